From an optimization exercise on the open Yosys and OpenROAD flow, aimed at a short achievable clock period and few clock cycles; shortcuts taken in it are not production practice. In this exercise RTL edits were held to simulation tests only and were not proved equivalent to the original. The runs stand in the order in which they began. Some may have run side by side, so a run need not build on the results above it, and the first need not be the original design. Not every run is shown, and edits may drop behaviour that the tests do not exercise. Power and IR drop assume default switching activity.

==> flow/design.v <==
module ALUcntrl
(
input [3:0] Opcode,
input [3:0] OpcodeExt_ImmHi,
input [15:0] Reg2Data,
input [3:0] Rsrc_ImmLo,
output reg [3:0] ALUctrl,
output reg [15:0] Rsrc_Imm
);
reg [15:0] signExt, zeroExt, shiftExt;
reg [7:0] Imm;
parameter ADDI = 4'b0101;
parameter SUBI = 4'b1001;
parameter CMPI = 4'b1011;
parameter ANDI = 4'b0001;
parameter ORI = 4'b0010;
parameter XORI = 4'b0011;
parameter MOVI = 4'b1101;
parameter LSH= 4'b1000;
parameter LUI = 4'b1111;
parameter ADD = 4'b0101;
parameter SUB = 4'b1001;
parameter CMP = 4'b1011;
parameter AND = 4'b0001;
parameter OR = 4'b0010;
parameter XOR = 4'b0011;
parameter MOV = 4'b1101;
always@(*) begin
	Rsrc_Imm <= 16'b0;
	Imm <= {OpcodeExt_ImmHi[3:0], Rsrc_ImmLo[3:0]};  
	zeroExt <= {8'b00000000, Imm[7:0]};  
	signExt <= {{8{Imm[7]}}, Imm[7:0]};  
	shiftExt <= {{12{Rsrc_ImmLo[3]}}, Imm[3:0]};  
	case(Opcode) 
		ADDI: begin ALUctrl <= 4'b0101; Rsrc_Imm <= signExt; end
		SUBI: begin ALUctrl <= 4'b1001; Rsrc_Imm <= signExt; end
		CMPI: begin ALUctrl <= 4'b1011; Rsrc_Imm <= signExt; end
		ANDI: begin ALUctrl <= 4'b0001; Rsrc_Imm <= zeroExt; end
		ORI: begin ALUctrl <= 4'b0010; Rsrc_Imm <= zeroExt; end
		XORI: begin ALUctrl <= 4'b0011; Rsrc_Imm <= zeroExt; end
		MOVI: begin ALUctrl <= 4'b1101; Rsrc_Imm <= zeroExt; end
		LSH:
			if(OpcodeExt_ImmHi[2])  
			begin
				ALUctrl <= 4'b0100;
			end
		else if (OpcodeExt_ImmHi[0])
			begin
				ALUctrl <= 4'b0111;  
				Rsrc_Imm <= shiftExt;
			end
		else 
			begin
				ALUctrl <= 4'b0000;  
				Rsrc_Imm <= shiftExt;
			end
		LUI:
		begin
			ALUctrl <= 4'b1111; 
			Rsrc_Imm <= {8'b0, Imm[7:0]};
		end
		default: case(OpcodeExt_ImmHi)  
			ADD: begin ALUctrl <= 4'b0101; Rsrc_Imm <= Reg2Data; end
			SUB: begin ALUctrl <= 4'b1001; Rsrc_Imm <= Reg2Data; end
			CMP: begin ALUctrl <= 4'b1011; Rsrc_Imm <= Reg2Data; end
			AND: begin ALUctrl <= 4'b0001; Rsrc_Imm <= Reg2Data; end
			OR: begin ALUctrl <= 4'b0010; Rsrc_Imm <= Reg2Data; end
			XOR: begin ALUctrl <= 4'b0011; Rsrc_Imm <= Reg2Data; end
			MOV: begin ALUctrl <= 4'b1101; Rsrc_Imm <= Reg2Data; end
			default: begin ALUctrl <= 4'b0000; Rsrc_Imm <= Reg2Data; end 
			endcase
		endcase
	end
endmodule
module ALU (
	input clk,
	input Reset,
	input ALUen,
	input [15:0] Rdest,
	input [15:0] Rsrc,
	input [3:0] alucont,
	output reg [15:0] result,
	output reg [15:0] PSR
);
parameter ADD = 4'b0101;
parameter SUB = 4'b1001;
parameter AND = 4'b0001;
parameter OR = 4'b0010;
parameter XOR = 4'b0011;
parameter LSH = 4'b0100;
parameter LSHI = 4'b0000;
parameter RSHI = 4'b0111;
parameter CMP = 4'b1011;
parameter MOV = 4'b1101;
parameter LUI = 4'b1111;
reg [16:0] temp;   
reg [15:0] PSR_next;  
always @(posedge clk) begin
	if (~Reset) PSR <= 16'b0;
	else PSR <= PSR_next & 16'h00E5;
end
always @(*) begin
	result = 16'b0;
	temp = 17'b0;
	PSR_next = PSR;
	if (ALUen) begin
	case (alucont)
		AND: result = Rdest & Rsrc;  
		OR: result = Rdest | Rsrc;   
		XOR: result = Rdest ^ Rsrc;  
		MOV: result = Rsrc; 		 
		ADD: begin
			temp = Rdest + Rsrc;  
			result = temp[15:0];  
			PSR_next[0] = temp[16];  
			PSR_next[5] = (Rdest[15] == Rsrc[15]) && (result[15] != Rdest[15]);  
		end
		SUB: begin
			temp = Rdest + (~Rsrc + 1);  
			result = temp[15:0];  
			PSR_next[0] = temp[16];  
			PSR_next[5] = (Rdest[15] != Rsrc[15]) && (result[15] != Rdest[15]);  
		end
		LSH: begin
			if (Rsrc == 16'b1111111111111111) begin       
				 result = Rdest >> 1;          				 
			end else if (Rsrc == 16'h0001) begin			 
				 result = Rdest << 1;          				 
			end else begin
				 result = Rdest;               				 
			end
      end
		LSHI:begin
			result = Rdest << Rsrc;  
		end
		RSHI:begin
			result = Rdest >> Rsrc;  
		end
		CMP: begin
			temp = Rdest - Rsrc;	 
		   result = 16'b0;
			PSR_next[6] = (temp[15:0] == 16'b0);    
			PSR_next[7] = temp[16];                 
			PSR_next[2] = (temp[15] == 1'b1);       
		end
		LUI:
			result = (Rsrc << 8) | Rdest[7:0];  
		default: result = 16'b0;  
	endcase
	end
end
endmodule
module mux(
input [15:0] data1, data2,
input select,
output [15:0] dataout
);
assign dataout = select ? data1 : data2;
endmodule
module Controller(
input clk,
input Reset,
input [3:0] OpCode,
input [3:0] OpCodeExt_ImmHi,
input [3:0] RSource_ImmLo,     
output reg AluEn,
output reg MemMuxEn,
output reg RegFileEn,
output reg MemWriteEn,
output reg PCEn,
output reg InstrEn,
output reg PCRead,
output reg PCWrite
);
reg [3:0] state;
reg [3:0] NS;
parameter FETCH = 4'b0000;
parameter DECODE = 4'b0001;
parameter MEMEX = 4'b0010;  
parameter ALUEX = 4'b0011;  
parameter REGWB = 4'b0111;
parameter MEMWB = 4'b0100;
parameter JEX = 4'b0101;
parameter JEXWB = 4'b1000;
parameter PCUPDATE = 4'b1111;
parameter MEMTYPE = 4'b0100;
parameter BranchTYPE = 4'b1100;
always @(posedge clk) begin
	if(~Reset)
	begin
	state <= FETCH;
	end
	else state <= NS;
end
always @(*) begin
	NS <= FETCH;
	case(state)
		FETCH:NS<= DECODE;
		DECODE:begin
			case(OpCode)
				MEMTYPE:begin
					if(OpCodeExt_ImmHi == 4'b0000 || OpCodeExt_ImmHi == 4'b0100)begin
					NS <= MEMEX;  
					end
					if(OpCodeExt_ImmHi == 4'b1100 || OpCodeExt_ImmHi == 4'b1000 || OpCodeExt_ImmHi == 4'b1111)begin
					NS <= JEX;  
					end
				end
				BranchTYPE: NS <= JEX;
				default: NS <= ALUEX;
				endcase
		end
		MEMEX:NS <= MEMWB;
		ALUEX:NS <= REGWB;
		REGWB: NS <= JEX;
		MEMWB: NS <= JEX;
		JEX: NS <= JEXWB;
		JEXWB: NS <= PCUPDATE;
		PCUPDATE: NS <= FETCH;
		default:NS <= FETCH;
	endcase
		if(~Reset)
		begin
			NS <= FETCH;
		end
end
always @(*) begin
	AluEn <= 0;
	MemMuxEn <= 0;
	RegFileEn <= 0;
	PCEn <= 0;
	MemWriteEn <= 0;
	InstrEn <= 0;
	PCRead <= 0;
	PCWrite <= 0;
	case(state)
		FETCH:begin
			AluEn <= 0;
			MemMuxEn <= 0;
			RegFileEn <= 0;
			PCEn <= 0;
			MemWriteEn <= 0;
			InstrEn <= 1;
			PCRead <= 1;
			PCWrite <= 0;
		end
		DECODE:begin
		end
		MEMEX: begin
		MemMuxEn <= 1;
		end
		ALUEX:AluEn <= 1;
		MEMWB:begin
			if(OpCode == 4'b0100 && OpCodeExt_ImmHi == 4'b0100) begin
				MemWriteEn <=1;
				RegFileEn <= 0;
			end
			else if(OpCode == 4'b0100 && OpCodeExt_ImmHi == 4'b0000)begin
				MemMuxEn <= 1;
				RegFileEn <= 1;
			end
			else
			RegFileEn <=1;
		end
		REGWB: begin
		if((OpCode == 4'b0000 && OpCodeExt_ImmHi == 4'b1011)||(OpCode == 4'b1011 || (OpCode == 4'b0100 && OpCodeExt_ImmHi == 4'b0100))) RegFileEn <=0;
		else RegFileEn <=1;
		AluEn <= 1;
		end
		JEX: begin
			PCEn <= 1;
		end
		JEXWB: begin
			PCWrite <=1;
			MemWriteEn <= 1;
		end
		PCUPDATE: begin
			PCRead <= 1;
		end
		default: RegFileEn <=0;
		endcase
end
endmodule
module InstrReg(
input clk,
input En,
input [15:0] instruction,
output reg[3:0] opcode,
output reg[3:0] opcodeExt_ImmHi,
output reg[3:0] Rdest,
output reg[3:0] Rsrc_ImmLo
);
always @(posedge clk)
	if(En)begin
		opcode <= instruction[15:12];  
		Rdest <= instruction[11:8];	 
		opcodeExt_ImmHi <= instruction[7:4];	 
		Rsrc_ImmLo <= instruction[3:0];  
	end
endmodule
module PCControl(
input clk, PCen, Reset,
input [15:0] PSR,             
input [15:0] RegData,
input [3:0] dispLo,           
input [3:0] OpcodeExt_dispHi,
input [3:0] CondRlink,        
input [3:0] Opcode,           
output reg [15:0]PC           
);
reg [3:0] RlinkIndex;
reg [15:0] Rlink [7:0];
parameter JUMP = 4'b0100;
parameter BCOND = 4'b1100;
parameter EQ = 4'b0000;  
parameter NE = 4'b0001;  
parameter GE = 4'b1101;  
parameter CS = 4'b0010;  
parameter CC = 4'b0011;  
parameter HI = 4'b0100;  
parameter LS = 4'b0101;  
parameter LO = 4'b1010;  
parameter HS = 4'b1011;  
parameter GT = 4'b0110;  
parameter LE = 4'b0111;  
parameter FS = 4'b1000;  
parameter FC = 4'b1001;  
parameter LT = 4'b1100;  
parameter UC = 4'b1110;  
parameter JAL = 4'b1000;  
parameter JCOND = 4'b1100;  
parameter RET = 4'b1111;  
always @(posedge clk) begin
if(~Reset) begin
	PC <= 16'h0;
	RlinkIndex <= 4'd0;
end
else if(PCen)begin
    case (Opcode)
        JUMP: begin
            case (OpcodeExt_dispHi)
                JAL: begin
						  if (RlinkIndex < 8) begin
								Rlink[RlinkIndex] <= PC + 1'b1;
								RlinkIndex <= RlinkIndex + 1'b1;
							end
                    PC <= RegData;
                end
                JCOND: begin
                    case (CondRlink)
                        EQ: PC <= PSR[6] ? RegData : PC + 1'b1;   
                        NE: PC <= ~PSR[6] ? RegData : PC + 1'b1;  
                        GE: PC <= (PSR[7] | PSR[6]) ? RegData : PC + 1'b1;  
                        CS: PC <= PSR[0] ? RegData : PC + 1'b1;  
                        CC: PC <= ~PSR[0] ? RegData : PC + 1'b1;  
                        HI: PC <= PSR[2] ? RegData : PC + 1'b1;  
                        LS: PC <= ~PSR[2] ? RegData : PC + 1'b1;  
                        LO: PC <= (~PSR[2] & ~PSR[6]) ? RegData : PC + 1'b1;  
                        HS: PC <= (PSR[2] | PSR[6]) ? RegData : PC + 1'b1;  
                        GT: PC <= PSR[7] ? RegData : PC + 1'b1;  
                        LE: PC <= ~PSR[7] ? RegData : PC + 1'b1;  
                        FS: PC <= PSR[5] ? RegData : PC + 1'b1;  
                        FC: PC <= ~PSR[5] ? RegData : PC + 1'b1;  
                        LT: PC <= (~PSR[7] & ~PSR[6]) ? RegData : PC + 1'b1;  
                        UC: PC <= RegData;  
                        default: PC <= PC + 1'b1;  
                    endcase
                end
                RET: begin
					 if(RlinkIndex >0) begin
							RlinkIndex <= RlinkIndex - 1;
                    PC <= Rlink[RlinkIndex - 1];
                end else begin
						 PC <= PC +1;
						 end
					 end
                default: PC <= PC + 1'b1;  
            endcase
        end
        BCOND: begin
            case (CondRlink)
                EQ: PC <= PSR[6] ? PC + {{8{OpcodeExt_dispHi[3]}},OpcodeExt_dispHi[3:0], dispLo[3:0]} : PC + 1'b1;   
                NE: PC <= ~PSR[6] ? PC + {{8{OpcodeExt_dispHi[3]}},OpcodeExt_dispHi[3:0], dispLo[3:0]} : PC + 1'b1;  
                GE: PC <= (PSR[7] | PSR[6]) ? PC + {{8{OpcodeExt_dispHi[3]}},OpcodeExt_dispHi[3:0], dispLo[3:0]} : PC + 1'b1;  
                CS: PC <= PSR[0] ? PC + {{8{OpcodeExt_dispHi[3]}},OpcodeExt_dispHi[3:0], dispLo[3:0]} : PC + 1'b1;  
                CC: PC <= ~PSR[0] ? PC + {{8{OpcodeExt_dispHi[3]}},OpcodeExt_dispHi[3:0], dispLo[3:0]} : PC + 1'b1;  
                HI: PC <= PSR[2] ? PC + {{8{OpcodeExt_dispHi[3]}},OpcodeExt_dispHi[3:0], dispLo[3:0]} : PC + 1'b1;  
                LS: PC <= ~PSR[2] ? PC + {{8{OpcodeExt_dispHi[3]}},OpcodeExt_dispHi[3:0], dispLo[3:0]} : PC + 1'b1;  
                LO: PC <= (~PSR[2] & ~PSR[6]) ? PC + {{8{OpcodeExt_dispHi[3]}},OpcodeExt_dispHi[3:0], dispLo[3:0]} : PC + 1'b1;  
                HS: PC <= (PSR[2] | PSR[6]) ? PC + {{8{OpcodeExt_dispHi[3]}},OpcodeExt_dispHi[3:0], dispLo[3:0]} : PC + 1'b1;  
                GT: PC <= PSR[7] ? PC + {{8{OpcodeExt_dispHi[3]}},OpcodeExt_dispHi[3:0], dispLo[3:0]} : PC + 1'b1;  
                LE: PC <= ~PSR[7] ? PC + {{8{OpcodeExt_dispHi[3]}},OpcodeExt_dispHi[3:0], dispLo[3:0]} : PC + 1'b1;  
                FS: PC <= PSR[5] ? PC + {{8{OpcodeExt_dispHi[3]}},OpcodeExt_dispHi[3:0], dispLo[3:0]} : PC + 1'b1;  
                FC: PC <= ~PSR[5] ? PC + {{8{OpcodeExt_dispHi[3]}},OpcodeExt_dispHi[3:0], dispLo[3:0]} : PC + 1'b1;  
                LT: PC <= (~PSR[7] & ~PSR[6]) ? PC + {{8{OpcodeExt_dispHi[3]}},OpcodeExt_dispHi[3:0], dispLo[3:0]} : PC + 1'b1;  
                UC: PC <= PC + {{8{OpcodeExt_dispHi[3]}},OpcodeExt_dispHi[3:0], dispLo[3:0]};  
                default: PC <= PC + 1'b1;  
            endcase
        end
        default: PC <= PC + 1'b1;  
    endcase
	 end
end
endmodule
module RegFile (
	 input Reset,
    input clk,                     
    input En,                      
    input [3:0] read_addr,         
    input [3:0] readwrite_addr,    
    input [15:0] write_data,       
    output [15:0] read_data1,      
    output [15:0] read_data2       
);
	reg [15:0] registers [15:0];
	integer i;  
always @(posedge clk) begin
        if (!Reset) begin
            for (i = 0; i < 16; i = i + 1) begin
		    registers[i] <= 16'h0000;  
            end
        end 
	else if (En) begin  
            registers[readwrite_addr] <= write_data;  
        end
		  end
 assign read_data2 = registers[read_addr];  
 assign read_data1 = registers[readwrite_addr];  
endmodule
module CPUCore(
input clk,
input Reset,
output wire [15:0] mem_addr,
output wire        mem_we,
output wire [15:0] mem_wdata,
input  wire [15:0] mem_rdata
);
wire[3:0] OpCodeExt_ImmHi;
wire[3:0] OpCode;
wire[3:0] Rdest;
wire[3:0] Rsrc_ImmLo;
wire AluEn;
wire MemMuxEn;
wire RegFileEn;
wire MemWriteEn;
wire PCEn;
wire InstrEn;
wire PCRead;
wire PCWrite;
wire [15:0] PC;
wire[15:0] read_data1;  
wire[15:0] read_data2;
wire [15:0] MemData;
wire [15:0] Rsrc_ImmData;
wire [15:0] ALUResult;
wire [15:0] PSR;
wire [3:0]alucont;
wire [15:0] Mem_a1;
wire [15:0] MemAddr;
wire [15:0] AluMuxOut;
wire [15:0] MemDataFromMux;
assign MemData   = mem_rdata;
assign mem_addr  = MemAddr;
assign mem_we    = MemWriteEn;
assign mem_wdata = MemDataFromMux;
InstrReg InstrReg(
.clk(clk),
.En(InstrEn),
.instruction(MemData),
.opcode(OpCode),
.opcodeExt_ImmHi(OpCodeExt_ImmHi),
.Rdest(Rdest),
.Rsrc_ImmLo(Rsrc_ImmLo)
);
Controller Controller(
	.clk(clk),
	.Reset(Reset),
	.OpCode(OpCode),
	.OpCodeExt_ImmHi(OpCodeExt_ImmHi),
	.RSource_ImmLo(Rsrc_ImmLo),
	.AluEn(AluEn),
	.MemMuxEn(MemMuxEn),
	.RegFileEn(RegFileEn),
	.PCEn(PCEn),
	.PCRead(PCRead),
	.PCWrite(PCWrite),
	.MemWriteEn(MemWriteEn),
	.InstrEn(InstrEn)
);
PCControl PCControl(
	.Reset(Reset),
	.clk(clk),
	.PSR(PSR),
	.PCen(PCEn),
	.RegData(read_data2),
	.dispLo(Rsrc_ImmLo),   
	.OpcodeExt_dispHi(OpCodeExt_ImmHi),
	.CondRlink(Rdest),
	.Opcode(OpCode),  
	.PC(PC)  
);
RegFile RegFile (
	 .Reset(Reset),
    .clk(clk),                 
    .En(RegFileEn),                  
    .read_addr(Rsrc_ImmLo),  
    .readwrite_addr(Rdest),    
    .write_data(AluMuxOut),   
    .read_data1(read_data1),  
    .read_data2(read_data2)   
);
ALUcntrl ALUcntrl
(
	.Opcode(OpCode),
	.OpcodeExt_ImmHi(OpCodeExt_ImmHi),
	.Reg2Data(read_data2),
	.Rsrc_ImmLo(Rsrc_ImmLo),
	.ALUctrl(alucont),
	.Rsrc_Imm(Rsrc_ImmData)
);
ALU ALU (
	.clk(clk),
	.Reset(Reset),
	.ALUen(AluEn),
	.Rdest(read_data1),
	.Rsrc(Rsrc_ImmData),
	.alucont(alucont),
	.result(ALUResult),
	.PSR(PSR)
);
mux muxALu(
.select(MemMuxEn),
.data1(MemData),
.data2(ALUResult),
.dataout(AluMuxOut)
);
mux muxMEM1(
.select(PCWrite),
.data1(16'h8000),
.data2(read_data2),  
.dataout(Mem_a1)
);
mux muxMEM2(
.select(PCRead),
.data1(PC),
.data2(Mem_a1),
.dataout(MemAddr)
);
mux muxMEMdata(
.select(PCWrite),
.data1(PC),
.data2(read_data1),
.dataout(MemDataFromMux)
);
endmodule
==> flow/run.sh <==
#!/bin/bash
# synth_recipe.tcl (not shown) runs the flow's synth.tcl, then flattens the netlist and writes it again
# the make line also repeats each setting of config.mk as NAME=value (left out here)
make -C /OpenROAD-flow-scripts/flow DESIGN_CONFIG=/design/flow/config.mk WORK_HOME=/design/flow/orfs CLKGATE_MAP_FILE= SYNTH_SCRIPT=/design/flow/synth_recipe.tcl finish
==> flow/config.mk <==
export PLATFORM = sky130hd
export DESIGN_NAME = CPUCore
export DESIGN_NICKNAME = CPUCore
export VERILOG_FILES = /design/flow/design.v
export SDC_FILE = /design/flow/constraint.sdc
export NUM_CORES = 4
export LEC_CHECK = 0
export CAP_MARGIN = 20
export CORE_MARGIN = 2
export CORE_UTILIZATION = 40
export PLACE_DENSITY = 0.6
export SLEW_MARGIN = 20
==> flow/constraint.sdc <==
create_clock -name core_clock -period 8.0 [get_ports {clk}]
set_input_delay 1.6000 -clock core_clock [delete_from_list [all_inputs] [get_ports {clk}]]
set_output_delay 1.6000 -clock core_clock [all_outputs]
set_load 0.01 [all_outputs]
==> reports/results.ini, run 1 <==
[pwr]
p_total_mw = 10.7
p_per_area_mw_per_mm2 = 313
worst_ir_drop_vdd_mv = 0.203
power_leakage_nw = 11.8

[yosys]
synth_async_sr_flop_share_pct = 0
synth.cell_area_mm2 = 0.0308
seq_area_frac_synth_pct = 41.4
synth-edff-count = 400
synth-seq-cells = 437
postSynthAreaPerCell_um2 = 9.83
synthDistinctLibCells = 94
syn_nets = 3206
synth_warnings = 6
synth_ff_type = edfxtp_1
syn_inst = 3130

[floorplan]
pin_count = 51
die_x_um = 281
core_mm2 = 0.0761
initial_core_util_pct = 40.5
num_rows = 101
fp.dieArea_mm2 = 0.0792
fp.dieH_um = 281

[clock_tree]
postCtsSetupRepairBufs = 0
cts_tree = yes
clkLatencyLatePin_ns = 0.65
clockRootBuffer = clkbuf_16
cts.reportedPaths.clkPinSlew_ns = 0.06
cts_sinks = 437
cts_buffers = 48
cts_buffer_depth = 3
hold_buffers = 0
ctsHtreeMaxLevel = 2
cts_resized = 0

[timing]
setup_viol = 0
rsz0062_at_grt = false
tightest_slew_ns = 1.24
clock_skew_ns = 0.0622
fin_setup_tns_ns = 0
slew_headroom_pct = 17.1
fin_crit_ns = 6.72
fin_crit_sh_pct = 84.0
finalMaxSlewViolations = 0
final_hold_viol_count = 0
fmax_mhz = 149

[routing]
wire_per_inst_um = 33.3
drt_pass1_iterations = 9
route.detailed.drc = 0
routed_wl_um = 139000
drt_first_iter_violations = 4574
ant_nets = 0
vias = 28913
viasPerCell = 6.92

[finish]
final_common_cell = nor2_1
final_cell_mix = nor2_1 (458), edfxtp_1 (400), nand2_1 (327)
area_growth_pct = 10.6
final_nets = 3188
drive_gt1_share_pct = 14.3

[placement]
port_buffers = 50
gp_congestion = 1.02
post-dp-hpwl_um = 98600

[setup_path]
crit_start = InstrReg.opcode[1]$_DFFE_PP_
rr_endpoint = RegFile.registers[0][15]$_SDFFCE_PN0P_
critPathLaunchType = register
slowest_stage = a2111oi_0
crit_required_ns = 8.31
cp_max_fo = 20
reg2reg_depth = 17
path_cells = nor2b_1, a2111oi_0, o2111ai_1, and2_1, inv_1, buf_4, ha_1, a2111oi_0, buf_4, o31ai_1, nor4_1, o41ai_1, and2_1, nor4_1, o21ai_0, a41o_1, nor2_1
critPathKind = reg -> reg
endpoint = RegFile.registers[0][15]$_SDFFCE_PN0P_
critPathBufInv = 3
critPathTopFamily = compound AO/OA/AOI/OAI gates
cp.depth = 17
cp.arrival_ns = 7.03
critPathMaxStageDelay_ns = 0.96
timing.rr.start = InstrReg.opcode[1]$_DFFE_PP_
reg2reg_slack_ns = 1.28
end_kind = register

[grt]
antenna_found_initial = 8
grt_max_degree = 50
gr-total-overflow = 0
grt_usage_pct = 34.4
grt_pass1_vias = 27109
grt_pass1_wl_um = 196000

[flow_run]
cap_violations = 0

[outcome]
run_status = no timing/DRC/antenna violations

[min_path]
holdCritPathClass = reg -> reg

==> metal layers <==
metal | vias up | routed length (um) | global-route usage, %
li1 | 11965 | - | -
met1 | 14301 | 54700 | 47.2
met2 | 2216 | 59600 | 51.1
met3 | 427 | 17400 | 8.81
met4 | 4 | 7330 | 15.8
met5 | - | 24 | 0
==> per-stage QoR <==
stage | setup slack (ns) | instances | hold WS [ns] | instance area [um^2] | utilization, %
final | 1.28 | 4180 | 0.622 | 34000 | 44.7
after global routing | 1.10 | 4179 | 0.637 | 34000 | 44.7
after CTS | 1.53 | 4179 | 0.616 | 34000 | 44.7
after detailed placement | 1.56 | 4092 | 0.599 | 32500 | 42.7
after global placement | 1.65 | 4092 | 0.581 | 32500 | 42.7
after floorplan | 2.08 | 3130 | 0.505 | 30800 | -
==> layout make-up <==
cell class | instances | area, um^2
antenna | 1 | 2.50
clock buffer | 61 | 1250
clock inverter | 26 | 270
fill | 7238 | 42000
inverter | 73 | 274
multi-input combinational | 2373 | 16700
sequential | 437 | 12800
tap | 1030 | 1290
timing repair buffer | 179 | 1460
==> flip-flops by register name (all words and copies together), names as in the netlist, named ones only <==
signal	flops
RegFile.registers	256
PCControl.Rlink	128
PCControl.PC	16
ALU.PSR	5
Controller.state	4
InstrReg.Rdest	4
InstrReg.Rsrc_ImmLo	4
InstrReg.opcodeExt_ImmHi	4
InstrReg.opcode	4
PCControl.RlinkIndex	4
==> cells by family after synthesis <==
logic type / Yosys count / synth area share (%)
adder cells (fa/ha/maj): 58 / 2.41
buffers and inverters: 320 / 4.56
AND/OR/NAND/NOR: 1167 / 17.0
flip-flops: 437 / 41.4
AO/OA/AOI/OAI: 840 / 18.1
XOR/XNOR: 48 / 1.37
multiplexers: 260 / 15.2
==> worst register-to-register path, cell delays in order, from the launching register on <==
cell	delay (ns)
edfxtp_1	0.74
nor2b_1	0.22
a2111oi_0	0.96
o2111ai_1	0.41
and2_1	0.43
inv_1	0.15
buf_4	0.28
ha_1	0.33
a2111oi_0	0.10
buf_4	0.15
o31ai_1	0.41
nor4_1	0.14
o41ai_1	0.63
and2_1	0.26
nor4_1	0.06
o21ai_0	0.25
a41o_1	0.81
nor2_1	0.12
==> power by group <==
| part | internal (mW) | switching (mW) |
|---|---|---|
| sequential | 2.59 | 0.226 |
| combinational | 1.92 | 3.76 |
| clock | 1.19 | 0.977 |
==> cell usage after synthesis (10+ instances only) <==
cell type  number  area share, %
a2111oi_0      10           0.28
a211oi_1       27           0.66
a21o_1         20           0.49
a21oi_1       195            3.2
a221oi_1       42            1.2
a22o_1         18           0.51
a22oi_1        24           0.59
a31oi_1        41           0.83
and2_1         23           0.47
and3_1         23           0.47
buf_1          19           0.23
buf_2          32           0.52
buf_4          11           0.27
buf_6          16           0.59
clkbuf_1      169            2.1
dfxtp_1        37            2.4
edfxtp_1      400             39
ha_1           56            2.3
inv_1          66           0.80
mux2_2         25           0.91
mux2i_1        72            2.3
mux4_2        162             12
nand2_1       331            4.0
nand2b_1       27           0.55
nand3_1        68            1.1
nand4_1        36           0.73
nor2_1        460            5.6
nor2b_1        16           0.33
nor3_1         90            1.5
nor4_1         24           0.49
o2111ai_1      13           0.37
o211ai_1       22           0.54
o21a_1         12           0.29
o21ai_0       216            3.5
o21ai_1        10           0.16
o21bai_1       14           0.34
o221ai_1       25           0.71
o22ai_1        29           0.59
o41ai_1        10           0.28
or2_2          11           0.22
or3_1          14           0.28
xnor2_1        34           0.97
xor2_1         14           0.40
==> how the worst min path moves through the flow <==
stage | from | endpoint | slack [ns] | cells past startpoint
6_report | PCControl.RlinkIndex[1]$_SDFFE_PN0P_ | PCControl.RlinkIndex[1]$_SDFFE_PN0P_ | 0.62 | 2
5_1_grt | InstrReg.Rsrc_ImmLo[2]$_DFFE_PP_ | register | 0.64 | 1
4_1_cts | PCControl.RlinkIndex[1]$_SDFFE_PN0P_ | PCControl.RlinkIndex[1]$_SDFFE_PN0P_ | 0.62 | 2
3_5_place_dp | Controller.state[2]$_SDFF_PN0_ | Controller.state[1]$_SDFF_PN0_ | 0.60 | 1
3_3_place_gp | Controller.state[2]$_SDFF_PN0_ | Controller.state[1]$_SDFF_PN0_ | 0.58 | 1
2_1_floorplan | InstrReg.Rsrc_ImmLo[2]$_DFFE_PP_ | register | 0.51 | 1
Testbench counts, summed over its fixed seeds: cycles 635,459.
==> run 2: changes to the inputs <==
==> flow/design.v (replaced) <==
module CPUCore(
input clk,
input Reset,
output wire [15:0] mem_addr,
output wire        mem_we,
output wire [15:0] mem_wdata,
input  wire [15:0] mem_rdata
);
localparam CW = 9;             
localparam CN = 1 << CW;
localparam TW = 16 - CW;
localparam QD = 4;             
localparam FL = 3;             
localparam FD = 8;             
integer k, kq;
reg [15:0] pa, pwd;
reg        pwe;
reg        p_fetch, p_load;    
reg [3:0]  p_ldrd;
reg        r_fetch, r_load;    
reg [3:0]  r_ldrd;
reg [15:0] r_addr;
assign mem_addr  = pa;
assign mem_we    = pwe;
assign mem_wdata = pwd;
reg [15:0] regs [0:15];
reg [15:0] PSR;
reg [15:0] rlink [0:7];
reg [3:0]  ridx;
reg [15:0] pend;               
reg [15:0]   cd [0:CN-1];
reg [TW-1:0] ct [0:CN-1];
reg [CN-1:0] cv;
reg [15:0] qpc;
reg [15:0] qi  [0:QD-1];
reg [15:0] qp  [0:QD-1];
reg [QD-1:0] qf;               
reg [TW-1:0] qt [0:QD-1];      
reg [QD-1:0] qc;
reg [QD-1:0] qv;               
integer kv;
always @(*)
	for (kv = 0; kv < QD; kv = kv + 1)
		qv[kv] = qf[kv] || (qc[kv] && qt[kv] == qp[kv][15:CW]);
reg [QD-1:0] qs;               
reg [2:0]  qn;                 
reg [CN-1:0] qoh;              
wire byp = r_fetch && (r_addr == qpc);
reg [15:0]   c_d;
reg [TW-1:0] c_t;
reg          c_v;
integer ko;
always @(*) begin
	c_d = 16'b0; c_t = {TW{1'b0}}; c_v = 1'b0;
	for (ko = 0; ko < CN; ko = ko + 1) begin
		c_d = c_d | (cd[ko] & {16{qoh[ko]}});
		c_t = c_t | (ct[ko] & {TW{qoh[ko]}});
		c_v = c_v | (cv[ko] & qoh[ko]);
	end
end
reg [15:0] fa [0:FD-1];
reg [15:0] fd [0:FD-1];
reg [FD-1:0] fwe, fld;
reg [3:0]  frd [0:FD-1];
reg [2:0]  frp, fwp;
reg [3:0]  fn;
wire [2:0] fwp1 = fwp + 3'd1;
wire [15:0] hi  = qi[0];
wire [15:0] hpc = qp[0];
wire        hv  = (qn != 3'd0) && qv[0];
wire [3:0] op  = hi[15:12];
wire [3:0] rd  = hi[11:8];
wire [3:0] ext = hi[7:4];
wire [3:0] rs  = hi[3:0];
reg [15:0] RA_q, RB_q, lastres;
reg        fA, fB, rdy;
wire [15:0] RA = fA ? lastres : RA_q;
wire [15:0] RB = fB ? lastres : RB_q;
wire is_ls   = (op == 4'b0100) && (ext == 4'b0000 || ext == 4'b0100);
wire is_load = is_ls && (ext == 4'b0000);
wire is_jmp  = (op == 4'b0100) && !is_ls;
wire is_br   = (op == 4'b1100);
wire is_alu  = !(op == 4'b0100) && !is_br;
wire hazard = !is_br && (pend[rd] || pend[rs]);
wire go = hv && rdy && !hazard && (fn <= FD - 2);
reg [3:0]  actl;
reg [15:0] bsrc;
wire [7:0] imm = {ext, rs};
always @(*) begin
	bsrc = 16'b0;
	case (op)
	4'b0101: begin actl = 4'b0101; bsrc = {{8{imm[7]}}, imm}; end
	4'b1001: begin actl = 4'b1001; bsrc = {{8{imm[7]}}, imm}; end
	4'b1011: begin actl = 4'b1011; bsrc = {{8{imm[7]}}, imm}; end
	4'b0001: begin actl = 4'b0001; bsrc = {8'b0, imm}; end
	4'b0010: begin actl = 4'b0010; bsrc = {8'b0, imm}; end
	4'b0011: begin actl = 4'b0011; bsrc = {8'b0, imm}; end
	4'b1101: begin actl = 4'b1101; bsrc = {8'b0, imm}; end
	4'b1000:
		if (ext[2]) actl = 4'b0100;
		else if (ext[0]) begin actl = 4'b0111; bsrc = {{12{rs[3]}}, rs}; end
		else begin actl = 4'b0000; bsrc = {{12{rs[3]}}, rs}; end
	4'b1111: begin actl = 4'b1111; bsrc = {8'b0, imm}; end
	default: begin
		bsrc = RB;
		case (ext)
		4'b0101, 4'b1001, 4'b1011, 4'b0001, 4'b0010, 4'b0011, 4'b1101: actl = ext;
		default: actl = 4'b0000;
		endcase
	end
	endcase
end
reg [15:0] ares;
reg [15:0] psr_n;
reg [16:0] t;
always @(*) begin
	ares = 16'b0;
	psr_n = PSR;
	t = 17'b0;
	case (actl)
	4'b0001: ares = RA & bsrc;
	4'b0010: ares = RA | bsrc;
	4'b0011: ares = RA ^ bsrc;
	4'b1101: ares = bsrc;
	4'b0101: begin
		t = RA + bsrc;
		ares = t[15:0];
		psr_n[0] = t[16];
		psr_n[5] = (RA[15] == bsrc[15]) && (ares[15] != RA[15]);
	end
	4'b1001: begin
		t = RA + (~bsrc + 1);
		ares = t[15:0];
		psr_n[0] = t[16];
		psr_n[5] = (RA[15] != bsrc[15]) && (ares[15] != RA[15]);
	end
	4'b0100: ares = RA;
	4'b0000: ares = RA << bsrc;
	4'b0111: ares = RA >> bsrc;
	4'b1011: begin
		t = RA - bsrc;
		ares = 16'b0;
		psr_n[6] = (t[15:0] == 16'b0);
		psr_n[7] = t[16];
		psr_n[2] = t[15];
	end
	4'b1111: ares = (bsrc << 8) | RA[7:0];
	default: ares = 16'b0;
	endcase
end
wire alu_wb = is_alu && !((op == 4'b0000 && ext == 4'b1011) || op == 4'b1011);
reg cond;
always @(*) begin
	case (rd)
	4'b0000: cond = PSR[6];
	4'b0001: cond = ~PSR[6];
	4'b1101: cond = PSR[7] | PSR[6];
	4'b0010: cond = PSR[0];
	4'b0011: cond = ~PSR[0];
	4'b0100: cond = PSR[2];
	4'b0101: cond = ~PSR[2];
	4'b1010: cond = ~PSR[2] & ~PSR[6];
	4'b1011: cond = PSR[2] | PSR[6];
	4'b0110: cond = PSR[7];
	4'b0111: cond = ~PSR[7];
	4'b1000: cond = PSR[5];
	4'b1001: cond = ~PSR[5];
	4'b1100: cond = ~PSR[7] & ~PSR[6];
	4'b1110: cond = 1'b1;
	default: cond = 1'b0;
	endcase
end
wire [15:0] pc1 = hpc + 16'd1;
wire is_jal  = is_jmp && ext == 4'b1000;
wire is_jc   = is_jmp && ext == 4'b1100;
wire is_ret  = is_jmp && ext == 4'b1111;
wire ret_ok  = (ridx != 4'd0);
wire [2:0]  rtopi = ridx[2:0] - 3'd1;
wire [15:0] rtop = rlink[rtopi];
wire taken = is_br ? cond : (is_jal | (is_jc & cond) | (is_ret & ret_ok));
reg [15:0] tgt;
always @(*) begin
	if (is_br)       tgt = hpc + {{8{ext[3]}}, ext, rs};
	else if (is_ret) tgt = rtop;
	else             tgt = RB;
end
wire [15:0] npc = taken ? tgt : pc1;
wire flush = go && taken;
integer kf;
reg        fsel_any;
reg [1:0]  fsel;
always @(*) begin
	fsel_any = 1'b0; fsel = 2'd0;
	for (kf = FL - 1; kf >= 0; kf = kf - 1)
		if (kf < qn && !qv[kf] && !qs[kf]) begin fsel_any = 1'b1; fsel = kf[1:0]; end
end
wire do_fetch = fsel_any && !flush;
reg fconf;
integer kc;
always @(*) begin
	fconf = 1'b0;
	for (kc = 0; kc < FD; kc = kc + 1)
		if (fa[kc] == RB && fwe[kc] && ((kc - frp) & (FD - 1)) < fn) fconf = 1'b1;
end
wire ld_now   = go && is_load && !fconf && !do_fetch;
wire do_fifo  = !do_fetch && !ld_now && (fn != 4'd0);
reg [15:0] ni [0:QD-1];
reg [15:0] np [0:QD-1];
reg [QD-1:0] nv, ns, nc;
reg [TW-1:0] nt [0:QD-1];
reg [QD-1:0] uv, us;
reg [15:0] ui [0:QD-1];
reg [2:0] nn;
wire push = (qn < QD) && !flush;
wire pop  = go;
always @(*) begin
	for (kq = 0; kq < QD; kq = kq + 1) begin
		uv[kq] = qf[kq];
		ui[kq] = qi[kq];
		us[kq] = qs[kq] || (do_fetch && fsel == kq);
		if (!qf[kq] && r_fetch && qp[kq] == r_addr) begin
			uv[kq] = 1'b1; ui[kq] = mem_rdata;
		end
	end
	for (kq = 0; kq < QD; kq = kq + 1) begin
		if (pop && kq < QD - 1) begin
			ni[kq] = ui[kq+1]; np[kq] = qp[kq+1]; nv[kq] = uv[kq+1]; ns[kq] = us[kq+1];
			nt[kq] = qt[kq+1]; nc[kq] = qc[kq+1];
		end else if (pop) begin
			ni[kq] = ui[kq]; np[kq] = qp[kq]; nv[kq] = 1'b0; ns[kq] = 1'b0;
			nt[kq] = qt[kq]; nc[kq] = 1'b0;
		end else begin
			ni[kq] = ui[kq]; np[kq] = qp[kq]; nv[kq] = uv[kq]; ns[kq] = us[kq];
			nt[kq] = qt[kq]; nc[kq] = qc[kq];
		end
	end
	nn = qn - {2'b0, pop};
	if (push) begin
		for (kq = 0; kq < QD; kq = kq + 1)
			if (kq == nn) begin
				ni[kq] = byp ? mem_rdata : c_d;
				np[kq] = qpc;
				nv[kq] = byp;
				ns[kq] = 1'b0;
				nt[kq] = c_t;
				nc[kq] = c_v;
			end
		nn = nn + 3'd1;
	end
end
wire [15:0] nh  = pop ? qi[1] : qi[0];
wire [3:0]  nrd = nh[11:8];
wire [3:0]  nrs = nh[3:0];
wire ex_wr = go && alu_wb;
always @(posedge clk) begin
	if (!Reset || flush) rdy <= 1'b0;
	else rdy <= pop ? (qn >= 3'd2 && qv[1]) : (qn >= 3'd1 && qv[0]);
	RA_q <= (r_load && r_ldrd == nrd) ? mem_rdata : regs[nrd];
	RB_q <= (r_load && r_ldrd == nrs) ? mem_rdata : regs[nrs];
	fA <= ex_wr && rd == nrd;
	fB <= ex_wr && rd == nrs;
	if (go) lastres <= ares;
end
always @(posedge clk) begin
	if (!Reset) begin
		pa <= 16'h0; pwe <= 1'b0; pwd <= 16'h0;
		p_fetch <= 1'b0; p_load <= 1'b0; p_ldrd <= 4'd0;
		r_fetch <= 1'b1; r_load <= 1'b0; r_ldrd <= 4'd0; r_addr <= 16'h0;
		cv <= {CN{1'b0}};
		qpc <= 16'h0; qoh <= {{(CN-1){1'b0}}, 1'b1}; qn <= 3'd0; qf <= {QD{1'b0}}; qc <= {QD{1'b0}}; qs <= {QD{1'b0}};
		frp <= 2'd0; fwp <= 2'd0; fn <= 3'd0;
		PSR <= 16'h0; ridx <= 4'd0; pend <= 16'h0;
		for (k = 0; k < 16; k = k + 1) regs[k] <= 16'h0;
	end else begin
		r_fetch <= p_fetch; r_load <= p_load; r_ldrd <= p_ldrd; r_addr <= pa;
		if (do_fetch) begin
			pa <= qp[fsel]; pwe <= 1'b0; p_fetch <= 1'b1; p_load <= 1'b0;
		end else if (ld_now) begin
			pa <= RB; pwe <= 1'b0; p_fetch <= 1'b0; p_load <= 1'b1; p_ldrd <= rd;
		end else if (do_fifo) begin
			pa <= fa[frp]; pwe <= fwe[frp]; pwd <= fd[frp];
			p_fetch <= 1'b0; p_load <= fld[frp]; p_ldrd <= frd[frp];
		end else begin
			pwe <= 1'b0; p_fetch <= 1'b0; p_load <= 1'b0;
		end
		if (r_fetch) begin
			cd[r_addr[CW-1:0]] <= mem_rdata;
			ct[r_addr[CW-1:0]] <= r_addr[15:CW];
			cv[r_addr[CW-1:0]] <= 1'b1;
		end
		if (ld_now) begin
			fa[fwp] <= 16'h8000; fd[fwp] <= pc1; fwe[fwp] <= 1'b1; fld[fwp] <= 1'b0;
			fwp <= fwp + 3'd1;
		end else if (go && is_ls) begin
			fa[fwp] <= RB; fd[fwp] <= RA; fwe[fwp] <= !is_load; fld[fwp] <= is_load; frd[fwp] <= rd;
			fa[fwp1] <= 16'h8000; fd[fwp1] <= pc1; fwe[fwp1] <= 1'b1; fld[fwp1] <= 1'b0;
			fwp <= fwp + 3'd2;
		end else if (go) begin
			fa[fwp] <= 16'h8000; fd[fwp] <= npc; fwe[fwp] <= 1'b1; fld[fwp] <= 1'b0;
			fwp <= fwp + 3'd1;
		end
		if (do_fifo) frp <= frp + 3'd1;
		fn <= fn - {3'b0, do_fifo} + (go ? ((is_ls && !ld_now) ? 4'd2 : 4'd1) : 4'd0);
		if (r_load) regs[r_ldrd] <= mem_rdata;
		for (k = 0; k < 16; k = k + 1)
			pend[k] <= (pend[k] && !(r_load && r_ldrd == k)) || (go && is_load && rd == k);
		if (go && is_alu) begin
			PSR <= psr_n & 16'h00E5;
			if (alu_wb) regs[rd] <= ares;
		end
		if (go && is_jal) begin
			if (ridx < 4'd8) begin
				rlink[ridx[2:0]] <= pc1;
				ridx <= ridx + 4'd1;
			end
		end
		if (go && is_ret && ret_ok) ridx <= ridx - 4'd1;
		if (flush) begin
			qpc <= tgt; qoh <= {{(CN-1){1'b0}}, 1'b1} << tgt[CW-1:0]; qn <= 3'd0; qf <= {QD{1'b0}}; qc <= {QD{1'b0}}; qs <= {QD{1'b0}};
		end else begin
			qpc <= qpc + {15'd0, push};
			if (push) qoh <= {qoh[CN-2:0], qoh[CN-1]};
			qn <= nn;
			for (k = 0; k < QD; k = k + 1) begin
				qi[k] <= ni[k]; qp[k] <= np[k]; qt[k] <= nt[k];
			end
			qf <= nv; qc <= nc; qs <= ns;
		end
	end
end
endmodule
--- a/flow/config.mk
+++ b/flow/config.mk
@@ -10,3 +10,5 @@
 export CORE_UTILIZATION = 40
 export PLACE_DENSITY = 0.6
+export SETUP_SLACK_MARGIN = 5
 export SLEW_MARGIN = 20
+export SYNTH_MEMORY_MAX_BITS = 65536
==> reports/results.ini, run 2 <==
[outcome]
run_status = did not finish
haltStage = 5_1_grt
error_line = [ERROR GRT-0116] Global routing finished with congestion. Check the congestion regions in the DRC Viewer.

[grt]
grt_usage_pct = 96.1
grt_pass1_wl_um = 8240000
gr-total-overflow = 36684
grt_pass1_vias = 576948
grt_max_degree = 180

[placement]
dp.cells = 51704
port_buffers = 50
gp_congestion = 1.31
post-dp-hpwl_um = 3850000

[yosys]
synth_simple_gate_area_share_pct = 5.83
synth-compound-area-share_pct = 13.1
synth_warnings = 11
seq_area_frac_synth_pct = 77.0
synth.cell_area_mm2 = 0.522
syn_inst = 33085
synth_ff_type = edfxtp_1
synth_xor_area_share_pct = 0.545
synth.top_cell.area_share_pct = 71.9
synth-seq-cells = 13825
synthMuxAreaShare_pct = 1.33
postSynthAreaPerCell_um2 = 15.8
synth_top_family_by_area = compound AO/OA/AOI/OAI gates
synthTopCellsByArea = edfxtp_1 (72%), dfxtp_1 (5.0%), a221oi_1 (3.5%)
syn_nets = 33221
synth_top_area_cell = edfxtp_1
synthDistinctLibCells = 96
yosysMostFrequentCell = edfxtp_1
synthAdderAreaFrac_pct = 0.290
synth-edff-count = 12508
synth_async_sr_flop_share_pct = 0
yosys-top-cells-count = edfxtp_1 (12508), nor2_1 (3054), clkbuf_1 (2301), a221oi_1 (2100), a22o_1 (2097)

[clock_tree]
cts_buffers = 1554
ctsHtreeMaxLevel = 7
hold_buffers = 0
cts_buffer_depth = 6
clockRootBuffer = clkbuf_16
cts_sinks = 13825

[floorplan]
fp.dieH_um = 1150
initial_core_util_pct = 40.1
pin_count = 51
num_rows = 419
die_x_um = 1150

[run 2: cells by family after synthesis]
kind of cell / after synthesis
xor gates and xnor gates: 325
DFF: 13825
buffers and inverters: 2749
AOI/OAI and AO/OA: 8832
and+or+nand+nor: 6696
muxes: 540
adders and majority gates: 118
[run 2: power groups by stage]
stage          combinational, mW  sequential, mW  clock (mW)
3_5_place_dp                69.8            91.8           0
3_3_place_gp                70.3            91.8           0
2_1_floorplan               20.6            83.3           0
4_1_cts                     87.7            88.2        71.0
[run 2: routing by layer]
metal / overflow / global-route usage (%)
met5: 457 / 84.9
met4: 7945 / 95.0
met3: 5388 / 93.4
met1: 5470 / 94.4
met2: 17424 / 102
[run 2: repair_timing]
action                     4_1_cts
buffers inserted              2674
pin swaps                     1608
resized for setup             6737
cloned                         348
setup endpoints to repair    15857
[run 2: worst max path at each step]
stage | start | end | slack, ns | depth (start not counted)
after floorplan | qi[0][0]$_DFFE_PP_ | qi[0][0]$_DFFE_PP_ | 3.01 | 12
after detailed placement | frp[1]$_SDFFE_PN0P_ | fn[2]$_SDFF_PN0_ | 1.06 | 22
after global placement | qoh[199]$_SDFFE_PN0P_ | qi[2][1]$_DFFE_PP_ | -0.25 | 11
after CTS | qoh[193]$_SDFFE_PN0P_ | qi[3][12]$_DFFE_PP_ | 3.44 | 14
[run 2: through the flow]
stage / TNS, ns / setup WS (ns) / instance area (um^2)
after CTS: 0 / 3.44 / 696000
after detailed placement: 0 / 1.06 / 580000
after global placement: -0.948 / -0.250 / 576000
after floorplan: 0 / 3.01 / 523000
Testbench counts for the RTL of run 2, summed over its fixed seeds: cycles 147,732.
==> run 3: changes to the inputs <==
==> flow/design.v (replaced) <==
module CPUCore(
input clk,
input Reset,
output wire [15:0] mem_addr,
output wire        mem_we,
output wire [15:0] mem_wdata,
input  wire [15:0] mem_rdata
);
localparam CW = 9;             
localparam CN = 1 << CW;
localparam TW = 16 - CW;
localparam QD = 4;             
localparam FL = 3;             
localparam FD = 8;             
localparam BW = 5;             
localparam BN = 1 << BW;
integer k, kq;
reg [15:0] pa, pwd;
reg        pwe;
reg        p_fetch, p_load;    
reg [3:0]  p_ldrd;
reg        r_fetch, r_load;    
reg [3:0]  r_ldrd;
reg [15:0] r_addr;
assign mem_addr  = pa;
assign mem_we    = pwe;
assign mem_wdata = pwd;
reg [15:0] regs [0:15];
reg [15:0] PSR;
reg [15:0] rlink [0:7];
reg [3:0]  ridx;
reg [15:0] pend;               
reg [15:0]   cd [0:CN-1];
reg [TW-1:0] ct [0:CN-1];
reg [CN-1:0] cv;
reg [15:0] qpc;
reg [15:0] qi  [0:QD-1];
reg [15:0] qp  [0:QD-1];
reg [QD-1:0] qf;               
reg [TW-1:0] qt [0:QD-1];      
reg [QD-1:0] qc;
reg [QD-1:0] qv;               
integer kv;
always @(*)
	for (kv = 0; kv < QD; kv = kv + 1)
		qv[kv] = qf[kv] || (qc[kv] && qt[kv] == qp[kv][15:CW]);
reg [QD-1:0] qs;               
reg [2:0]  qn;                 
reg [CN-1:0] qoh;              
reg [QD-1:0] qpt;              
reg [15:0] qptg [0:QD-1];      
reg [BN-1:0]  bv, bret, bcall;
reg [15-BW:0] btag [0:BN-1];
reg [15:0]    btgt [0:BN-1];
reg [15:0]    fr [0:7];
reg [3:0]     fridx;
reg [BN-1:0]  boh;             
reg [15-BW:0] b_tag;
reg [15:0]    b_tgt;
reg           b_v, b_ret, b_call;
integer kb;
always @(*) begin
	b_tag = 0; b_tgt = 16'b0; b_v = 1'b0; b_ret = 1'b0; b_call = 1'b0;
	for (kb = 0; kb < BN; kb = kb + 1) begin
		b_tag  = b_tag  | (btag[kb] & {(16-BW){boh[kb]}});
		b_tgt  = b_tgt  | (btgt[kb] & {16{boh[kb]}});
		b_v    = b_v    | (bv[kb] & boh[kb]);
		b_ret  = b_ret  | (bret[kb] & boh[kb]);
		b_call = b_call | (bcall[kb] & boh[kb]);
	end
end
wire bhit  = b_v && (b_tag == qpc[15:BW]);
wire [2:0] fri1 = fridx[2:0] - 3'd1;
wire fr_ok = (fridx != 4'd0);
wire [15:0] frtop = fr[fri1];
wire p_tk  = bhit && (!b_ret || fr_ok);
wire [15:0] p_tg = b_ret ? frtop : b_tgt;
wire byp = r_fetch && (r_addr == qpc);
localparam GN = CN / 4;
reg [15:0]   g_d [0:GN-1];
reg [TW-1:0] g_t [0:GN-1];
reg [GN-1:0] g_v;
integer ko;
always @(*)
	for (ko = 0; ko < GN; ko = ko + 1) begin
		g_d[ko] = (cd[4*ko] & {16{qoh[4*ko]}}) | (cd[4*ko+1] & {16{qoh[4*ko+1]}})
		        | (cd[4*ko+2] & {16{qoh[4*ko+2]}}) | (cd[4*ko+3] & {16{qoh[4*ko+3]}});
		g_t[ko] = (ct[4*ko] & {TW{qoh[4*ko]}}) | (ct[4*ko+1] & {TW{qoh[4*ko+1]}})
		        | (ct[4*ko+2] & {TW{qoh[4*ko+2]}}) | (ct[4*ko+3] & {TW{qoh[4*ko+3]}});
		g_v[ko] = (cv[4*ko] & qoh[4*ko]) | (cv[4*ko+1] & qoh[4*ko+1])
		        | (cv[4*ko+2] & qoh[4*ko+2]) | (cv[4*ko+3] & qoh[4*ko+3]);
	end
wire [CW-3:0] gsel = qpc[CW-1:2];
wire [15:0]   c_d = g_d[gsel];
wire [TW-1:0] c_t = g_t[gsel];
wire          c_v = g_v[gsel];
reg [15:0] fa [0:FD-1];
reg [15:0] fd [0:FD-1];
reg [FD-1:0] fwe, fld;
reg [3:0]  frd [0:FD-1];
reg [2:0]  frp, fwp;
reg [3:0]  fn;
wire [2:0] fwp1 = fwp + 3'd1;
wire [15:0] hi  = qi[0];
wire [15:0] hpc = qp[0];
wire        hv  = (qn != 3'd0) && qv[0];
wire [3:0] op  = hi[15:12];
wire [3:0] rd  = hi[11:8];
wire [3:0] ext = hi[7:4];
wire [3:0] rs  = hi[3:0];
reg [15:0] RA_q, RB_q, lastres, brtgt_q;
reg        fA, fB, rdy, bmatch_q, rbmatch_q, retmatch_q;
wire [15:0] RA = fA ? lastres : RA_q;
wire [15:0] RB = fB ? lastres : RB_q;
wire is_ls   = (op == 4'b0100) && (ext == 4'b0000 || ext == 4'b0100);
wire is_load = is_ls && (ext == 4'b0000);
wire is_jmp  = (op == 4'b0100) && !is_ls;
wire is_br   = (op == 4'b1100);
wire is_alu  = !(op == 4'b0100) && !is_br;
reg  hz_q, fok;                
wire hazard = !is_br && hz_q;
wire go = hv && rdy && !hazard && fok;
localparam K_ADD = 0, K_SUB = 1, K_CMP = 2, K_AND = 3, K_OR = 4, K_XOR = 5,
           K_MOV = 6, K_KEEP = 7, K_SHL = 8, K_SHR = 9, K_LUI = 10;
reg [10:0] acls;               
reg [15:0] bq;                 
reg        fBa;                
wire [15:0] AO = RA;
wire [15:0] BO = fBa ? lastres : bq;
wire        subop = acls[K_SUB] | acls[K_CMP];
wire [16:0] s17 = {1'b0, AO} + {1'b0, BO ^ {16{subop}}} + {16'b0, subop};
wire [15:0] sum = s17[15:0];
wire        cout = s17[16];
wire        shbig = |BO[15:4];
wire [15:0] shl = shbig ? 16'b0 : (AO << BO[3:0]);
wire [15:0] shr = shbig ? 16'b0 : (AO >> BO[3:0]);
wire [15:0] ares = ({16{acls[K_ADD] | acls[K_SUB]}} & sum)
                 | ({16{acls[K_AND]}}  & (AO & BO))
                 | ({16{acls[K_OR]}}   & (AO | BO))
                 | ({16{acls[K_XOR]}}  & (AO ^ BO))
                 | ({16{acls[K_MOV]}}  & BO)
                 | ({16{acls[K_KEEP]}} & AO)
                 | ({16{acls[K_SHL]}}  & shl)
                 | ({16{acls[K_SHR]}}  & shr)
                 | ({16{acls[K_LUI]}}  & {BO[7:0], AO[7:0]});
reg [15:0] psr_n;
always @(*) begin
	psr_n = PSR;
	if (acls[K_ADD]) begin
		psr_n[0] = cout;
		psr_n[5] = (AO[15] == BO[15]) && (sum[15] != AO[15]);
	end
	if (acls[K_SUB]) begin
		psr_n[0] = !cout;
		psr_n[5] = (AO[15] != BO[15]) && (sum[15] != AO[15]);
	end
	if (acls[K_CMP]) begin
		psr_n[6] = (AO == BO);
		psr_n[7] = !cout;
		psr_n[2] = sum[15];
	end
end
function [27:0] adec;
	input [15:0] w;
	reg [3:0] o, e, r;
	reg [7:0] im;
	reg [10:0] c;
	reg ui;
	reg [15:0] iv;
	begin
		o = w[15:12]; e = w[7:4]; r = w[3:0]; im = w[7:0];
		c = 11'b0; ui = 1'b1; iv = 16'b0;
		case (o)
		4'b0101: begin c[K_ADD] = 1'b1; iv = {{8{im[7]}}, im}; end
		4'b1001: begin c[K_SUB] = 1'b1; iv = {{8{im[7]}}, im}; end
		4'b1011: begin c[K_CMP] = 1'b1; iv = {{8{im[7]}}, im}; end
		4'b0001: begin c[K_AND] = 1'b1; iv = {8'b0, im}; end
		4'b0010: begin c[K_OR]  = 1'b1; iv = {8'b0, im}; end
		4'b0011: begin c[K_XOR] = 1'b1; iv = {8'b0, im}; end
		4'b1101: begin c[K_MOV] = 1'b1; iv = {8'b0, im}; end
		4'b1000:
			if (e[2]) c[K_KEEP] = 1'b1;
			else if (e[0]) begin c[K_SHR] = 1'b1; iv = {{12{r[3]}}, r}; end
			else begin c[K_SHL] = 1'b1; iv = {{12{r[3]}}, r}; end
		4'b1111: begin c[K_LUI] = 1'b1; iv = {8'b0, im}; end
		default: begin
			ui = 1'b0;
			case (e)
			4'b0101: c[K_ADD] = 1'b1;
			4'b1001: c[K_SUB] = 1'b1;
			4'b1011: c[K_CMP] = 1'b1;
			4'b0001: c[K_AND] = 1'b1;
			4'b0010: c[K_OR]  = 1'b1;
			4'b0011: c[K_XOR] = 1'b1;
			4'b1101: c[K_MOV] = 1'b1;
			default: c[K_SHL] = 1'b1;
			endcase
		end
		endcase
		adec = {c, ui, iv};
	end
endfunction
wire alu_wb = is_alu && !((op == 4'b0000 && ext == 4'b1011) || op == 4'b1011);
reg cond;
always @(*) begin
	case (rd)
	4'b0000: cond = PSR[6];
	4'b0001: cond = ~PSR[6];
	4'b1101: cond = PSR[7] | PSR[6];
	4'b0010: cond = PSR[0];
	4'b0011: cond = ~PSR[0];
	4'b0100: cond = PSR[2];
	4'b0101: cond = ~PSR[2];
	4'b1010: cond = ~PSR[2] & ~PSR[6];
	4'b1011: cond = PSR[2] | PSR[6];
	4'b0110: cond = PSR[7];
	4'b0111: cond = ~PSR[7];
	4'b1000: cond = PSR[5];
	4'b1001: cond = ~PSR[5];
	4'b1100: cond = ~PSR[7] & ~PSR[6];
	4'b1110: cond = 1'b1;
	default: cond = 1'b0;
	endcase
end
wire [15:0] pc1 = hpc + 16'd1;
wire is_jal  = is_jmp && ext == 4'b1000;
wire is_jc   = is_jmp && ext == 4'b1100;
wire is_ret  = is_jmp && ext == 4'b1111;
wire ret_ok  = (ridx != 4'd0);
reg  [15:0] rtop;               
wire [2:0]  rtopi2 = ridx[2:0] - 3'd2;
wire taken = is_br ? cond : (is_jal | (is_jc & cond) | (is_ret & ret_ok));
reg [15:0] tgt;
always @(*) begin
	if (is_br)       tgt = brtgt_q;
	else if (is_ret) tgt = rtop;
	else             tgt = RB;
end
wire [15:0] npc = taken ? tgt : pc1;
wire lmatch = (lastres == qptg[0]);
wire tmatch = is_br ? bmatch_q : is_ret ? retmatch_q : fB ? lmatch : rbmatch_q;
wire mis   = (taken != qpt[0]) || (taken && !tmatch);
wire flush = go && mis;
wire is_cti = is_br || is_jmp;
wire jal_push = go && is_jal && (ridx < 4'd8);
wire ret_pop  = go && is_ret && ret_ok;
wire [3:0] ridx_n = jal_push ? ridx + 4'd1 : ret_pop ? ridx - 4'd1 : ridx;
integer kf;
reg        fsel_any;
reg [1:0]  fsel;
always @(*) begin
	fsel_any = 1'b0; fsel = 2'd0;
	for (kf = FL - 1; kf >= 0; kf = kf - 1)
		if (kf < qn && !qv[kf] && !qs[kf]) begin fsel_any = 1'b1; fsel = kf[1:0]; end
end
wire do_fetch = fsel_any;
reg fconf;
integer kc;
always @(*) begin
	fconf = 1'b0;
	for (kc = 0; kc < FD; kc = kc + 1)
		if (fa[kc] == RB && fwe[kc] && ((kc - frp) & (FD - 1)) < fn) fconf = 1'b1;
end
wire ld_now   = go && is_load && !fconf && !do_fetch;
wire do_fifo  = !do_fetch && !ld_now && (fn != 4'd0);
reg [15:0] ni [0:QD-1];
reg [15:0] np [0:QD-1];
reg [QD-1:0] nv, ns, nc, npt;
reg [15:0] nptg [0:QD-1];
reg [TW-1:0] nt [0:QD-1];
reg [QD-1:0] uv, us;
reg [15:0] ui [0:QD-1];
reg [2:0] nn;
wire push = (qn < QD) && !flush;
wire pop  = go;
always @(*) begin
	for (kq = 0; kq < QD; kq = kq + 1) begin
		uv[kq] = qf[kq];
		ui[kq] = qi[kq];
		us[kq] = qs[kq] || (do_fetch && fsel == kq);
		if (!qf[kq] && r_fetch && qp[kq] == r_addr) begin
			uv[kq] = 1'b1; ui[kq] = mem_rdata;
		end
	end
	for (kq = 0; kq < QD; kq = kq + 1) begin
		if (pop && kq < QD - 1) begin
			ni[kq] = ui[kq+1]; np[kq] = qp[kq+1]; nv[kq] = uv[kq+1]; ns[kq] = us[kq+1];
			nt[kq] = qt[kq+1]; nc[kq] = qc[kq+1]; npt[kq] = qpt[kq+1]; nptg[kq] = qptg[kq+1];
		end else if (pop) begin
			ni[kq] = ui[kq]; np[kq] = qp[kq]; nv[kq] = 1'b0; ns[kq] = 1'b0;
			nt[kq] = qt[kq]; nc[kq] = 1'b0; npt[kq] = 1'b0; nptg[kq] = qptg[kq];
		end else begin
			ni[kq] = ui[kq]; np[kq] = qp[kq]; nv[kq] = uv[kq]; ns[kq] = us[kq];
			nt[kq] = qt[kq]; nc[kq] = qc[kq]; npt[kq] = qpt[kq]; nptg[kq] = qptg[kq];
		end
	end
	nn = qn - {2'b0, pop};
	if (push) begin
		for (kq = 0; kq < QD; kq = kq + 1)
			if (kq == nn) begin
				ni[kq] = byp ? mem_rdata : c_d;
				np[kq] = qpc;
				nv[kq] = byp;
				ns[kq] = 1'b0;
				nt[kq] = c_t;
				nc[kq] = c_v;
				npt[kq] = p_tk;
				nptg[kq] = p_tg;
			end
		nn = nn + 3'd1;
	end
end
wire [3:0]  rd0 = qi[0][11:8], rs0 = qi[0][3:0];
wire [3:0]  rd1 = qi[1][11:8], rs1 = qi[1][3:0];
wire [15:0] ra0 = (r_load && r_ldrd == rd0) ? mem_rdata : regs[rd0];
wire [15:0] rb0 = (r_load && r_ldrd == rs0) ? mem_rdata : regs[rs0];
wire [15:0] ra1 = (r_load && r_ldrd == rd1) ? mem_rdata : regs[rd1];
wire [15:0] rb1 = (r_load && r_ldrd == rs1) ? mem_rdata : regs[rs1];
wire [15:0] bt0 = qp[0] + {{8{qi[0][7]}}, qi[0][7:0]};
wire [15:0] bt1 = qp[1] + {{8{qi[1][7]}}, qi[1][7:0]};
wire ex_wr = go && alu_wb;
wire [27:0] ad0 = adec(qi[0]);
wire [27:0] ad1 = adec(qi[1]);
wire [3:0] fn_n = fn - {3'b0, do_fifo} + (go ? ((is_ls && !ld_now) ? 4'd2 : 4'd1) : 4'd0);
reg [15:0] pend_n;
integer kp;
always @(*)
	for (kp = 0; kp < 16; kp = kp + 1)
		pend_n[kp] = (pend[kp] && !(r_load && r_ldrd == kp)) || (go && is_load && rd == kp);
always @(posedge clk) begin
	if (!Reset || flush) rdy <= 1'b0;
	else rdy <= pop ? (qn >= 3'd2 && qv[1]) : (qn >= 3'd1 && qv[0]);
	RA_q      <= pop ? ra1 : ra0;
	RB_q      <= pop ? rb1 : rb0;
	brtgt_q   <= pop ? bt1 : bt0;
	bmatch_q  <= pop ? (bt1 == qptg[1]) : (bt0 == qptg[0]);
	rbmatch_q <= pop ? (rb1 == qptg[1]) : (rb0 == qptg[0]);
	retmatch_q <= pop ? (jal_push ? (pc1 == qptg[1]) : ret_pop ? (rlink[rtopi2] == qptg[1]) : (rtop == qptg[1]))
	                  : (rtop == qptg[0]);
	acls <= pop ? ad1[27:17] : ad0[27:17];
	bq   <= pop ? (ad1[16] ? ad1[15:0] : rb1) : (ad0[16] ? ad0[15:0] : rb0);
	fBa  <= ex_wr && (pop ? (rd == rs1 && !ad1[16]) : (rd == rs0 && !ad0[16]));
	fA <= ex_wr && (pop ? (rd == rd1) : (rd == rd0));
	fB <= ex_wr && (pop ? (rd == rs1) : (rd == rs0));
	if (go) lastres <= ares;
	if (!Reset) hz_q <= 1'b0;
	else hz_q <= pop ? (pend_n[rd1] || pend_n[rs1]) : (pend_n[rd0] || pend_n[rs0]);
end
always @(posedge clk) begin
	if (!Reset) begin
		pa <= 16'h0; pwe <= 1'b0; pwd <= 16'h0;
		p_fetch <= 1'b0; p_load <= 1'b0; p_ldrd <= 4'd0;
		r_fetch <= 1'b1; r_load <= 1'b0; r_ldrd <= 4'd0; r_addr <= 16'h0;
		cv <= {CN{1'b0}};
		qpc <= 16'h0; qoh <= {{(CN-1){1'b0}}, 1'b1}; boh <= {{(BN-1){1'b0}}, 1'b1}; qn <= 3'd0; qf <= {QD{1'b0}}; qc <= {QD{1'b0}}; qs <= {QD{1'b0}};
		frp <= 2'd0; fwp <= 2'd0; fn <= 3'd0; fok <= 1'b1; rtop <= 16'h0;
		PSR <= 16'h0; ridx <= 4'd0; pend <= 16'h0;
		bv <= {BN{1'b0}}; fridx <= 4'd0; qpt <= {QD{1'b0}};
		for (k = 0; k < 16; k = k + 1) regs[k] <= 16'h0;
	end else begin
		r_fetch <= p_fetch; r_load <= p_load; r_ldrd <= p_ldrd; r_addr <= pa;
		if (do_fetch) begin
			pa <= qp[fsel]; pwe <= 1'b0; p_fetch <= 1'b1; p_load <= 1'b0;
		end else if (ld_now) begin
			pa <= RB; pwe <= 1'b0; p_fetch <= 1'b0; p_load <= 1'b1; p_ldrd <= rd;
		end else if (do_fifo) begin
			pa <= fa[frp]; pwe <= fwe[frp]; pwd <= fd[frp];
			p_fetch <= 1'b0; p_load <= fld[frp]; p_ldrd <= frd[frp];
		end else begin
			pwe <= 1'b0; p_fetch <= 1'b0; p_load <= 1'b0;
		end
		if (r_fetch) begin
			cd[r_addr[CW-1:0]] <= mem_rdata;
			ct[r_addr[CW-1:0]] <= r_addr[15:CW];
			cv[r_addr[CW-1:0]] <= 1'b1;
		end
		if (ld_now) begin
			fa[fwp] <= 16'h8000; fd[fwp] <= pc1; fwe[fwp] <= 1'b1; fld[fwp] <= 1'b0;
			fwp <= fwp + 3'd1;
		end else if (go && is_ls) begin
			fa[fwp] <= RB; fd[fwp] <= RA; fwe[fwp] <= !is_load; fld[fwp] <= is_load; frd[fwp] <= rd;
			fa[fwp1] <= 16'h8000; fd[fwp1] <= pc1; fwe[fwp1] <= 1'b1; fld[fwp1] <= 1'b0;
			fwp <= fwp + 3'd2;
		end else if (go) begin
			fa[fwp] <= 16'h8000; fd[fwp] <= npc; fwe[fwp] <= 1'b1; fld[fwp] <= 1'b0;
			fwp <= fwp + 3'd1;
		end
		if (do_fifo) frp <= frp + 3'd1;
		fn <= fn_n;
		fok <= (fn_n <= FD - 2);
		if (r_load) regs[r_ldrd] <= mem_rdata;
		pend <= pend_n;
		if (go && is_alu) begin
			PSR <= psr_n & 16'h00E5;
			if (alu_wb) regs[rd] <= ares;
		end
		if (jal_push) begin
			rlink[ridx[2:0]] <= pc1;
			ridx <= ridx + 4'd1;
			rtop <= pc1;
		end
		if (ret_pop) begin
			ridx <= ridx - 4'd1;
			rtop <= rlink[rtopi2];
		end
		for (k = 0; k < QD; k = k + 1) begin
			qi[k] <= ni[k]; qp[k] <= np[k]; qt[k] <= nt[k]; qptg[k] <= nptg[k];
		end
		if (go && is_cti && taken) begin
			bv[hpc[BW-1:0]] <= 1'b1;
			btag[hpc[BW-1:0]] <= hpc[15:BW];
			btgt[hpc[BW-1:0]] <= tgt;
			bret[hpc[BW-1:0]] <= is_ret;
			bcall[hpc[BW-1:0]] <= is_jal;
		end else if (go && qpt[0] && !taken)
			bv[hpc[BW-1:0]] <= 1'b0;
		if (flush) begin
			qpc <= npc; qoh <= {{(CN-1){1'b0}}, 1'b1} << npc[CW-1:0]; boh <= {{(BN-1){1'b0}}, 1'b1} << npc[BW-1:0]; qn <= 3'd0; qf <= {QD{1'b0}}; qc <= {QD{1'b0}}; qs <= {QD{1'b0}};
			qpt <= {QD{1'b0}};
			for (k = 0; k < 8; k = k + 1)
				fr[k] <= (jal_push && ridx[2:0] == k) ? pc1 : rlink[k];
			fridx <= ridx_n;
		end else begin
			if (push && p_tk) begin
				qpc <= p_tg; qoh <= {{(CN-1){1'b0}}, 1'b1} << p_tg[CW-1:0];
				boh <= {{(BN-1){1'b0}}, 1'b1} << p_tg[BW-1:0];
			end else if (push) begin
				qpc <= qpc + 16'd1; qoh <= {qoh[CN-2:0], qoh[CN-1]};
				boh <= {boh[BN-2:0], boh[BN-1]};
			end
			if (push && bhit && b_ret && fr_ok) fridx <= fridx - 4'd1;
			else if (push && bhit && b_call && fridx < 4'd8) begin
				fr[fridx[2:0]] <= qpc + 16'd1;
				fridx <= fridx + 4'd1;
			end
			qn <= nn;
			qf <= nv; qc <= nc; qs <= ns; qpt <= npt;
		end
	end
end
endmodule
==> reports/results.ini, run 3 <==
[outcome]
run_status = did not finish
haltStage = 5_1_grt
error_line = [ERROR GRT-0232] Routing congestion too high. Check the congestion heatmap in the GUI.

[placement]
placed_area_mm2 = 0.671
port_buffers = 50
gp_congestion = 1.22
post-dp-hpwl_um = 3400000

[yosys]
synth.top_cell.area_share_pct = 68.7
synth.cell_area_mm2 = 0.596
synth_warnings = 16
seq_area_frac_synth_pct = 73.6
yosys-top-cells-count = edfxtp_1 (13628), clkbuf_1 (3046), a221oi_1 (2708), a22o_1 (2556), a22oi_1 (1757)
synth_ff_type = edfxtp_1
synth_top_area_cell = edfxtp_1
syn_inst = 38541
synthDistinctLibCells = 107
syn_nets = 38707
synth_async_sr_flop_share_pct = 0
synth-edff-count = 13628
postSynthAreaPerCell_um2 = 15.5
yosysMostFrequentCell = edfxtp_1
synth-seq-cells = 15098
synthTopCellsByArea = edfxtp_1 (69%), dfxtp_1 (4.9%), a221oi_1 (4.0%)

[floorplan]
pin_count = 51
die_x_um = 1220
initial_core_util_pct = 40.1
num_rows = 448
fp.dieH_um = 1220

[grt]
grt_max_degree = 160
gr-total-overflow = 5
grt_usage_pct = 65.3

[clock_tree]
cts_sinks = 15098
cts_buffers = 1678
hold_buffers = 0
clockRootBuffer = clkbuf_16
ctsHtreeMaxLevel = 7
cts_buffer_depth = 6

## run 3: changes by cell type after synthesis, sizes merged, moves of 459 or more
cell	delta
nor2	-1330
o22ai	+1198
edfxtp	+1120
clkbuf	+745
nand4	-625
a221oi	+608
a211oi	+580
a22o	+459
## run 3: how the worst min path moves through the flow
stage                     slack (ns)                 end  depth (start not counted)          startpoint
after CTS                       0.41  r_fetch$_SDFF_PN1_                          1  p_fetch$_SDFF_PN0_
after global placement          0.41  r_fetch$_SDFF_PN1_                          1  p_fetch$_SDFF_PN0_
after floorplan                 0.39  r_fetch$_SDFF_PN1_                          1  p_fetch$_SDFF_PN0_
after detailed placement        0.40  r_fetch$_SDFF_PN1_                          1  p_fetch$_SDFF_PN0_
## run 3: power groups by stage
stage / clock, mW / combinational [mW] / sequential [mW]
3_5_place_dp: 0 / 107 / 98.7
4_1_cts: 78.6 / 125 / 96.6
2_1_floorplan: 0 / 33.2 / 93.1
3_3_place_gp: 0 / 104 / 98.8
## run 3: cells by family after synthesis
family | share of synthesized area, %
AOI/OAI and AO/OA | 15.7
xor gates and xnor gates | 0.740
adders and majority gates | 0.317
buffers and inverters | 2.34
DFF | 73.6
muxes | 2.70
and+or+nand+nor | 4.53
## run 3: per-layer routing
metal,GRT usage [%],GRT overflow
met4,70.4,4
met3,48.3,1
met5,23.3,0
met2,80.9,0
met1,64.8,0
## run 3: what timing repair did
item | CTS
buffers inserted | 2254
gates resized for setup | 6861
pin swaps | 1785
cloned | 512
setup endpoints to repair | 17895
## run 3: per-stage QoR
| stage | hold slack [ns] | TNS, ns | setup slack (ns) | std cells |
|---|---|---|---|---|
| floorplan | 0.386 | 0 | 3.51 | 38541 |
| global placement | 0.412 | -0.634 | -0.217 | 59442 |
| detailed placement | 0.405 | 0 | 1.14 | 59816 |
| CTS | 0.414 | 0 | 2.59 | 65584 |
Testbench counts for the RTL of run 3, summed over its fixed seeds: cycles 138,331.
==> run 4: changes to the inputs <==
--- a/flow/design.v
+++ b/flow/design.v
@@ -77,22 +77,16 @@
 wire [15:0] p_tg = b_ret ? frtop : b_tgt;
 wire byp = r_fetch && (r_addr == qpc);
-localparam GN = CN / 4;
-reg [15:0]   g_d [0:GN-1];
-reg [TW-1:0] g_t [0:GN-1];
-reg [GN-1:0] g_v;
+reg [15:0]   c_d;
+reg [TW-1:0] c_t;
+reg          c_v;
 integer ko;
-always @(*)
-	for (ko = 0; ko < GN; ko = ko + 1) begin
-		g_d[ko] = (cd[4*ko] & {16{qoh[4*ko]}}) | (cd[4*ko+1] & {16{qoh[4*ko+1]}})
-		        | (cd[4*ko+2] & {16{qoh[4*ko+2]}}) | (cd[4*ko+3] & {16{qoh[4*ko+3]}});
-		g_t[ko] = (ct[4*ko] & {TW{qoh[4*ko]}}) | (ct[4*ko+1] & {TW{qoh[4*ko+1]}})
-		        | (ct[4*ko+2] & {TW{qoh[4*ko+2]}}) | (ct[4*ko+3] & {TW{qoh[4*ko+3]}});
-		g_v[ko] = (cv[4*ko] & qoh[4*ko]) | (cv[4*ko+1] & qoh[4*ko+1])
-		        | (cv[4*ko+2] & qoh[4*ko+2]) | (cv[4*ko+3] & qoh[4*ko+3]);
+always @(*) begin
+	c_d = 16'b0; c_t = {TW{1'b0}}; c_v = 1'b0;
+	for (ko = 0; ko < CN; ko = ko + 1) begin
+		c_d = c_d | (cd[ko] & {16{qoh[ko]}});
+		c_t = c_t | (ct[ko] & {TW{qoh[ko]}});
+		c_v = c_v | (cv[ko] & qoh[ko]);
 	end
-wire [CW-3:0] gsel = qpc[CW-1:2];
-wire [15:0]   c_d = g_d[gsel];
-wire [TW-1:0] c_t = g_t[gsel];
-wire          c_v = g_v[gsel];
+end
 reg [15:0] fa [0:FD-1];
 reg [15:0] fd [0:FD-1];
--- a/flow/config.mk
+++ b/flow/config.mk
@@ -8,6 +8,6 @@
 export CAP_MARGIN = 20
 export CORE_MARGIN = 2
-export CORE_UTILIZATION = 40
-export PLACE_DENSITY = 0.6
+export CORE_UTILIZATION = 25
+export PLACE_DENSITY = 0.5
 export SETUP_SLACK_MARGIN = 5
 export SLEW_MARGIN = 20
==> reports/results.ini, run 4 <==
[outcome]
run_status = did not finish
haltStage = 5_1_grt
error_line = [ERROR GRT-0232] Routing congestion too high. Check the congestion heatmap in the GUI.

[placement]
gp_congestion = 1.16
post-place-ws_ns = 1.55
dp.cells = 69717
port_buffers = 50
post-dp-hpwl_um = 5110000

[yosys]
synth_ff_type = edfxtp_1
synth_async_sr_flop_share_pct = 0
synth.cell_area_mm2 = 0.584
synth-edff-count = 13628
seq_area_frac_synth_pct = 75.1
synth_top_area_cell = edfxtp_1
synthDistinctLibCells = 109
synth_warnings = 14
synth.top_cell.area_share_pct = 70.1
synth-seq-cells = 15098
syn_nets = 37123
yosys-top-cells-count = edfxtp_1 (13628), clkbuf_1 (2522), a221oi_1 (2518), a22o_1 (2275), a22oi_1 (2207)
postSynthAreaPerCell_um2 = 15.8
yosysMostFrequentCell = edfxtp_1
syn_inst = 36957
synthTopCellsByArea = edfxtp_1 (70%), dfxtp_1 (5.0%), a221oi_1 (3.8%)

[floorplan]
initial_core_util_pct = 25.0
pin_count = 51
fp.dieH_um = 1530
die_x_um = 1530
num_rows = 561

[clock_tree]
cts_buffer_depth = 6
cts_buffers = 1774
hold_buffers = 0
cts_sinks = 15098
clockRootBuffer = clkbuf_16
ctsHtreeMaxLevel = 7

[grt]
grt_max_degree = 184
gr-total-overflow = 2
grt_usage_pct = 65.7

## run 4: cell count changes after synthesis, sizes merged, moves of 145 or more
| cell | previous run | this run |
|---|---|---|
| a221oi | 2709 | 2564 |
| o21ai | 959 | 1326 |
| a22oi | 1757 | 2207 |
| a22o | 2556 | 2275 |
| a211oi | 682 | 53 |
| nand4 | 274 | 1020 |
| mux2i | 425 | 250 |
| o22ai | 1312 | 82 |
| nand2 | 1338 | 1550 |
| clkbuf | 3049 | 2523 |
## run 4: routing by layer
metal	GRT overflow	track usage (%)
met4	0	69.5
met1	0	63.1
met5	0	43.6
met3	0	58.1
met2	2	75.2
## run 4: cells by family after synthesis
family	count (synthesis)	share of synthesized area [%]
and+or+nand+nor	6355	5.21
xor gates and xnor gates	476	0.714
muxes	815	2.43
buffers and inverters	3305	2.26
AOI/OAI and AO/OA	10760	13.9
DFF	15098	75.1
adders and majority gates	148	0.324
## run 4: through the flow
| stage | power (mW) | cell area [um^2] | hold slack (ns) | util, % |
|---|---|---|---|---|
| after detailed placement | 247 | 666000 | 0.394 | 28.6 |
| after global placement | 247 | 663000 | 0.391 | 28.4 |
| after CTS | 354 | 825000 | 0.366 | 35.4 |
| after floorplan | 129 | 585000 | 0.386 | - |
## run 4: timing repair
action / in CTS
endpoints found under the hold margin: 0
cloned: 555
setup endpoints to repair: 18165
pin swaps: 1698
gates resized for setup: 9565
buffers inserted: 4112
## run 4: worst max-delay path by stage
stage,startpoint,endpoint,slack (ns),cells after the start
after floorplan,fridx[0]$_SDFFE_PN0P_,qoh[198]$_SDFFE_PN0P_,3.71,17
after global placement,qoh[163]$_SDFFE_PN0P_,register,1.30,13
after detailed placement,qi[0][11]$_DFFE_PP_,qoh[376]$_SDFFE_PN0P_,1.55,11
after CTS,qoh[166]$_SDFFE_PN0P_,register,3.06,16
## run 4: power groups by stage
stage	combinational, mW	clock [mW]	sequential [mW]
4_1_cts	166	82.1	106
3_5_place_dp	134	0	113
3_3_place_gp	132	0	114
2_1_floorplan	36.1	0	92.8
Testbench counts for the RTL of run 4, summed over its fixed seeds: cycles 138,331.
==> run 5: changes to the inputs <==
==> flow/design.v (replaced) <==
module CPUCore(
input clk,
input Reset,
output wire [15:0] mem_addr,
output wire        mem_we,
output wire [15:0] mem_wdata,
input  wire [15:0] mem_rdata
);
localparam CW = 8;             
localparam CN = 1 << CW;
localparam TW = 16 - CW;
localparam QD = 4;             
localparam FL = 4;             
localparam FD = 4;             
integer k;
reg [15:0] pa, pwd;
reg        pwe;
reg        p_fetch, p_load;    
reg [3:0]  p_ldrd;
reg        r_fetch, r_load;    
reg [3:0]  r_ldrd;
reg [15:0] r_addr;
assign mem_addr  = pa;
assign mem_we    = pwe;
assign mem_wdata = pwd;
reg [15:0] regs [0:15];
reg [15:0] PSR;
reg [15:0] rlink [0:7];
reg [3:0]  ridx;
reg [15:0] pend;               
reg [15:0]   cd [0:CN-1];
reg [TW-1:0] ct [0:CN-1];
reg [CN-1:0] cv;
reg [15:0] qpc;
reg [15:0] qi  [0:QD-1];
reg [15:0] qp  [0:QD-1];
reg [QD-1:0] qv;               
reg [QD-1:0] qs;               
reg [2:0]  qn;                 
wire [CW-1:0] qidx = qpc[CW-1:0];
wire hit = cv[qidx] && (ct[qidx] == qpc[15:CW]);
wire byp = r_fetch && (r_addr == qpc);
reg [15:0] fa [0:FD-1];
reg [15:0] fd [0:FD-1];
reg [FD-1:0] fwe, fld;
reg [3:0]  frd [0:FD-1];
reg [1:0]  frp, fwp;
reg [2:0]  fn;
wire [1:0] fwp1 = fwp + 2'd1;
wire [15:0] hi  = qi[0];
wire [15:0] hpc = qp[0];
wire        hv  = (qn != 3'd0) && qv[0];
wire [3:0] op  = hi[15:12];
wire [3:0] rd  = hi[11:8];
wire [3:0] ext = hi[7:4];
wire [3:0] rs  = hi[3:0];
wire [15:0] RA = regs[rd];
wire [15:0] RB = regs[rs];
wire is_ls   = (op == 4'b0100) && (ext == 4'b0000 || ext == 4'b0100);
wire is_load = is_ls && (ext == 4'b0000);
wire is_jmp  = (op == 4'b0100) && !is_ls;
wire is_br   = (op == 4'b1100);
wire is_alu  = !(op == 4'b0100) && !is_br;
wire hazard = !is_br && (pend[rd] || pend[rs]);
wire go = hv && !hazard && (fn <= FD - 2);
reg [3:0]  actl;
reg [15:0] bsrc;
wire [7:0] imm = {ext, rs};
always @(*) begin
	bsrc = 16'b0;
	case (op)
	4'b0101: begin actl = 4'b0101; bsrc = {{8{imm[7]}}, imm}; end
	4'b1001: begin actl = 4'b1001; bsrc = {{8{imm[7]}}, imm}; end
	4'b1011: begin actl = 4'b1011; bsrc = {{8{imm[7]}}, imm}; end
	4'b0001: begin actl = 4'b0001; bsrc = {8'b0, imm}; end
	4'b0010: begin actl = 4'b0010; bsrc = {8'b0, imm}; end
	4'b0011: begin actl = 4'b0011; bsrc = {8'b0, imm}; end
	4'b1101: begin actl = 4'b1101; bsrc = {8'b0, imm}; end
	4'b1000:
		if (ext[2]) actl = 4'b0100;
		else if (ext[0]) begin actl = 4'b0111; bsrc = {{12{rs[3]}}, rs}; end
		else begin actl = 4'b0000; bsrc = {{12{rs[3]}}, rs}; end
	4'b1111: begin actl = 4'b1111; bsrc = {8'b0, imm}; end
	default: begin
		bsrc = RB;
		case (ext)
		4'b0101, 4'b1001, 4'b1011, 4'b0001, 4'b0010, 4'b0011, 4'b1101: actl = ext;
		default: actl = 4'b0000;
		endcase
	end
	endcase
end
reg [15:0] ares;
reg [15:0] psr_n;
reg [16:0] t;
always @(*) begin
	ares = 16'b0;
	psr_n = PSR;
	t = 17'b0;
	case (actl)
	4'b0001: ares = RA & bsrc;
	4'b0010: ares = RA | bsrc;
	4'b0011: ares = RA ^ bsrc;
	4'b1101: ares = bsrc;
	4'b0101: begin
		t = RA + bsrc;
		ares = t[15:0];
		psr_n[0] = t[16];
		psr_n[5] = (RA[15] == bsrc[15]) && (ares[15] != RA[15]);
	end
	4'b1001: begin
		t = RA + (~bsrc + 1);
		ares = t[15:0];
		psr_n[0] = t[16];
		psr_n[5] = (RA[15] != bsrc[15]) && (ares[15] != RA[15]);
	end
	4'b0100: ares = RA;
	4'b0000: ares = RA << bsrc;
	4'b0111: ares = RA >> bsrc;
	4'b1011: begin
		t = RA - bsrc;
		ares = 16'b0;
		psr_n[6] = (t[15:0] == 16'b0);
		psr_n[7] = t[16];
		psr_n[2] = t[15];
	end
	4'b1111: ares = (bsrc << 8) | RA[7:0];
	default: ares = 16'b0;
	endcase
end
wire alu_wb = is_alu && !((op == 4'b0000 && ext == 4'b1011) || op == 4'b1011);
reg cond;
always @(*) begin
	case (rd)
	4'b0000: cond = PSR[6];
	4'b0001: cond = ~PSR[6];
	4'b1101: cond = PSR[7] | PSR[6];
	4'b0010: cond = PSR[0];
	4'b0011: cond = ~PSR[0];
	4'b0100: cond = PSR[2];
	4'b0101: cond = ~PSR[2];
	4'b1010: cond = ~PSR[2] & ~PSR[6];
	4'b1011: cond = PSR[2] | PSR[6];
	4'b0110: cond = PSR[7];
	4'b0111: cond = ~PSR[7];
	4'b1000: cond = PSR[5];
	4'b1001: cond = ~PSR[5];
	4'b1100: cond = ~PSR[7] & ~PSR[6];
	4'b1110: cond = 1'b1;
	default: cond = 1'b0;
	endcase
end
wire [15:0] pc1 = hpc + 16'd1;
wire is_jal  = is_jmp && ext == 4'b1000;
wire is_jc   = is_jmp && ext == 4'b1100;
wire is_ret  = is_jmp && ext == 4'b1111;
wire ret_ok  = (ridx != 4'd0);
wire [2:0]  rtopi = ridx[2:0] - 3'd1;
wire [15:0] rtop = rlink[rtopi];
wire taken = is_br ? cond : (is_jal | (is_jc & cond) | (is_ret & ret_ok));
reg [15:0] tgt;
always @(*) begin
	if (is_br)       tgt = hpc + {{8{ext[3]}}, ext, rs};
	else if (is_ret) tgt = rtop;
	else             tgt = RB;
end
wire [15:0] npc = taken ? tgt : pc1;
wire flush = go && taken;
reg        fsel_any;
reg [1:0]  fsel;
always @(*) begin
	fsel_any = 1'b0; fsel = 2'd0;
	for (k = FL - 1; k >= 0; k = k - 1)
		if (k < qn && !qv[k] && !qs[k]) begin fsel_any = 1'b1; fsel = k; end
end
wire do_fetch = fsel_any && !flush;
wire do_fifo  = !do_fetch && (fn != 3'd0);
reg [15:0] ni [0:QD-1];
reg [15:0] np [0:QD-1];
reg [QD-1:0] nv, ns;
reg [QD-1:0] uv, us;
reg [15:0] ui [0:QD-1];
reg [2:0] nn;
wire push = (qn < QD) && !flush;
wire pop  = go;
always @(*) begin
	for (k = 0; k < QD; k = k + 1) begin
		uv[k] = qv[k];
		ui[k] = qi[k];
		us[k] = qs[k] || (do_fetch && fsel == k);
		if (!qv[k] && r_fetch && qp[k] == r_addr) begin
			uv[k] = 1'b1; ui[k] = mem_rdata;
		end
	end
	for (k = 0; k < QD; k = k + 1) begin
		if (pop && k < QD - 1) begin
			ni[k] = ui[k+1]; np[k] = qp[k+1]; nv[k] = uv[k+1]; ns[k] = us[k+1];
		end else if (pop) begin
			ni[k] = ui[k]; np[k] = qp[k]; nv[k] = 1'b0; ns[k] = 1'b0;
		end else begin
			ni[k] = ui[k]; np[k] = qp[k]; nv[k] = uv[k]; ns[k] = us[k];
		end
	end
	nn = qn - {2'b0, pop};
	if (push) begin
		for (k = 0; k < QD; k = k + 1)
			if (k == nn) begin
				ni[k] = byp ? mem_rdata : cd[qidx];
				np[k] = qpc;
				nv[k] = hit || byp;
				ns[k] = 1'b0;
			end
		nn = nn + 3'd1;
	end
end
always @(posedge clk) begin
	if (!Reset) begin
		pa <= 16'h0; pwe <= 1'b0; pwd <= 16'h0;
		p_fetch <= 1'b0; p_load <= 1'b0; p_ldrd <= 4'd0;
		r_fetch <= 1'b1; r_load <= 1'b0; r_ldrd <= 4'd0; r_addr <= 16'h0;
		cv <= {CN{1'b0}};
		qpc <= 16'h0; qn <= 3'd0; qv <= {QD{1'b0}}; qs <= {QD{1'b0}};
		frp <= 2'd0; fwp <= 2'd0; fn <= 3'd0;
		PSR <= 16'h0; ridx <= 4'd0; pend <= 16'h0;
		for (k = 0; k < 16; k = k + 1) regs[k] <= 16'h0;
	end else begin
		r_fetch <= p_fetch; r_load <= p_load; r_ldrd <= p_ldrd; r_addr <= pa;
		if (do_fetch) begin
			pa <= qp[fsel]; pwe <= 1'b0; p_fetch <= 1'b1; p_load <= 1'b0;
		end else if (do_fifo) begin
			pa <= fa[frp]; pwe <= fwe[frp]; pwd <= fd[frp];
			p_fetch <= 1'b0; p_load <= fld[frp]; p_ldrd <= frd[frp];
		end else begin
			pwe <= 1'b0; p_fetch <= 1'b0; p_load <= 1'b0;
		end
		if (r_fetch) begin
			cd[r_addr[CW-1:0]] <= mem_rdata;
			ct[r_addr[CW-1:0]] <= r_addr[15:CW];
			cv[r_addr[CW-1:0]] <= 1'b1;
		end
		if (go && is_ls) begin
			fa[fwp] <= RB; fd[fwp] <= RA; fwe[fwp] <= !is_load; fld[fwp] <= is_load; frd[fwp] <= rd;
			fa[fwp1] <= 16'h8000; fd[fwp1] <= pc1; fwe[fwp1] <= 1'b1; fld[fwp1] <= 1'b0;
			fwp <= fwp + 2'd2;
		end else if (go) begin
			fa[fwp] <= 16'h8000; fd[fwp] <= npc; fwe[fwp] <= 1'b1; fld[fwp] <= 1'b0;
			fwp <= fwp + 2'd1;
		end
		if (do_fifo) frp <= frp + 2'd1;
		fn <= fn - {2'b0, do_fifo} + (go ? (is_ls ? 3'd2 : 3'd1) : 3'd0);
		if (r_load) regs[r_ldrd] <= mem_rdata;
		for (k = 0; k < 16; k = k + 1)
			pend[k] <= (pend[k] && !(r_load && r_ldrd == k)) || (go && is_load && rd == k);
		if (go && is_alu) begin
			PSR <= psr_n & 16'h00E5;
			if (alu_wb) regs[rd] <= ares;
		end
		if (go && is_jal) begin
			if (ridx < 4'd8) begin
				rlink[ridx[2:0]] <= pc1;
				ridx <= ridx + 4'd1;
			end
		end
		if (go && is_ret && ret_ok) ridx <= ridx - 4'd1;
		if (flush) begin
			qpc <= tgt; qn <= 3'd0; qv <= {QD{1'b0}}; qs <= {QD{1'b0}};
		end else begin
			qpc <= qpc + {15'd0, push};
			qn <= nn;
			for (k = 0; k < QD; k = k + 1) begin
				qi[k] <= ni[k]; qp[k] <= np[k];
			end
			qv <= nv; qs <= ns;
		end
	end
end
endmodule
--- a/flow/config.mk
+++ b/flow/config.mk
@@ -6,9 +6,10 @@
 export NUM_CORES = 4
 export LEC_CHECK = 0
+export ABC_CLOCK_PERIOD_IN_PS = 4000
 export CAP_MARGIN = 20
 export CORE_MARGIN = 2
-export CORE_UTILIZATION = 25
-export PLACE_DENSITY = 0.5
-export SETUP_SLACK_MARGIN = 5
+export CORE_UTILIZATION = 40
+export PLACE_DENSITY = 0.6
+export SETUP_SLACK_MARGIN = 3.5
 export SLEW_MARGIN = 20
 export SYNTH_MEMORY_MAX_BITS = 65536
==> reports/results.ini, run 5 <==
[floorplan]
num_rows = 313
pin_count = 51
fp.dieH_um = 857
core_mm2 = 0.726
die_x_um = 857
fp.dieArea_mm2 = 0.734
initial_core_util_pct = 40.1

[clock_tree]
clockRootBuffer = clkbuf_16
clkLatencyLatePin_ns = 1.13
hold_buffers = 0
ctsHtreeMaxLevel = 6
cts_tree = yes
cts_buffer_depth = 4
cts_buffers = 735
cts.reportedPaths.clkPinSlew_ns = 0.06
cts_sinks = 7194

[finish]
final_common_cell = edfxtp_1
final_area_mm2 = 0.339
final_cell_mix = edfxtp_1 (6744), mux4_2 (2321), nor2_1 (1139)
largest_reg_flops = 4096
final_util_pct = 46.7
area_growth_pct = 16.4
final_nets = 15638
drive_gt1_share_pct = 31.1

[pwr]
p_per_area_mw_per_mm2 = 358
p_seq_share_pct = 36.2
p_total_mw = 121
worst_ir_drop_vdd_mv = 0.439
intPower_mw = 80.2
p_sw_share_pct = 33.9
p_clk_share_pct = 27.6
power_leakage_nw = 105
p_sw_mw = 41.1
combinationalPowerShare_pct = 36.3

[yosys]
synth.cell_area_mm2 = 0.291
synth.top_cell.area_share_pct = 69.6
synth_top_area_cell = edfxtp_1
synth-seq-cells = 7194
synth_async_sr_flop_share_pct = 0
syn_inst = 14798
seq_area_frac_synth_pct = 72.7
synth-edff-count = 6744
postSynthAreaPerCell_um2 = 19.7
synth_ff_type = edfxtp_1
synthTopCellsByArea = edfxtp_1 (70%), mux4_2 (18%), dfxtp_1 (3.1%)
yosysMostFrequentCell = edfxtp_1
syn_nets = 14903
yosys-top-cells-count = edfxtp_1 (6744), mux4_2 (2318), nor2_1 (1432), clkbuf_1 (667), dfxtp_1 (450)
synth_warnings = 8
synthDistinctLibCells = 102

[timing]
setup_viol = 0
finalMaxSlewViolations = 0
fin_crit_sh_pct = 59.0
hold_slack_ns = 0.422
clock_skew_ns = 0.0829
fmax_mhz = 212
slew_headroom_pct = 14.0
final_hold_viol_count = 0
tightest_slew_ns = 1.28
rsz0062_at_grt = true
fin_setup_tns_ns = 0
fin_crit_ns = 4.72

[routing]
route.detailed.drc = 0
drt_pass1_iterations = 8
vias = 154896
viasPerCell = 6.01
ant_nets = 0
drt_first_iter_violations = 21457
routed_wl_um = 865000
wire_per_inst_um = 33.6

[setup_path]
cp.arrival_ns = 5.71
critPathKind = reg -> reg
crit_required_ns = 8.99
end_kind = register
cp_max_fo = 8
critPathMaxStageDelay_ns = 0.66
path_cells = buf_6, buf_12, buf_16, buf_12, buf_16, buf_12, clkbuf_16, mux4_2, mux4_2, mux4_2, mux4_2, mux2i_4, o21ai_2, mux2_4
slowest_stage = mux4_2
critPathMostFrequentCell = mux4_2
critPathLaunchType = register

[placement]
placed_area_mm2 = 0.307
gp_congestion = 0.893
post-dp-hpwl_um = 493000
port_buffers = 50

[grt]
grt_max_degree = 218
grt_pass1_vias = 151768
antenna_found_initial = 50
grt_usage_pct = 22.9
gr-total-overflow = 0
grt_pass1_wl_um = 1200000

[flow_run]
cap_violations = 0

[min_path]
holdCritPathClass = reg -> reg

[outcome]
run_status = no timing/DRC/antenna violations

## run 5: cell types whose count changed after synthesis, sizes merged, moves of 428 or more
cell    delta
nor4     -428
nand3    -481
edfxtp  -6884
dfxtp   -1020
a22oi   -2172
o21ai    -861
clkbuf  -1855
a221oi  -2548
nand2   -1136
a22o    -2213
mux4    +1852
nand4    -989
a21oi    -780
## run 5: layer usage
layer | GRT usage [%] | wire, um | up-vias
met4 | 7.96 | 35000 | 8
li1 | - | - | 62354
met2 | 36.4 | 409000 | 7774
met5 | 0 | 50 | -
met1 | 31.9 | 344000 | 83338
met3 | 4.14 | 78000 | 1422
## run 5: final timing paths
kind	slack [ns]	depth (start not counted)	start	endpoint
worst min register to register	0.42	1	p_fetch$_SDFF_PN0_	r_fetch$_SDFF_PN1_
worst min-delay path	0.42	1	p_fetch$_SDFF_PN0_	r_fetch$_SDFF_PN1_
worst max-delay path	3.28	14	qpc[0]$_SDFF_PN0_	register
worst max register to register	3.28	14	qpc[0]$_SDFF_PN0_	register
## run 5: repair_timing
action | CTS | global route
buffers inserted | 194 | 137
gates resized for setup | 478 | 298
endpoints found under the setup margin | 1084 | 753
pin swaps | 102 | 117
cloned | 40 | 13
## run 5: critical path: cells and delay by family (launching register included)
kind	cells	cell delay, ns
buffers and inverters	7	0.99
AO/OA/AOI/OAI	1	0.12
multiplexers	6	3.01
flip-flops	1	0.39
## run 5: power groups by stage
stage          clock network (mW)  registers (mW)  logic [mW]
2_1_floorplan                   0            44.3        23.3
3_3_place_gp                    0            45.0        35.6
3_5_place_dp                    0            45.0        35.7
4_1_cts                      33.8            43.8        41.5
5_1_grt                      35.3            43.9        45.8
6_report                     33.4            43.9        44.0
## run 5: per-stage QoR
stage               std cells  setup slack (ns)
floorplan               14798              2.95
global placement        23962              1.70
detailed placement      23983              1.76
CTS                     25557              3.33
global route            25749              3.19
finish                  25771              3.28
## run 5: kinds of logic after synthesis
kind of cell,Yosys count,share of synthesized area (%)
AO/OA/AOI/OAI,1211,2.57
adder cells (fa/ha/maj),87,0.384
flip-flops,7194,72.7
AND/OR/NAND/NOR,2559,3.78
buffers and inverters,1088,1.50
multiplexers,2501,18.6
XOR/XNOR,158,0.475
## run 5: layout make-up
type | count | area (um^2)
multi-input combinational | 6519 | 79500
tap | 9607 | 12000
clock inverter | 404 | 3850
timing repair buffer | 964 | 11900
timing repair inverter | 1 | 8.76
antenna | 28 | 70.1
inverter | 118 | 509
sequential | 7194 | 212000
clock buffer | 936 | 19400
fill | 59911 | 387000
Testbench counts for the RTL of run 5, summed over its fixed seeds: cycles 160,147.
==> run 6: changes to the inputs <==
==> flow/design.v (replaced) <==
module CPUCore(
input clk,
input Reset,
output wire [15:0] mem_addr,
output wire        mem_we,
output wire [15:0] mem_wdata,
input  wire [15:0] mem_rdata
);
localparam CW = 9;             
localparam CN = 1 << CW;
localparam TW = 16 - CW;
localparam QD = 4;             
localparam FL = 3;             
localparam FD = 8;             
localparam BW = 5;             
localparam BN = 1 << BW;
integer k, kq;
reg [15:0] pa, pwd;
reg        pwe;
reg        p_fetch, p_load;    
reg [3:0]  p_ldrd;
reg        r_fetch, r_load;    
reg [3:0]  r_ldrd;
reg [15:0] r_addr;
assign mem_addr  = pa;
assign mem_we    = pwe;
assign mem_wdata = pwd;
reg [15:0] regs [0:15];
reg [15:0] PSR;
reg [15:0] rlink [0:7];
reg [3:0]  ridx;
reg [15:0] pend;               
reg [15:0]   cd [0:CN-1];
reg [TW-1:0] ct [0:CN-1];
reg [CN-1:0] cv;
reg [15:0] qpc;
reg [15:0] qi  [0:QD-1];
reg [15:0] qp  [0:QD-1];
reg [QD-1:0] qf;               
reg [TW-1:0] qt [0:QD-1];      
reg [QD-1:0] qc;
reg [QD-1:0] qv;               
integer kv;
always @(*)
	for (kv = 0; kv < QD; kv = kv + 1)
		qv[kv] = qf[kv] || (qc[kv] && qt[kv] == qp[kv][15:CW]);
reg [QD-1:0] qs;               
reg [2:0]  qn;                 
reg [QD-1:0] qpt;              
reg [15:0] qptg [0:QD-1];      
reg [BN-1:0]  bv, bret, bcall;
reg [15-BW:0] btag [0:BN-1];
reg [15:0]    btgt [0:BN-1];
reg [15:0]    fr [0:7];
reg [3:0]     fridx;
reg [BN-1:0]  boh;             
reg [15-BW:0] b_tag;
reg [15:0]    b_tgt;
reg           b_v, b_ret, b_call;
integer kb;
always @(*) begin
	b_tag = 0; b_tgt = 16'b0; b_v = 1'b0; b_ret = 1'b0; b_call = 1'b0;
	for (kb = 0; kb < BN; kb = kb + 1) begin
		b_tag  = b_tag  | (btag[kb] & {(16-BW){boh[kb]}});
		b_tgt  = b_tgt  | (btgt[kb] & {16{boh[kb]}});
		b_v    = b_v    | (bv[kb] & boh[kb]);
		b_ret  = b_ret  | (bret[kb] & boh[kb]);
		b_call = b_call | (bcall[kb] & boh[kb]);
	end
end
wire bhit  = b_v && (b_tag == qpc[15:BW]);
wire [2:0] fri1 = fridx[2:0] - 3'd1;
wire fr_ok = (fridx != 4'd0);
wire [15:0] frtop = fr[fri1];
wire p_tk  = bhit && (!b_ret || fr_ok);
wire [15:0] p_tg = b_ret ? frtop : b_tgt;
wire byp = r_fetch && (r_addr == qpc);
reg          f2v, f2f, f2c, f2pt;
reg [15:0]   f2pc, f2w, f2ptg;
reg [TW-1:0] f2t;
wire byp2 = r_fetch && (r_addr == f2pc) && !f2f;
wire [CW-1:0] qidx = qpc[CW-1:0];
wire [15:0]   c_d = cd[qidx];
wire [TW-1:0] c_t = ct[qidx];
wire          c_v = cv[qidx];
reg [15:0] fa [0:FD-1];
reg [15:0] fd [0:FD-1];
reg [FD-1:0] fwe, fld;
reg [3:0]  frd [0:FD-1];
reg [2:0]  frp, fwp;
reg [3:0]  fn;
wire [2:0] fwp1 = fwp + 3'd1;
wire [15:0] hi  = qi[0];
wire [15:0] hpc = qp[0];
wire        hv  = (qn != 3'd0) && qv[0];
wire [3:0] op  = hi[15:12];
wire [3:0] rd  = hi[11:8];
wire [3:0] ext = hi[7:4];
wire [3:0] rs  = hi[3:0];
reg [15:0] RA_q, RB_q, lastres, brtgt_q;
reg        fA, fB, rdy, bmatch_q, rbmatch_q, retmatch_q;
wire [15:0] RA = fA ? lastres : RA_q;
wire [15:0] RB = fB ? lastres : RB_q;
wire is_ls   = (op == 4'b0100) && (ext == 4'b0000 || ext == 4'b0100);
wire is_load = is_ls && (ext == 4'b0000);
wire is_jmp  = (op == 4'b0100) && !is_ls;
wire is_br   = (op == 4'b1100);
wire is_alu  = !(op == 4'b0100) && !is_br;
reg  hz_q, fok;                
wire hazard = !is_br && hz_q;
wire go = hv && rdy && !hazard && fok;
localparam K_ADD = 0, K_SUB = 1, K_CMP = 2, K_AND = 3, K_OR = 4, K_XOR = 5,
           K_MOV = 6, K_KEEP = 7, K_SHL = 8, K_SHR = 9, K_LUI = 10;
reg [10:0] acls;               
reg [15:0] bq;                 
reg        fBa;                
wire [15:0] AO = RA;
wire [15:0] BO = fBa ? lastres : bq;
wire        subop = acls[K_SUB] | acls[K_CMP];
wire [16:0] s17 = {1'b0, AO} + {1'b0, BO ^ {16{subop}}} + {16'b0, subop};
wire [15:0] sum = s17[15:0];
wire        cout = s17[16];
wire        shbig = |BO[15:4];
wire [15:0] shl = shbig ? 16'b0 : (AO << BO[3:0]);
wire [15:0] shr = shbig ? 16'b0 : (AO >> BO[3:0]);
wire [15:0] ares = ({16{acls[K_ADD] | acls[K_SUB]}} & sum)
                 | ({16{acls[K_AND]}}  & (AO & BO))
                 | ({16{acls[K_OR]}}   & (AO | BO))
                 | ({16{acls[K_XOR]}}  & (AO ^ BO))
                 | ({16{acls[K_MOV]}}  & BO)
                 | ({16{acls[K_KEEP]}} & AO)
                 | ({16{acls[K_SHL]}}  & shl)
                 | ({16{acls[K_SHR]}}  & shr)
                 | ({16{acls[K_LUI]}}  & {BO[7:0], AO[7:0]});
reg [15:0] psr_n;
always @(*) begin
	psr_n = PSR;
	if (acls[K_ADD]) begin
		psr_n[0] = cout;
		psr_n[5] = (AO[15] == BO[15]) && (sum[15] != AO[15]);
	end
	if (acls[K_SUB]) begin
		psr_n[0] = !cout;
		psr_n[5] = (AO[15] != BO[15]) && (sum[15] != AO[15]);
	end
	if (acls[K_CMP]) begin
		psr_n[6] = (AO == BO);
		psr_n[7] = !cout;
		psr_n[2] = sum[15];
	end
end
function [27:0] adec;
	input [15:0] w;
	reg [3:0] o, e, r;
	reg [7:0] im;
	reg [10:0] c;
	reg ui;
	reg [15:0] iv;
	begin
		o = w[15:12]; e = w[7:4]; r = w[3:0]; im = w[7:0];
		c = 11'b0; ui = 1'b1; iv = 16'b0;
		case (o)
		4'b0101: begin c[K_ADD] = 1'b1; iv = {{8{im[7]}}, im}; end
		4'b1001: begin c[K_SUB] = 1'b1; iv = {{8{im[7]}}, im}; end
		4'b1011: begin c[K_CMP] = 1'b1; iv = {{8{im[7]}}, im}; end
		4'b0001: begin c[K_AND] = 1'b1; iv = {8'b0, im}; end
		4'b0010: begin c[K_OR]  = 1'b1; iv = {8'b0, im}; end
		4'b0011: begin c[K_XOR] = 1'b1; iv = {8'b0, im}; end
		4'b1101: begin c[K_MOV] = 1'b1; iv = {8'b0, im}; end
		4'b1000:
			if (e[2]) c[K_KEEP] = 1'b1;
			else if (e[0]) begin c[K_SHR] = 1'b1; iv = {{12{r[3]}}, r}; end
			else begin c[K_SHL] = 1'b1; iv = {{12{r[3]}}, r}; end
		4'b1111: begin c[K_LUI] = 1'b1; iv = {8'b0, im}; end
		default: begin
			ui = 1'b0;
			case (e)
			4'b0101: c[K_ADD] = 1'b1;
			4'b1001: c[K_SUB] = 1'b1;
			4'b1011: c[K_CMP] = 1'b1;
			4'b0001: c[K_AND] = 1'b1;
			4'b0010: c[K_OR]  = 1'b1;
			4'b0011: c[K_XOR] = 1'b1;
			4'b1101: c[K_MOV] = 1'b1;
			default: c[K_SHL] = 1'b1;
			endcase
		end
		endcase
		adec = {c, ui, iv};
	end
endfunction
wire alu_wb = is_alu && !((op == 4'b0000 && ext == 4'b1011) || op == 4'b1011);
reg cond;
always @(*) begin
	case (rd)
	4'b0000: cond = PSR[6];
	4'b0001: cond = ~PSR[6];
	4'b1101: cond = PSR[7] | PSR[6];
	4'b0010: cond = PSR[0];
	4'b0011: cond = ~PSR[0];
	4'b0100: cond = PSR[2];
	4'b0101: cond = ~PSR[2];
	4'b1010: cond = ~PSR[2] & ~PSR[6];
	4'b1011: cond = PSR[2] | PSR[6];
	4'b0110: cond = PSR[7];
	4'b0111: cond = ~PSR[7];
	4'b1000: cond = PSR[5];
	4'b1001: cond = ~PSR[5];
	4'b1100: cond = ~PSR[7] & ~PSR[6];
	4'b1110: cond = 1'b1;
	default: cond = 1'b0;
	endcase
end
wire [15:0] pc1 = hpc + 16'd1;
wire is_jal  = is_jmp && ext == 4'b1000;
wire is_jc   = is_jmp && ext == 4'b1100;
wire is_ret  = is_jmp && ext == 4'b1111;
wire ret_ok  = (ridx != 4'd0);
reg  [15:0] rtop;               
wire [2:0]  rtopi2 = ridx[2:0] - 3'd2;
wire taken = is_br ? cond : (is_jal | (is_jc & cond) | (is_ret & ret_ok));
reg [15:0] tgt;
always @(*) begin
	if (is_br)       tgt = brtgt_q;
	else if (is_ret) tgt = rtop;
	else             tgt = RB;
end
wire [15:0] npc = taken ? tgt : pc1;
wire lmatch = (lastres == qptg[0]);
wire tmatch = is_br ? bmatch_q : is_ret ? retmatch_q : fB ? lmatch : rbmatch_q;
wire mis   = (taken != qpt[0]) || (taken && !tmatch);
wire flush = go && mis;
wire is_cti = is_br || is_jmp;
wire jal_push = go && is_jal && (ridx < 4'd8);
wire ret_pop  = go && is_ret && ret_ok;
wire [3:0] ridx_n = jal_push ? ridx + 4'd1 : ret_pop ? ridx - 4'd1 : ridx;
integer kf;
reg        fsel_any;
reg [1:0]  fsel;
always @(*) begin
	fsel_any = 1'b0; fsel = 2'd0;
	for (kf = FL - 1; kf >= 0; kf = kf - 1)
		if (kf < qn && !qv[kf] && !qs[kf]) begin fsel_any = 1'b1; fsel = kf[1:0]; end
end
wire do_fetch = fsel_any;
reg fconf;
integer kc;
always @(*) begin
	fconf = 1'b0;
	for (kc = 0; kc < FD; kc = kc + 1)
		if (fa[kc] == RB && fwe[kc] && ((kc - frp) & (FD - 1)) < fn) fconf = 1'b1;
end
wire ld_now   = go && is_load && !fconf && !do_fetch;
wire do_fifo  = !do_fetch && !ld_now && (fn != 4'd0);
reg [15:0] ni [0:QD-1];
reg [15:0] np [0:QD-1];
reg [QD-1:0] nv, ns, nc, npt;
reg [15:0] nptg [0:QD-1];
reg [TW-1:0] nt [0:QD-1];
reg [QD-1:0] uv, us;
reg [15:0] ui [0:QD-1];
reg [2:0] nn;
wire push = f2v && (qn < QD) && !flush;
wire adv  = !flush && (!f2v || push);    
wire pop  = go;
always @(*) begin
	for (kq = 0; kq < QD; kq = kq + 1) begin
		uv[kq] = qf[kq];
		ui[kq] = qi[kq];
		us[kq] = qs[kq] || (do_fetch && fsel == kq);
		if (!qf[kq] && r_fetch && qp[kq] == r_addr) begin
			uv[kq] = 1'b1; ui[kq] = mem_rdata;
		end
	end
	for (kq = 0; kq < QD; kq = kq + 1) begin
		if (pop && kq < QD - 1) begin
			ni[kq] = ui[kq+1]; np[kq] = qp[kq+1]; nv[kq] = uv[kq+1]; ns[kq] = us[kq+1];
			nt[kq] = qt[kq+1]; nc[kq] = qc[kq+1]; npt[kq] = qpt[kq+1]; nptg[kq] = qptg[kq+1];
		end else if (pop) begin
			ni[kq] = ui[kq]; np[kq] = qp[kq]; nv[kq] = 1'b0; ns[kq] = 1'b0;
			nt[kq] = qt[kq]; nc[kq] = 1'b0; npt[kq] = 1'b0; nptg[kq] = qptg[kq];
		end else begin
			ni[kq] = ui[kq]; np[kq] = qp[kq]; nv[kq] = uv[kq]; ns[kq] = us[kq];
			nt[kq] = qt[kq]; nc[kq] = qc[kq]; npt[kq] = qpt[kq]; nptg[kq] = qptg[kq];
		end
	end
	nn = qn - {2'b0, pop};
	if (push) begin
		for (kq = 0; kq < QD; kq = kq + 1)
			if (kq == nn) begin
				ni[kq] = byp2 ? mem_rdata : f2w;
				np[kq] = f2pc;
				nv[kq] = f2f || byp2;
				ns[kq] = 1'b0;
				nt[kq] = f2t;
				nc[kq] = f2c;
				npt[kq] = f2pt;
				nptg[kq] = f2ptg;
			end
		nn = nn + 3'd1;
	end
end
wire [3:0]  rd0 = qi[0][11:8], rs0 = qi[0][3:0];
wire [3:0]  rd1 = qi[1][11:8], rs1 = qi[1][3:0];
wire [15:0] ra0 = (r_load && r_ldrd == rd0) ? mem_rdata : regs[rd0];
wire [15:0] rb0 = (r_load && r_ldrd == rs0) ? mem_rdata : regs[rs0];
wire [15:0] ra1 = (r_load && r_ldrd == rd1) ? mem_rdata : regs[rd1];
wire [15:0] rb1 = (r_load && r_ldrd == rs1) ? mem_rdata : regs[rs1];
wire [15:0] bt0 = qp[0] + {{8{qi[0][7]}}, qi[0][7:0]};
wire [15:0] bt1 = qp[1] + {{8{qi[1][7]}}, qi[1][7:0]};
wire ex_wr = go && alu_wb;
wire [27:0] ad0 = adec(qi[0]);
wire [27:0] ad1 = adec(qi[1]);
wire [3:0] fn_n = fn - {3'b0, do_fifo} + (go ? ((is_ls && !ld_now) ? 4'd2 : 4'd1) : 4'd0);
reg [15:0] pend_n;
integer kp;
always @(*)
	for (kp = 0; kp < 16; kp = kp + 1)
		pend_n[kp] = (pend[kp] && !(r_load && r_ldrd == kp)) || (go && is_load && rd == kp);
always @(posedge clk) begin
	if (!Reset || flush) rdy <= 1'b0;
	else rdy <= pop ? (qn >= 3'd2 && qv[1]) : (qn >= 3'd1 && qv[0]);
	RA_q      <= pop ? ra1 : ra0;
	RB_q      <= pop ? rb1 : rb0;
	brtgt_q   <= pop ? bt1 : bt0;
	bmatch_q  <= pop ? (bt1 == qptg[1]) : (bt0 == qptg[0]);
	rbmatch_q <= pop ? (rb1 == qptg[1]) : (rb0 == qptg[0]);
	retmatch_q <= pop ? (jal_push ? (pc1 == qptg[1]) : ret_pop ? (rlink[rtopi2] == qptg[1]) : (rtop == qptg[1]))
	                  : (rtop == qptg[0]);
	acls <= pop ? ad1[27:17] : ad0[27:17];
	bq   <= pop ? (ad1[16] ? ad1[15:0] : rb1) : (ad0[16] ? ad0[15:0] : rb0);
	fBa  <= ex_wr && (pop ? (rd == rs1 && !ad1[16]) : (rd == rs0 && !ad0[16]));
	fA <= ex_wr && (pop ? (rd == rd1) : (rd == rd0));
	fB <= ex_wr && (pop ? (rd == rs1) : (rd == rs0));
	if (go) lastres <= ares;
	if (!Reset) hz_q <= 1'b0;
	else hz_q <= pop ? (pend_n[rd1] || pend_n[rs1]) : (pend_n[rd0] || pend_n[rs0]);
end
always @(posedge clk) begin
	if (!Reset) begin
		pa <= 16'h0; pwe <= 1'b0; pwd <= 16'h0;
		p_fetch <= 1'b0; p_load <= 1'b0; p_ldrd <= 4'd0;
		r_fetch <= 1'b1; r_load <= 1'b0; r_ldrd <= 4'd0; r_addr <= 16'h0;
		cv <= {CN{1'b0}};
		qpc <= 16'h0; boh <= {{(BN-1){1'b0}}, 1'b1}; qn <= 3'd0; qf <= {QD{1'b0}}; qc <= {QD{1'b0}}; qs <= {QD{1'b0}};
		frp <= 2'd0; fwp <= 2'd0; fn <= 3'd0; fok <= 1'b1; rtop <= 16'h0;
		PSR <= 16'h0; ridx <= 4'd0; pend <= 16'h0;
		bv <= {BN{1'b0}}; fridx <= 4'd0; qpt <= {QD{1'b0}}; f2v <= 1'b0;
		for (k = 0; k < 16; k = k + 1) regs[k] <= 16'h0;
	end else begin
		r_fetch <= p_fetch; r_load <= p_load; r_ldrd <= p_ldrd; r_addr <= pa;
		if (do_fetch) begin
			pa <= qp[fsel]; pwe <= 1'b0; p_fetch <= 1'b1; p_load <= 1'b0;
		end else if (ld_now) begin
			pa <= RB; pwe <= 1'b0; p_fetch <= 1'b0; p_load <= 1'b1; p_ldrd <= rd;
		end else if (do_fifo) begin
			pa <= fa[frp]; pwe <= fwe[frp]; pwd <= fd[frp];
			p_fetch <= 1'b0; p_load <= fld[frp]; p_ldrd <= frd[frp];
		end else begin
			pwe <= 1'b0; p_fetch <= 1'b0; p_load <= 1'b0;
		end
		if (r_fetch) begin
			cd[r_addr[CW-1:0]] <= mem_rdata;
			ct[r_addr[CW-1:0]] <= r_addr[15:CW];
			cv[r_addr[CW-1:0]] <= 1'b1;
		end
		if (ld_now) begin
			fa[fwp] <= 16'h8000; fd[fwp] <= pc1; fwe[fwp] <= 1'b1; fld[fwp] <= 1'b0;
			fwp <= fwp + 3'd1;
		end else if (go && is_ls) begin
			fa[fwp] <= RB; fd[fwp] <= RA; fwe[fwp] <= !is_load; fld[fwp] <= is_load; frd[fwp] <= rd;
			fa[fwp1] <= 16'h8000; fd[fwp1] <= pc1; fwe[fwp1] <= 1'b1; fld[fwp1] <= 1'b0;
			fwp <= fwp + 3'd2;
		end else if (go) begin
			fa[fwp] <= 16'h8000; fd[fwp] <= npc; fwe[fwp] <= 1'b1; fld[fwp] <= 1'b0;
			fwp <= fwp + 3'd1;
		end
		if (do_fifo) frp <= frp + 3'd1;
		fn <= fn_n;
		fok <= (fn_n <= FD - 2);
		if (r_load) regs[r_ldrd] <= mem_rdata;
		pend <= pend_n;
		if (go && is_alu) begin
			PSR <= psr_n & 16'h00E5;
			if (alu_wb) regs[rd] <= ares;
		end
		if (jal_push) begin
			rlink[ridx[2:0]] <= pc1;
			ridx <= ridx + 4'd1;
			rtop <= pc1;
		end
		if (ret_pop) begin
			ridx <= ridx - 4'd1;
			rtop <= rlink[rtopi2];
		end
		for (k = 0; k < QD; k = k + 1) begin
			qi[k] <= ni[k]; qp[k] <= np[k]; qt[k] <= nt[k]; qptg[k] <= nptg[k];
		end
		if (go && is_cti && taken) begin
			bv[hpc[BW-1:0]] <= 1'b1;
			btag[hpc[BW-1:0]] <= hpc[15:BW];
			btgt[hpc[BW-1:0]] <= tgt;
			bret[hpc[BW-1:0]] <= is_ret;
			bcall[hpc[BW-1:0]] <= is_jal;
		end else if (go && qpt[0] && !taken)
			bv[hpc[BW-1:0]] <= 1'b0;
		if (flush) begin
			qpc <= npc; boh <= {{(BN-1){1'b0}}, 1'b1} << npc[BW-1:0]; qn <= 3'd0; qf <= {QD{1'b0}}; qc <= {QD{1'b0}}; qs <= {QD{1'b0}};
			qpt <= {QD{1'b0}}; f2v <= 1'b0;
			for (k = 0; k < 8; k = k + 1)
				fr[k] <= (jal_push && ridx[2:0] == k) ? pc1 : rlink[k];
			fridx <= ridx_n;
		end else begin
			if (adv) begin
				f2pc <= qpc; f2w <= byp ? mem_rdata : c_d; f2f <= byp;
				f2t <= c_t; f2c <= c_v; f2pt <= p_tk; f2ptg <= p_tg;
			end
			if (adv) f2v <= 1'b1;
			else if (push) f2v <= 1'b0;
			if (adv && p_tk) begin
				qpc <= p_tg;
				boh <= {{(BN-1){1'b0}}, 1'b1} << p_tg[BW-1:0];
			end else if (adv) begin
				qpc <= qpc + 16'd1;
				boh <= {boh[BN-2:0], boh[BN-1]};
			end
			if (adv && bhit && b_ret && fr_ok) fridx <= fridx - 4'd1;
			else if (adv && bhit && b_call && fridx < 4'd8) begin
				fr[fridx[2:0]] <= qpc + 16'd1;
				fridx <= fridx + 4'd1;
			end
			qn <= nn;
			qf <= nv; qc <= nc; qs <= ns; qpt <= npt;
		end
	end
end
endmodule
--- a/flow/config.mk
+++ b/flow/config.mk
@@ -6,10 +6,10 @@
 export NUM_CORES = 4
 export LEC_CHECK = 0
-export ABC_CLOCK_PERIOD_IN_PS = 4000
 export CAP_MARGIN = 20
 export CORE_MARGIN = 2
 export CORE_UTILIZATION = 40
 export PLACE_DENSITY = 0.6
-export SETUP_SLACK_MARGIN = 3.5
+export SETUP_SLACK_MARGIN = 5
 export SLEW_MARGIN = 20
 export SYNTH_MEMORY_MAX_BITS = 65536
+export TNS_END_PERCENT = 10
==> reports/results.ini, run 6 <==
[floorplan]
fp.dieH_um = 1220
fp.dieArea_mm2 = 1.48
num_rows = 445
initial_core_util_pct = 40.1
die_x_um = 1220
pin_count = 51
core_mm2 = 1.47

[placement]
placed_area_mm2 = 0.621
gp_congestion = 0.913
port_buffers = 50
post-dp-hpwl_um = 1100000

[yosys]
synth.top_cell.area_share_pct = 69.8
syn_inst = 29673
postSynthAreaPerCell_um2 = 19.8
seq_area_frac_synth_pct = 73.1
synth.cell_area_mm2 = 0.588
synth_async_sr_flop_share_pct = 0
synthDistinctLibCells = 98
yosysMostFrequentCell = edfxtp_1
synthTopCellsByArea = edfxtp_1 (70%), mux4_2 (17%), dfxtp_1 (3.3%)
synth-seq-cells = 14654
synth-edff-count = 13686
yosys-top-cells-count = edfxtp_1 (13686), mux4_2 (4511), nor2_1 (2293), clkbuf_1 (1356), nand2_1 (1047)
synth_top_area_cell = edfxtp_1
syn_nets = 29838
synth_ff_type = edfxtp_1
synth_warnings = 14

[timing]
finalMaxSlewViolations = 6
rsz0062_at_grt = true
fin_crit_sh_pct = 60.3
fin_setup_tns_ns = 0
fmax_mhz = 207
final_hold_viol_count = 0
tightest_slew_ns = 1.55
clock_skew_ns = 0.192
slew_headroom_pct = -3.87
setup_viol = 0
fin_crit_ns = 4.82

[setup_path]
critPathBufInv = 6
path_cells = buf_16, buf_16, buf_16, buf_6, buf_12, buf_16, mux4_2, mux4_2, mux4_2, mux4_2, nand2_2, nor2_1, a211o_1
critPathMaxStageDelay_ns = 0.77
critPathLaunchType = register
cp.arrival_ns = 5.97
critPathKind = reg -> reg
slowest_stage = mux4_2
cp_max_fo = 8
end_kind = register
critPathTopFamily = multiplexers
crit_required_ns = 9.15

[clock_tree]
clkLatencyLatePin_ns = 1.44
cts_tree = yes
ctsHtreeMaxLevel = 7
cts.reportedPaths.clkPinSlew_ns = 0.06
cts_buffer_depth = 6
cts_sinks = 14654
clockRootBuffer = clkbuf_16
cts_buffers = 1567
hold_buffers = 0

[grt]
gr-total-overflow = 0
grt_max_degree = 230
grt_pass1_wl_um = 2620000
grt_usage_pct = 25.2
grt_pass1_vias = 318580
antenna_found_initial = 150

[routing]
routed_wl_um = 1930000
drt_pass1_iterations = 7
vias = 326936
ant_nets = 0
viasPerCell = 6.19
drt_first_iter_violations = 50215
route.detailed.drc = 0
wire_per_inst_um = 36.6

[finish]
drive_gt1_share_pct = 33.1
final_common_cell = edfxtp_1
largest_reg_flops = 8192
area_growth_pct = 18.3
final_nets = 32125
final_area_mm2 = 0.696
final_cell_mix = edfxtp_1 (13686), mux4_2 (4511), nor2_1 (1674)

[pwr]
worst_ir_drop_vdd_mv = 0.296
p_total_mw = 183
power_leakage_nw = 218
p_per_area_mw_per_mm2 = 262

[outcome]
run_status = failed layout checks
check-failures = max-capacitance violations, max-slew violations

[min_path]
holdCritPathClass = reg -> reg

[flow_run]
cap_violations = 1

[run 6: routing by layer]
layer / wire (um) / global-route usage, %
met1: 717000 / 33.7
met2: 895000 / 39.4
met3: 208000 / 5.79
met4: 112000 / 11.9
met5: 466 / 0
[run 6: timing repair]
item / 4_1_cts / 5_1_grt
cloned: 238 / 60
buffers inserted: 727 / 266
setup endpoints to repair: 16496 / 16259
endpoints found under the hold margin: 0 / 0
resized for setup: 1462 / 896
pin swaps: 244 / 169
[run 6: cell type report]
| type | instances | area [um^2] |
|---|---|---|
| fill | 119753 | 771000 |
| sequential | 14654 | 431000 |
| multi-input combinational | 12960 | 159000 |
| clock buffer | 1968 | 41600 |
| timing repair buffer | 2612 | 32900 |
| tap | 19444 | 24300 |
| clock inverter | 769 | 6450 |
| inverter | 154 | 744 |
| antenna | 220 | 551 |
| timing repair inverter | 11 | 138 |
[run 6: kinds of logic after synthesis]
| logic type | count (synthesis) | synth area share, % |
|---|---|---|
| DFF | 14654 | 73.1 |
| muxes | 5026 | 18.2 |
| and+or+nand+nor | 4557 | 3.33 |
| AOI/OAI and AO/OA | 2670 | 2.89 |
| buffers and inverters | 2118 | 1.40 |
| xor gates and xnor gates | 501 | 0.746 |
| adders and majority gates | 147 | 0.319 |
[run 6: path summary, 6_finish.rpt]
check | start | endpoint | slack (ns) | cells past startpoint
worst max-delay path | register | f2w[1]$_DFFE_PP_ | 3.18 | 13
worst min-delay path | p_fetch$_SDFF_PN0_ | r_fetch$_SDFF_PN1_ | 0.41 | 1
worst max register to register | register | f2w[1]$_DFFE_PP_ | 3.18 | 13
worst min register to register | p_fetch$_SDFF_PN0_ | r_fetch$_SDFF_PN1_ | 0.41 | 1
[run 6: stage by stage]
| step | util (%) | hold WS [ns] | worst slack (ns) | std cells |
|---|---|---|---|---|
| detailed placement | 42.3 | 0.417 | 2.04 | 48539 |
| floorplan | - | 0.386 | 3.52 | 29673 |
| global route | 47.4 | 0.423 | 3.21 | 52722 |
| CTS | 46.9 | 0.416 | 3.24 | 52241 |
| finish | 47.4 | 0.413 | 3.18 | 52792 |
| global placement | 42.3 | 0.401 | 1.55 | 48519 |
[run 6: where the power goes]
part           switching, mW  total (mW)  internal (mW)  leakage, nW
Combinational           16.6        25.9           9.32         62.5
Clock                   29.7        69.6           39.8         23.5
Sequential              1.18        87.0           85.8          132
Testbench counts for the RTL of run 6, summed over its fixed seeds: cycles 142,422.

-- port drivers added, routing unchanged --
How much do the figures lean on ideal ports? The routed layouts below were timed once more, with nothing changed but the port constraints. Step 1 (the two cells are an assumption about what drives the block):
set clk [get_ports {clk}]
set_driving_cell -lib_cell sky130_fd_sc_hd__clkbuf_16 $clk
set_driving_cell -lib_cell sky130_fd_sc_hd__buf_2 [delete_from_list [all_inputs] $clk]
Step 2, shift: input delay + t, output delay - t, t = (earliest + latest rising clock arrival at the registers) / 2. This alone moves slack from input paths to output paths. Slacks: no drivers / after step 1 / after step 2; pairs: no drivers / after step 1.
| run | t (ns) | setup WS [ns] | worst setup path after step 2 |
|---|---|---|---|
| run 1 | 0.678 | 1.279 / 1.279 / 1.279 | register to register |
| run 5 | 1.228 | 3.280 / 3.280 / 2.338 | input to register |
| run 6 | 1.532 | 3.175 / 3.175 / 3.010 | input to register |
For run 5, which loses most, drivers alone change the setup slack by 0.000 ns; drivers and shift together by -0.942 ns.
